Context: an optimization exercise on an open-source flow, tuned for small area, a short achievable clock period and few clock cycles per item. The choices shown serve that exercise and are no tape-out recipe. Function was checked by simulation only, so behaviour that the tests miss may differ from the original. Order is by start time. A run may have started before the one above it ended, and the first run may already hold edits. Not every run is shown, and edits may drop behaviour that the tests do not exercise. No activity file was given, so power comes from the tool's default toggle rates.

$ cat config.mk
export PLATFORM = sky130hd
export DESIGN_NAME = Main_DP
export DESIGN_NICKNAME = Main_DP
export VERILOG_FILES = /design/flow/design.v
export SDC_FILE = /design/flow/constraint.sdc
export NUM_CORES = 8
export LEC_CHECK = 0
export CAP_MARGIN = 20
export CORE_MARGIN = 2
export CORE_UTILIZATION = 40
export SLEW_MARGIN = 20
$ cat constraint.sdc
create_clock -name core_clock -period 10.0 [get_ports {clk}]
set_input_delay 2.0000 -clock core_clock [delete_from_list [all_inputs] [get_ports {clk}]]
set_output_delay 2.0000 -clock core_clock [all_outputs]
set_load 0.01 [all_outputs]
$ cat design.v
module Main_DP (
	input clk, rst,
	input en,
	output [31:0] Data_o,
	output [27:0] Addr_GBF_in,
	output [27:0] Addr_GBF_w,
	output [23:0] Addr_GBF_o,
	input [31:0] Data_in,
	input [31:0] Data_w,
	output [3:0] we_o,
	output done
	);
	reg [3:0] k;
	reg [2:0] T;
	reg done_r;
	wire last = (T == 3'd4) && (k == 4'd5);
	wire adv = en && !last;
	wire [3:0] kn = !adv ? k : (k == 4'd11) ? 4'd0 : k + 4'd1;
	wire [2:0] Tn = !adv ? T : (k == 4'd11) ? T + 3'd1 : T;
	reg [6:0] addr_a [0:3];
	reg [4:0] addr_bh [0:3];
	reg [3:0] first;      
	reg we_r;
	reg [1:0] wcol;
	reg [1:0] wtile;
	integer p;
	always @(posedge clk or posedge rst) begin
		if (rst) begin
			k <= 4'd0;
			T <= 3'd0;
			done_r <= 1'b0;
			for (p = 0; p < 4; p = p + 1) begin
				addr_a[p] <= 7'd12 * p;
				addr_bh[p] <= 5'd0;
			end
			first <= 4'd0;
			we_r <= 1'b0;
			wcol <= 2'd0;
			wtile <= 2'd0;
		end else begin
			k <= kn;
			T <= Tn;
			done_r <= (Tn == 3'd4) && (kn == 4'd5);
			for (p = 0; p < 4; p = p + 1)
				addr_a[p] <= {Tn[1], 2'b00} * 7'd12 + 7'd12 * p + kn;
			addr_bh[0] <= {kn, Tn[0]};
			for (p = 1; p < 4; p = p + 1)
				addr_bh[p] <= addr_bh[p-1];
			for (p = 0; p < 4; p = p + 1)
				first[p] <= (kn == p + 1);
			we_r <= (Tn != 3'd0) && (kn >= 4'd1) && (kn <= 4'd4);
			wcol <= kn[1:0] - 2'd1;
			wtile <= Tn[1:0] - 2'd1;
		end
	end
	reg [7:0] a_d [0:3][0:3];    
	reg [7:0] b_r [0:3];
	reg [7:0] acc [0:3][0:3];    
	integer i, j;
	always @(posedge clk) begin
		for (i = 0; i < 4; i = i + 1) begin
			a_d[0][i] <= Data_in[8*i +: 8];
			b_r[i] <= Data_w[8*i +: 8];
		end
		for (j = 1; j < 4; j = j + 1)
			for (i = 0; i < 4; i = i + 1)
				a_d[j][i] <= a_d[j-1][i];
		for (i = 0; i < 4; i = i + 1)
			for (j = 0; j < 4; j = j + 1)
				acc[i][j] <= (first[j] ? 8'd0 : acc[i][j]) + a_d[j][i] * b_r[j];
	end
	genvar g;
	generate
		for (g = 0; g < 4; g = g + 1) begin : ports
			assign Addr_GBF_in[7*g +: 7] = addr_a[g];
			assign Addr_GBF_w[7*g +: 7] = {addr_bh[g], g[1:0]};
			assign Addr_GBF_o[6*g +: 6] = {wtile[1], g[1:0], wtile[0], wcol};
			assign Data_o[8*g +: 8] = acc[g][wcol];
			assign we_o[g] = we_r;
		end
	endgenerate
	assign done = done_r;
endmodule
$ cat run.sh
#!/bin/bash
# synth_recipe.tcl (not shown) runs the flow's synth.tcl, then flattens the netlist and writes it again
# the make line also repeats each setting of config.mk as NAME=value (left out here)
make -C /OpenROAD-flow-scripts/flow DESIGN_CONFIG=/design/flow/config.mk WORK_HOME=/design/flow/orfs CLKGATE_MAP_FILE= SYNTH_SCRIPT=/design/flow/synth_recipe.tcl finish
==> impl_metrics.ini, run 1 <==
[clocking]
postCtsResizedCells = 0
clock-root-buffer = sky130_fd_sc_hd__clkbuf_16
h-tree-depth = 2
number_of_clock_sinks = 331
clock_latency_ps = 590
clock_tree.buffer_depth = 3
cts_buffers = 44
cts_tree = yes
post-cts-setup-buffers = 0
cts_hold_buf = 0
path_clk_slew_ps = 60

[route]
drt_first_pass_iters = 5
met3_wirelength_from_detailed_routing_um = 2910
routed_via_count = 17200
remaining_drc_errors = 0
wl_met2_um = 32900
routedWlPerCell_um = 17.7
top_layer_used = met5
route.final.wire_length_um = 65200
routedLengthMet1_um = 26100
drt_iter0_markers = 623
post_drt_via_cell_ratio = 4.68
drtAntennaViolNets = 0

[die]
num_io_pins = 184
floorplan.die.height_um = 260
placement_rows = 94
die_area_sq_mm = 0.0678
coreArea_sq_mm = 0.0654
initial_utilization_pct = 40.2
die_x_um = 260

[sta]
tightest_slew_ps = 1020
setup_violations_final = 0
final.period_utilization_pct = 49.0
slew-limit-headroom_pct = 31.9
clock_skew_ps = 15.5
setup_tns_ps = 0
max_slew_violation_count = 0
maxClockFrequency_ghz = 0.204
grt_setup_unrepaired = false
timing.final.crit_period_ps = 4900
timing_hold_violations_final = 0

[grt]
grt-ovfl-total = 0
grt_antenna_before_repair = 2
grt_first_pass_wirelength_um = 105000
grt.total_usage_pct = 20.1
first_global_vias = 19300
grt_start_max_net_pins = 44

[worst_hold_path]
hold_path.class = reg -> reg

[logic_synthesis]
post_synth_mux_area_share_pct = 2.79
synth.yosys.seq_area_share_pct = 26.0
netlist.top_cell.by_area = sky130_fd_sc_hd__dfxtp_1
synth_area_leaders = sky130_fd_sc_hd__dfxtp_1 22%, sky130_fd_sc_hd__fa_1 22%, sky130_fd_sc_hd__ha_1 14%
post_synth_most_frequent_cells = 520 x sky130_fd_sc_hd__inv_1, 392 x sky130_fd_sc_hd__nand2_1, 289 x sky130_fd_sc_hd__ha_1
yosysWarningCount = 6
synth_area_per_cell_sq_um = 9.88
synth_xor_area_share_pct = 10.2
simple_gate_share_of_the_synthesized_area_pct = 13.5
synthCells = 2663
synth_top_family_by_area = adder cells
post_synth_fa_ha_maj_area_fraction_pct = 35.7
postSynth.asyncResetShare_pct = 13.0
synthDistinctLibCells = 32
synthMostInstantiatedCell = sky130_fd_sc_hd__inv_1
yosys_register_bits = 331
synth_compound_area_share_pct = 1.86
synthesis.area_sq_mm = 0.0263
synth_enable_flop_cells = 0
synth_top_area_share_pct = 21.9
ys.flop_type = sky130_fd_sc_hd__dfxtp_1

[setup_path]
crit_path_cell_trace = buf_4 > mux4_2 > clkdlybuf4s50_1
critPathCaptureType = output port
worst_path_largest_cell_delay_ps = 640
critical_path_arrival_ps = 2900
crit_fanout = 27
path_class = reg -> out
timing.critical_path.required_ps = 8000
crit_slowest_cell = sky130_fd_sc_hd__mux4_2
element_type_at_the_critical_path_start = flip-flop

[placement]
post-dp-hpwl_um = 50700
gpl.final_weighted_congestion = 0.865
portBuffers = 166

[cells_and_area]
final_layout_size_suffix_gt1_share_pct = 4.89
final_net_count = 3433
fillerInstances = 6141
syn_to_final_growth_pct = 14.5

[job]
maxCapViolCount = 0

[run_status]
run_status = finished clean
## routing by layer
layer,GRT usage (%),vias to the layer above
met1,23.6,8599
met2,35.6,350
met3,3.44,151
met5,0,-
met4,9.46,4
li1,-,8143
## state kept, by name (all words and copies together), names as in the netlist
signal / count
addr_bh: 19
done_r: 1
first: 4
wtile: 2
we_r: 1
a_d: 128
b_r: 32
wcol: 2
addr_a: 13
acc: 128
T: 1
## path summary, 6_finish.rpt
check / end / cells after the start / startpoint / slack [ps]
max reg2reg: acc[6][7]$_DFF_P_ / 13 / b_r[2][3]$_DFF_P_ / 5760
max: Data_o[2] / 3 / wcol[1]$_DFF_PP0_ / 5100
min: a_d[9][7]$_DFF_P_ / 0 / a_d[5][7]$_DFF_P_ / 350
min reg2reg: a_d[9][7]$_DFF_P_ / 0 / a_d[5][7]$_DFF_P_ / 350
min in group asynchronous: addr_bh[3][1]$_DFF_PP0_ / 3 / rst / 1880
max in group asynchronous: first[0]$_DFF_PP0_ / 3 / rst / 7670
## through the flow
stage | cell area (sq um) | cells | hold WS (ps) | util, % | worst slack (ps)
after floorplan | 26400 | 2678 | 331 | - | 5870
after global placement | 28600 | 3607 | 344 | 43.7 | 5440
after detailed placement | 28600 | 3607 | 341 | 43.7 | 5540
after CTS | 30100 | 3686 | 352 | 46.0 | 5020
after global routing | 30100 | 3686 | 359 | 46.0 | 4980
final | 30100 | 3687 | 351 | 46.0 | 5100
## area by class of cell
type                    count  area [sq um]  area share (%)
inverters                 520          1950            6.48
flip-flops and latches    331          6850            22.8
diodes                      1          2.50         0.00831
well taps                 864          1080            3.59
multi-input cells        1709         16900            56.1
clock inverters            17           267           0.885
repair buffers            183          1790            5.94
clock buffers              62          1280            4.25
## placed cells by master, fill, tap and decap left out, types with 4 or more instances in the layout
cell,n
sky130_fd_sc_hd__a21o_1,33
sky130_fd_sc_hd__a21oi_1,33
sky130_fd_sc_hd__and2_1,191
sky130_fd_sc_hd__buf_4,17
sky130_fd_sc_hd__bufinv_16,6
sky130_fd_sc_hd__clkbuf_1,8
sky130_fd_sc_hd__clkbuf_16,45
sky130_fd_sc_hd__clkbuf_8,9
sky130_fd_sc_hd__clkdlybuf4s50_1,166
sky130_fd_sc_hd__clkinv_2,7
sky130_fd_sc_hd__conb_1,17
sky130_fd_sc_hd__dfrtp_1,35
sky130_fd_sc_hd__dfstp_2,5
sky130_fd_sc_hd__dfxtp_1,287
sky130_fd_sc_hd__fa_1,288
sky130_fd_sc_hd__ha_1,289
sky130_fd_sc_hd__inv_1,520
sky130_fd_sc_hd__mux4_2,32
sky130_fd_sc_hd__nand2_1,392
sky130_fd_sc_hd__nand2b_1,91
sky130_fd_sc_hd__nor2b_1,38
sky130_fd_sc_hd__o21ai_0,4
sky130_fd_sc_hd__xnor2_1,215
sky130_fd_sc_hd__xnor2_2,6
sky130_fd_sc_hd__xnor3_1,12
sky130_fd_sc_hd__xor2_1,48
## worst max-delay path, delay by kind of cell, from the launching register on
kind / cells / cell delay, ps
multiplexers: 1 / 640
flip-flops: 1 / 560
buffers and inverters: 2 / 1060
## cell families after synthesis
logic type	after synthesis
mux	33
fa+ha+maj	577
simple gates	724
other cells	2
xor+xnor	281
flops	331
buf+inv	638
compound gates	77
Testbench counts, summed over its fixed seeds: cycles 6,784, jobs 128.
Power of run 1 is not shown: the default activity estimate is doubtful for this run.
==> inputs of run 2 (changes only) <==
--- a/design.v
+++ b/design.v
@@ -1,2 +1,134 @@
+module mac8(input [7:0] a, input [7:0] b, input [7:0] s, input [2:0] cx, output [7:0] ns, output [2:0] ncx);
+wire w1;
+wire w2;
+wire w3;
+wire w4;
+wire w5;
+wire w6;
+wire w7;
+wire w8;
+wire w9;
+wire w10;
+wire w11;
+wire w12;
+wire w13;
+wire w14;
+wire w15;
+wire w16;
+wire w17;
+wire w18;
+wire w19;
+wire w20;
+wire w21;
+wire w22;
+wire w23;
+wire w24;
+wire w25;
+wire w26;
+wire w27;
+wire w28;
+wire w29;
+wire w30;
+wire w31;
+wire w32;
+wire w33;
+wire w34;
+wire w35;
+wire w36;
+wire w37;
+wire w38;
+wire w39;
+wire w40;
+wire w41;
+wire w42;
+wire w43;
+wire w44;
+wire w45;
+wire w46;
+wire w47;
+wire w48;
+wire w49;
+wire w50;
+wire w51;
+wire w52;
+wire w53;
+wire w54;
+wire w55;
+wire w56;
+wire w57;
+wire w58;
+wire w59;
+wire w60;
+wire w61;
+wire w62;
+wire w63;
+wire w64;
+assign w1 = s[0] ^ (a[0] & b[0]);
+assign w2 = s[0] & (a[0] & b[0]);
+assign w3 = s[1] ^ (a[0] & b[1]) ^ (a[1] & b[0]);
+assign w4 = (s[1] & (a[0] & b[1])) | (s[1] & (a[1] & b[0])) | ((a[0] & b[1]) & (a[1] & b[0]));
+assign w5 = w2 ^ w3;
+assign w6 = w2 & w3;
+assign w7 = s[2] ^ (a[0] & b[2]) ^ (a[1] & b[1]);
+assign w8 = (s[2] & (a[0] & b[2])) | (s[2] & (a[1] & b[1])) | ((a[0] & b[2]) & (a[1] & b[1]));
+assign w9 = (a[2] & b[0]) ^ w4 ^ w7;
+assign w10 = ((a[2] & b[0]) & w4) | ((a[2] & b[0]) & w7) | (w4 & w7);
+assign w11 = w6 ^ w9;
+assign w12 = w6 & w9;
+assign w13 = s[3] ^ (a[0] & b[3]) ^ (a[1] & b[2]);
+assign w14 = (s[3] & (a[0] & b[3])) | (s[3] & (a[1] & b[2])) | ((a[0] & b[3]) & (a[1] & b[2]));
+assign w15 = (a[2] & b[1]) ^ (a[3] & b[0]) ^ w8;
+assign w16 = ((a[2] & b[1]) & (a[3] & b[0])) | ((a[2] & b[1]) & w8) | ((a[3] & b[0]) & w8);
+assign w17 = w13 ^ w10 ^ w15;
+assign w18 = (w13 & w10) | (w13 & w15) | (w10 & w15);
+assign w19 = w12 ^ w17;
+assign w20 = w12 & w17;
+assign w21 = s[4] ^ (a[0] & b[4]) ^ (a[1] & b[3]);
+assign w22 = (s[4] & (a[0] & b[4])) | (s[4] & (a[1] & b[3])) | ((a[0] & b[4]) & (a[1] & b[3]));
+assign w23 = (a[2] & b[2]) ^ (a[3] & b[1]) ^ (a[4] & b[0]);
+assign w24 = ((a[2] & b[2]) & (a[3] & b[1])) | ((a[2] & b[2]) & (a[4] & b[0])) | ((a[3] & b[1]) & (a[4] & b[0]));
+assign w25 = w14 ^ w21 ^ w23;
+assign w26 = (w14 & w21) | (w14 & w23) | (w21 & w23);
+assign w27 = w16 ^ w25 ^ w18;
+assign w28 = (w16 & w25) | (w16 & w18) | (w25 & w18);
+assign w29 = w20 ^ w27;
+assign w30 = w20 & w27;
+assign w31 = s[5] ^ cx[0] ^ (a[0] & b[5]);
+assign w32 = (s[5] & cx[0]) | (s[5] & (a[0] & b[5])) | (cx[0] & (a[0] & b[5]));
+assign w33 = (a[1] & b[4]) ^ (a[2] & b[3]) ^ (a[3] & b[2]);
+assign w34 = ((a[1] & b[4]) & (a[2] & b[3])) | ((a[1] & b[4]) & (a[3] & b[2])) | ((a[2] & b[3]) & (a[3] & b[2]));
+assign w35 = (a[4] & b[1]) ^ (a[5] & b[0]) ^ w22;
+assign w36 = ((a[4] & b[1]) & (a[5] & b[0])) | ((a[4] & b[1]) & w22) | ((a[5] & b[0]) & w22);
+assign w37 = w24 ^ w31 ^ w33;
+assign w38 = (w24 & w31) | (w24 & w33) | (w31 & w33);
+assign w39 = w26 ^ w35 ^ w37;
+assign w40 = (w26 & w35) | (w26 & w37) | (w35 & w37);
+assign w41 = w39 ^ w28;
+assign w42 = w39 & w28;
+assign w43 = s[6] ^ cx[1] ^ (a[0] & b[6]);
+assign w44 = (s[6] & cx[1]) | (s[6] & (a[0] & b[6])) | (cx[1] & (a[0] & b[6]));
+assign w45 = (a[1] & b[5]) ^ (a[2] & b[4]) ^ (a[3] & b[3]);
+assign w46 = ((a[1] & b[5]) & (a[2] & b[4])) | ((a[1] & b[5]) & (a[3] & b[3])) | ((a[2] & b[4]) & (a[3] & b[3]));
+assign w47 = (a[4] & b[2]) ^ (a[5] & b[1]) ^ (a[6] & b[0]);
+assign w48 = ((a[4] & b[2]) & (a[5] & b[1])) | ((a[4] & b[2]) & (a[6] & b[0])) | ((a[5] & b[1]) & (a[6] & b[0]));
+assign w49 = w32 ^ w34 ^ w43;
+assign w50 = (w32 & w34) | (w32 & w43) | (w34 & w43);
+assign w51 = w45 ^ w47 ^ w36;
+assign w52 = (w45 & w47) | (w45 & w36) | (w47 & w36);
+assign w53 = w38 ^ w49 ^ w51;
+assign w54 = (w38 & w49) | (w38 & w51) | (w49 & w51);
+assign w55 = w40 ^ w53;
+assign w56 = w40 & w53;
+assign w57 = s[7] ^ cx[2] ^ (a[0] & b[7]);
+assign w58 = (a[1] & b[6]) ^ (a[2] & b[5]) ^ (a[3] & b[4]);
+assign w59 = (a[4] & b[3]) ^ (a[5] & b[2]) ^ (a[6] & b[1]);
+assign w60 = (a[7] & b[0]) ^ w57 ^ w58;
+assign w61 = w59 ^ w44 ^ w46;
+assign w62 = w48 ^ w60 ^ w61;
+assign w63 = w50 ^ w62 ^ w52;
+assign w64 = w63 ^ w54;
+assign ns = {w56, w42, w30, w29, w19, w11, w5, w1};
+assign ncx = {w64, w55, w41};
+endmodule
 module Main_DP (
 	input clk, rst,
@@ -14,5 +146,5 @@
 	reg [2:0] T;
 	reg done_r;
-	wire last = (T == 3'd4) && (k == 4'd5);
+	wire last = (T == 3'd4) && (k == 4'd6);
 	wire adv = en && !last;
 	wire [3:0] kn = !adv ? k : (k == 4'd11) ? 4'd0 : k + 4'd1;
@@ -20,5 +152,6 @@
 	reg [6:0] addr_a [0:3];
 	reg [4:0] addr_bh [0:3];
-	reg [3:0] first;      
+	reg [3:0] first;
+	reg [3:0] sel;
 	reg we_r;
 	reg [1:0] wcol;
@@ -35,4 +168,5 @@
 			end
 			first <= 4'd0;
+			sel <= 4'd0;
 			we_r <= 1'b0;
 			wcol <= 2'd0;
@@ -41,5 +175,5 @@
 			k <= kn;
 			T <= Tn;
-			done_r <= (Tn == 3'd4) && (kn == 4'd5);
+			done_r <= (Tn == 3'd4) && (kn == 4'd6);
 			for (p = 0; p < 4; p = p + 1)
 				addr_a[p] <= {Tn[1], 2'b00} * 7'd12 + 7'd12 * p + kn;
@@ -47,15 +181,38 @@
 			for (p = 1; p < 4; p = p + 1)
 				addr_bh[p] <= addr_bh[p-1];
-			for (p = 0; p < 4; p = p + 1)
+			for (p = 0; p < 4; p = p + 1) begin
 				first[p] <= (kn == p + 1);
-			we_r <= (Tn != 3'd0) && (kn >= 4'd1) && (kn <= 4'd4);
-			wcol <= kn[1:0] - 2'd1;
-			wtile <= Tn[1:0] - 2'd1;
+				sel[p] <= (kn == p + 1);
+			end
+			we_r <= (T != 3'd0) && (k >= 4'd1) && (k <= 4'd4);
+			wcol <= k[1:0] - 2'd1;
+			wtile <= T[1:0] - 2'd1;
 		end
 	end
 	reg [7:0] a_d [0:3][0:3];    
 	reg [7:0] b_r [0:3];
-	reg [7:0] acc [0:3][0:3];    
+	reg [7:0] acc_s [0:3][0:3];  
+	reg [2:0] acc_c [0:3][0:3];  
+	wire [7:0] nxt_s [0:3][0:3];
+	wire [2:0] nxt_c [0:3][0:3];
+	reg [7:0] dout [0:3];
+	genvar gi, gj;
+	generate
+		for (gi = 0; gi < 4; gi = gi + 1) begin : row
+			for (gj = 0; gj < 4; gj = gj + 1) begin : col
+				mac8 u (
+					.a(a_d[gj][gi]),
+					.b(b_r[gj]),
+					.s(first[gj] ? 8'd0 : acc_s[gi][gj]),
+					.cx(first[gj] ? 3'd0 : acc_c[gi][gj]),
+					.ns(nxt_s[gi][gj]),
+					.ncx(nxt_c[gi][gj])
+				);
+			end
+		end
+	endgenerate
 	integer i, j;
+	reg [7:0] ms;
+	reg [2:0] mc;
 	always @(posedge clk) begin
 		for (i = 0; i < 4; i = i + 1) begin
@@ -67,6 +224,17 @@
 				a_d[j][i] <= a_d[j-1][i];
 		for (i = 0; i < 4; i = i + 1)
-			for (j = 0; j < 4; j = j + 1)
-				acc[i][j] <= (first[j] ? 8'd0 : acc[i][j]) + a_d[j][i] * b_r[j];
+			for (j = 0; j < 4; j = j + 1) begin
+				acc_s[i][j] <= nxt_s[i][j];
+				acc_c[i][j] <= nxt_c[i][j];
+			end
+		for (i = 0; i < 4; i = i + 1) begin
+			ms = 8'd0;
+			mc = 3'd0;
+			for (j = 0; j < 4; j = j + 1) begin
+				ms = ms | ({8{sel[j]}} & acc_s[i][j]);
+				mc = mc | ({3{sel[j]}} & acc_c[i][j]);
+			end
+			dout[i] <= {ms[7:5] + mc, ms[4:0]};
+		end
 	end
 	genvar g;
@@ -76,5 +244,5 @@
 			assign Addr_GBF_w[7*g +: 7] = {addr_bh[g], g[1:0]};
 			assign Addr_GBF_o[6*g +: 6] = {wtile[1], g[1:0], wtile[0], wcol};
-			assign Data_o[8*g +: 8] = acc[g][wcol];
+			assign Data_o[8*g +: 8] = dout[g];
 			assign we_o[g] = we_r;
 		end
==> run 2 against run 1 <==
  * Sequential share of layout area grew 5.9 points
  * Routed wire length decreased by 7.9%
  * Maximum frequency up 28%
  * Register-to-register slack better by 460 ps
  * Non-clock buffer count is 1 higher
  * Critical path depth is 2 lower
  * Hold slack got worse by 13 ps
  * Final area shrank 2.0%
==> impl_metrics.ini, run 2 <==
[run_status]
run_status = finished clean

[die]
initial_utilization_pct = 40.5
die_area_sq_mm = 0.0659
coreArea_sq_mm = 0.0631
num_io_pins = 184
placement_rows = 92
die_x_um = 257
floorplan.die.height_um = 257

[sta]
final.period_utilization_pct = 38.3
clock_skew_ps = 23.5
grt_setup_unrepaired = false
setup_tns_ps = 0
setup_violations_final = 0
timing.final.crit_period_ps = 3830
maxClockFrequency_ghz = 0.261
tightest_slew_ps = 1060
timing_hold_violations_final = 0
setup_slack_ps = 6170
slew-limit-headroom_pct = 29.2
max_slew_violation_count = 0
hold-worst-slack_ps = 338

[setup_path]
crit_path_cell_trace = clkdlybuf4s50_1
element_type_at_the_critical_path_start = flip-flop
worst-r2r-setup-slack_ps = 6220
worst_path_largest_cell_delay_ps = 630
timing.critical_path.buf_inv = 1
timing.critical_path.required_ps = 8000
crit_fanout = 13
timing.reg2reg.worst_path_depth = 12
path_class = reg -> out
worst_r2r_startpoint = first[3]$_DFF_PP0_
crit_slowest_cell = sky130_fd_sc_hd__clkdlybuf4s50_1
reg2reg_to = acc_c[7][2]$_DFF_P_
critPathCaptureType = output port
critical_path.top_delay_family = buffers and inverters
critical_path_arrival_ps = 1830
worst_setup_startpoint = addr_bh[0][1]$_DFF_PP0_

[power]
power.switching_fraction_pct = 38.1
cellLeakagePower_nw = 12.8
total_power_mw = 9.08
internal_power_mw = 5.62
sequential_group_share_of_total_power_pct = 28.9
clk_network_pwr_share_pct = 21.3
comb_power_share_pct = 49.8
power.ir.vdd_worst_mv = 0.145
power.net_switching_mw = 3.46
power_density_mw_per_mm2 = 308

[clocking]
clock-root-buffer = sky130_fd_sc_hd__clkbuf_16
cts_buffers = 49
clock_latency_ps = 600
post-cts-setup-buffers = 0
path_clk_slew_ps = 60
cts_tree = yes
postCtsResizedCells = 0
clock_tree.buffer_depth = 3
number_of_clock_sinks = 411
cts_hold_buf = 0
h-tree-depth = 2

[route]
remaining_drc_errors = 0
drt_iter0_markers = 851
route.final.wire_length_um = 60000
drt_first_pass_iters = 5
routed_via_count = 16200
drtAntennaViolNets = 0
routedWlPerCell_um = 17.5
post_drt_via_cell_ratio = 4.74

[cells_and_area]
final_net_count = 3071
most-common-layout-cells = 382 x sky130_fd_sc_hd__nand2_1, 368 x sky130_fd_sc_hd__dfxtp_1, 340 x sky130_fd_sc_hd__fa_1
reg_top3 = a_d: 128 flops, acc_s: 128 flops, acc_c: 48 flops
final_design_area_no_fill_sq_mm = 0.0295
final_layout_size_suffix_gt1_share_pct = 4.47
area.sequential_sq_mm = 0.00845
utilization_pct = 46.8
syn_to_final_growth_pct = 15.5
multi_input_area_sq_mm = 0.0155
mostFrequentLayoutCell = sky130_fd_sc_hd__nand2_1
fin_cells = 3422
fillerInstances = 5910

[logic_synthesis]
synthCells = 2423
synth_top_area_share_pct = 28.8
ys.flop_type = sky130_fd_sc_hd__dfxtp_1
yosys_register_bits = 411
post_synth_most_frequent_cells = 382 x sky130_fd_sc_hd__nand2_1, 368 x sky130_fd_sc_hd__dfxtp_1, 340 x sky130_fd_sc_hd__fa_1
netlist.top_cell.by_area = sky130_fd_sc_hd__dfxtp_1
yosysWarningCount = 15
synthesis.area_sq_mm = 0.0255
postSynth.asyncResetShare_pct = 10.5
synth_area_leaders = sky130_fd_sc_hd__dfxtp_1 29%, sky130_fd_sc_hd__fa_1 27%, sky130_fd_sc_hd__xnor2_1 7.4%
synthDistinctLibCells = 39
synth_area_per_cell_sq_um = 10.5
synth_enable_flop_cells = 0
synthMostInstantiatedCell = sky130_fd_sc_hd__nand2_1
synth.yosys.seq_area_share_pct = 33.1

[grt]
met3_track_demand_over_resource_pct = 2.81
gr-usage-met2_pct = 29.3
grt_use_met1_pct = 27.5
grt-ovfl-total = 0
grt_start_max_net_pins = 85
first_global_vias = 17700
grt_antenna_before_repair = 1
grt_first_pass_wirelength_um = 97900
grt.total_usage_pct = 18.8
globalRoute.busiestLayer = met2

[placement]
portBuffers = 166
gpl.final_weighted_congestion = 0.826
place_ws_ps = 5850
post-dp-hpwl_um = 45700
placedInstanceArea_sq_mm = 0.0277
placedCellCount = 3329

[worst_hold_path]
holdPathStages = 0
worst_hold_path.endpoint = a_d[15][7]$_DFF_P_
hold_path.class = reg -> reg
min_from = a_d[11][7]$_DFF_P_

[job]
maxCapViolCount = 0
-- run 2: cell types whose count changed after synthesis, moves of 16 or more --
cell	previous run	this run
sky130_fd_sc_hd__nor2b_1	38	66
sky130_fd_sc_hd__a22oi_1	0	56
sky130_fd_sc_hd__a221oi_1	0	16
sky130_fd_sc_hd__inv_1	520	262
sky130_fd_sc_hd__and2_1	191	224
sky130_fd_sc_hd__a21o_1	33	3
sky130_fd_sc_hd__mux4_2	32	0
sky130_fd_sc_hd__ha_1	289	130
sky130_fd_sc_hd__clkbuf_1	50	80
sky130_fd_sc_hd__a21oi_1	33	2
sky130_fd_sc_hd__fa_1	288	340
sky130_fd_sc_hd__dfxtp_1	288	368
-- run 2: logic make-up after synthesis --
logic type / after synthesis / share of synthesized area [%]
other: 2 / 0.0294
DFF: 411 / 33.1
muxes: 2 / 0.127
adders and majority gates: 470 / 33.0
AOI/OAI and AO/OA: 99 / 3.08
and+or+nand+nor: 785 / 15.4
xor gates and xnor gates: 253 / 8.67
buffers and inverters: 401 / 6.64
-- run 2: how the worst max path moves through the flow --
stage                                 to  slack (ps)  depth (start not counted)
detailed placement      done_r$_DFF_PP0_        5850                          8
global placement        done_r$_DFF_PP0_        5860                          8
floorplan           acc_c[15][2]$_DFF_P_        6460                         14
global route        acc_c[15][2]$_DFF_P_        5960                         13
finish                    Addr_GBF_in[7]        6170                          1
CTS                       Addr_GBF_in[7]        6130                          1
-- run 2: area by class of cell --
class | instances | share of cell area (%)
Antenna cell | 1 | 0.00848
Clock buffer | 63 | 4.54
Clock inverter | 29 | 1.42
Inverter | 262 | 3.33
Multi-Input combinational cell | 1626 | 52.4
Sequential cell | 411 | 28.7
Tap cell | 846 | 3.59
Timing Repair Buffer | 184 | 6.09
-- run 2: power groups by stage --
| stage | Sequential [mW] | Clock (mW) | Combinational (mW) |
|---|---|---|---|
| 5_1_grt | 2.68 | 2.04 | 5.26 |
| 4_1_cts | 2.62 | 1.98 | 4.62 |
| 2_1_floorplan | 2.51 | 0 | 3.34 |
| 6_report | 2.62 | 1.93 | 4.53 |
| 3_5_place_dp | 2.65 | 0 | 4.56 |
| 3_3_place_gp | 2.65 | 0 | 4.37 |
-- run 2: layer usage --
metal,up-vias,routed length (um)
met1,8285,28800
li1,7503,-
met2,354,27100
met5,-,0
met3,80,2880
met4,0,1220
Testbench counts for the RTL of run 2, summed over its fixed seeds: cycles 6,912, jobs 128.
==> inputs of run 3 (changes only) <==
==> flow/run.sh (new file) <==
#!/bin/bash
# Standard layout (standard.sh: ORFS synthesis, floorplan, placement, CTS, routing),
# with the timing repair asked to leave a larger setup margin than the 10 ns clock needs, so
# that it sizes the design for a shorter achieved period. Clock, constraints and every other
# setting are the standard ones.
set -euo pipefail
bash standard.sh SETUP_SLACK_MARGIN=7.0 finish > run_standard.log 2>&1
==> standard.sh (new file) <==
#!/bin/bash
# synth_recipe.tcl (not shown) runs the flow's synth.tcl, then flattens the netlist and writes it again
# the make line also repeats each setting of config.mk as NAME=value (left out here)
make -C /OpenROAD-flow-scripts/flow DESIGN_CONFIG=/design/flow/config.mk WORK_HOME=/design/flow/orfs CLKGATE_MAP_FILE= SYNTH_SCRIPT=/design/flow/synth_recipe.tcl "${@:-finish}"
removed: run.sh
==> run 3 against run 2 <==
  * Still clean
  * Register-to-register slack improved by 680 ps
  * Clock-buffer cell count rose by 3
  * Die area did not move
  * Routed wire length rose by 10%
  * Global-route usage rose by 1.8 points
  * Flip-flop and latch count did not move
==> impl_metrics.ini, run 3 <==
[cells_and_area]
syn_to_final_growth_pct = 22.1
utilization_pct = 49.4
final_layout_size_suffix_gt1_share_pct = 19.7
reg_top3 = a_d: 128 flops, acc_s: 128 flops, acc_c: 48 flops
most-common-layout-cells = 382 x sky130_fd_sc_hd__nand2_1, 330 x sky130_fd_sc_hd__dfxtp_1, 254 x sky130_fd_sc_hd__inv_1
fillerInstances = 5729
multi_input_area_sq_mm = 0.0163
final_net_count = 3135
antennaDiodeCount = 0
mostFrequentLayoutCell = sky130_fd_sc_hd__nand2_1
area.sequential_sq_mm = 0.00854

[logic_synthesis]
synthMostInstantiatedCell = sky130_fd_sc_hd__nand2_1
synth_area_leaders = sky130_fd_sc_hd__dfxtp_1 29%, sky130_fd_sc_hd__fa_1 27%, sky130_fd_sc_hd__xnor2_1 7.4%
yosysWarningCount = 15
synth_enable_flop_cells = 0
synthDistinctLibCells = 39
synth.yosys.seq_area_share_pct = 33.1
post_synth_most_frequent_cells = 382 x sky130_fd_sc_hd__nand2_1, 368 x sky130_fd_sc_hd__dfxtp_1, 340 x sky130_fd_sc_hd__fa_1
postSynth.asyncResetShare_pct = 10.5
netlist.top_cell.by_area = sky130_fd_sc_hd__dfxtp_1
synth_area_per_cell_sq_um = 10.5
synth_top_area_share_pct = 28.8
synthesis.area_sq_mm = 0.0255
ys.flop_type = sky130_fd_sc_hd__dfxtp_1
synthCells = 2423
yosys_register_bits = 411

[route]
routedWlPerCell_um = 19.0
drtAntennaViolNets = 0
post_drt_via_cell_ratio = 4.80
route.final.wire_length_um = 66000
drt_iter0_markers = 986
routed_via_count = 16700
remaining_drc_errors = 0
drt_first_pass_iters = 5

[power]
power.ir.vdd_worst_mv = 0.148
cellLeakagePower_nw = 13.6
power_density_mw_per_mm2 = 313

[clocking]
clock-root-buffer = sky130_fd_sc_hd__clkbuf_16
cts_buffers = 48
clock_latency_ps = 590
number_of_clock_sinks = 411
path_clk_slew_ps = 60
h-tree-depth = 2
clock_tree.buffer_depth = 3
cts_tree = yes

[sta]
setup_tns_ps = 0
setup_violations_final = 0
clock_skew_ps = 19.9
final.period_utilization_pct = 32.4
timing.final.crit_period_ps = 3240
tightest_slew_ps = 546
grt_setup_unrepaired = true
timing_hold_violations_final = 0
max_slew_violation_count = 0
maxClockFrequency_ghz = 0.308
slew-limit-headroom_pct = 63.6

[placement]
gpl.final_weighted_congestion = 0.831
post-dp-hpwl_um = 45400
portBuffers = 166

[setup_path]
crit_path_cell_trace = buf_6
timing.critical_path.required_ps = 8000
timing.critical_path.buf_inv = 1
critPathCaptureType = output port
worst_path_largest_cell_delay_ps = 560
critical_path.top_delay_family = flip-flops
path_class = reg -> out
element_type_at_the_critical_path_start = flip-flop
crit_fanout = 2
crit_slowest_cell = sky130_fd_sc_hd__dfstp_2
critical_path_arrival_ps = 1240

[die]
placement_rows = 92
num_io_pins = 184
die_area_sq_mm = 0.0659
die_x_um = 257
floorplan.die.height_um = 257
initial_utilization_pct = 40.5
coreArea_sq_mm = 0.0631

[job]
maxCapViolCount = 0

[run_status]
run_status = finished clean

[grt]
grt_antenna_before_repair = 1
grt.total_usage_pct = 20.6
grt_start_max_net_pins = 44
grt-ovfl-total = 0
grt_first_pass_wirelength_um = 105000
first_global_vias = 18300

[worst_hold_path]
hold_path.class = reg -> reg
[run 3: worst paths after layout]
check | slack, ps | from | end | cells after the start
worst max register to register | 6900 | first[3]$_DFF_PP0_ | acc_s[7][4]$_DFF_P_ | 9
worst min register to register | 350 | a_d[2][7]$_DFF_P_ | a_d[6][7]$_DFF_P_ | 0
worst min-delay path | 350 | a_d[2][7]$_DFF_P_ | a_d[6][7]$_DFF_P_ | 0
max in group asynchronous | 7700 | rst | first[3]$_DFF_PP0_ | 3
worst max-delay path | 6760 | addr_a[3][2]$_DFF_PP1_ | Addr_GBF_in[23] | 1
min in group asynchronous | 1880 | rst | addr_bh[3][4]$_DFF_PP0_ | 3
[run 3: cell type report]
| cell class | count | area share (%) |
|---|---|---|
| clock inverter | 21 | 0.702 |
| clock buffer | 66 | 4.43 |
| timing repair buffer | 249 | 8.52 |
| inverter | 262 | 3.15 |
| tap | 846 | 3.40 |
| sequential | 411 | 27.4 |
| multi-input combinational | 1626 | 52.4 |
[run 3: cell families (layout without fill, tap and decap cells)]
logic type / Yosys count / count (layout) / share of synthesized area (%)
DFF: 411 / 411 / 33.1
adders and majority gates: 470 / 470 / 33.0
buffers and inverters: 401 / 598 / 6.64
xor gates and xnor gates: 253 / 253 / 8.67
and+or+nand+nor: 785 / 785 / 15.4
muxes: 2 / 2 / 0.127
other: 2 / 17 / 0.0294
AOI/OAI and AO/OA: 99 / 99 / 3.08
[run 3: metal layers]
| layer | up-vias | part of all wire, % | global-route usage (%) |
|---|---|---|---|
| met5 | - | 0 | 0 |
| met3 | 108 | 5.7 | 3.48 |
| li1 | 7633 | - | - |
| met4 | 0 | 3.0 | 6.82 |
| met2 | 470 | 47 | 33.0 |
| met1 | 8489 | 44 | 28.3 |
[run 3: repair_timing]
action	in CTS	in global routing
gates cloned	13	0
gates resized for setup	617	107
endpoints found under the setup margin	238	170
buffers inserted	47	8
pin swaps	116	105
hold buffers	0	0
[run 3: report_power, final]
group	switching (mW)	total, mW	internal, mW
Sequential	0.425	2.66	2.24
Combinational	2.58	5.29	2.71
Clock	0.725	1.79	1.07
[run 3: metrics by stage]
stage	area [sq um]	worst slack, ps	hold slack, ps	power (mW)	instances
after floorplan	26000	6760	331	6.01	2438
after detailed placement	28000	5890	346	7.30	3326
after global routing	31200	6730	358	10.6	3481
final	31200	6760	351	9.74	3481
after global placement	28000	5950	340	7.12	3326
after CTS	30700	6720	350	9.62	3473
==> inputs of run 4 (changes only) <==
==> design.v (replaced) <==
module mac8(input [3:0] one, input [3:0] two, input [3:0] neg, input [7:0] b, input [7:0] s, input [2:0] cx, output [7:0] ns, output [2:0] ncx);
wire w1;
wire w2;
wire w3;
wire w4;
wire w5;
wire w6;
wire w7;
wire w8;
wire w9;
wire w10;
wire w11;
wire w12;
wire w13;
wire w14;
wire w15;
wire w16;
wire w17;
wire w18;
wire w19;
wire w20;
wire w21;
wire w22;
wire w23;
wire w24;
wire w25;
wire w26;
wire w27;
wire w28;
wire w29;
wire w30;
wire w31;
wire w32;
wire w33;
wire w34;
wire w35;
wire w36;
wire w37;
wire w38;
wire w39;
wire w40;
assign w1 = neg[0] ^ s[0] ^ ((one[0] & b[0]) ^ neg[0]);
assign w2 = (neg[0] & s[0]) | (neg[0] & ((one[0] & b[0]) ^ neg[0])) | (s[0] & ((one[0] & b[0]) ^ neg[0]));
assign w3 = s[1] ^ (((one[0] & b[1]) | (two[0] & b[0])) ^ neg[0]) ^ w2;
assign w4 = (s[1] & (((one[0] & b[1]) | (two[0] & b[0])) ^ neg[0])) | (s[1] & w2) | ((((one[0] & b[1]) | (two[0] & b[0])) ^ neg[0]) & w2);
assign w5 = neg[1] ^ s[2] ^ (((one[0] & b[2]) | (two[0] & b[1])) ^ neg[0]);
assign w6 = (neg[1] & s[2]) | (neg[1] & (((one[0] & b[2]) | (two[0] & b[1])) ^ neg[0])) | (s[2] & (((one[0] & b[2]) | (two[0] & b[1])) ^ neg[0]));
assign w7 = ((one[1] & b[0]) ^ neg[1]) ^ w5 ^ w4;
assign w8 = (((one[1] & b[0]) ^ neg[1]) & w5) | (((one[1] & b[0]) ^ neg[1]) & w4) | (w5 & w4);
assign w9 = s[3] ^ (((one[0] & b[3]) | (two[0] & b[2])) ^ neg[0]) ^ (((one[1] & b[1]) | (two[1] & b[0])) ^ neg[1]);
assign w10 = (s[3] & (((one[0] & b[3]) | (two[0] & b[2])) ^ neg[0])) | (s[3] & (((one[1] & b[1]) | (two[1] & b[0])) ^ neg[1])) | ((((one[0] & b[3]) | (two[0] & b[2])) ^ neg[0]) & (((one[1] & b[1]) | (two[1] & b[0])) ^ neg[1]));
assign w11 = w6 ^ w9 ^ w8;
assign w12 = (w6 & w9) | (w6 & w8) | (w9 & w8);
assign w13 = neg[2] ^ s[4] ^ (((one[0] & b[4]) | (two[0] & b[3])) ^ neg[0]);
assign w14 = (neg[2] & s[4]) | (neg[2] & (((one[0] & b[4]) | (two[0] & b[3])) ^ neg[0])) | (s[4] & (((one[0] & b[4]) | (two[0] & b[3])) ^ neg[0]));
assign w15 = (((one[1] & b[2]) | (two[1] & b[1])) ^ neg[1]) ^ ((one[2] & b[0]) ^ neg[2]) ^ w10;
assign w16 = ((((one[1] & b[2]) | (two[1] & b[1])) ^ neg[1]) & ((one[2] & b[0]) ^ neg[2])) | ((((one[1] & b[2]) | (two[1] & b[1])) ^ neg[1]) & w10) | (((one[2] & b[0]) ^ neg[2]) & w10);
assign w17 = w13 ^ w15 ^ w12;
assign w18 = (w13 & w15) | (w13 & w12) | (w15 & w12);
assign w19 = s[5] ^ cx[0] ^ (((one[0] & b[5]) | (two[0] & b[4])) ^ neg[0]);
assign w20 = (s[5] & cx[0]) | (s[5] & (((one[0] & b[5]) | (two[0] & b[4])) ^ neg[0])) | (cx[0] & (((one[0] & b[5]) | (two[0] & b[4])) ^ neg[0]));
assign w21 = (((one[1] & b[3]) | (two[1] & b[2])) ^ neg[1]) ^ (((one[2] & b[1]) | (two[2] & b[0])) ^ neg[2]) ^ w14;
assign w22 = ((((one[1] & b[3]) | (two[1] & b[2])) ^ neg[1]) & (((one[2] & b[1]) | (two[2] & b[0])) ^ neg[2])) | ((((one[1] & b[3]) | (two[1] & b[2])) ^ neg[1]) & w14) | ((((one[2] & b[1]) | (two[2] & b[0])) ^ neg[2]) & w14);
assign w23 = w19 ^ w16 ^ w21;
assign w24 = (w19 & w16) | (w19 & w21) | (w16 & w21);
assign w25 = neg[3] ^ s[6] ^ cx[1];
assign w26 = (neg[3] & s[6]) | (neg[3] & cx[1]) | (s[6] & cx[1]);
assign w27 = (((one[0] & b[6]) | (two[0] & b[5])) ^ neg[0]) ^ (((one[1] & b[4]) | (two[1] & b[3])) ^ neg[1]) ^ (((one[2] & b[2]) | (two[2] & b[1])) ^ neg[2]);
assign w28 = ((((one[0] & b[6]) | (two[0] & b[5])) ^ neg[0]) & (((one[1] & b[4]) | (two[1] & b[3])) ^ neg[1])) | ((((one[0] & b[6]) | (two[0] & b[5])) ^ neg[0]) & (((one[2] & b[2]) | (two[2] & b[1])) ^ neg[2])) | ((((one[1] & b[4]) | (two[1] & b[3])) ^ neg[1]) & (((one[2] & b[2]) | (two[2] & b[1])) ^ neg[2]));
assign w29 = ((one[3] & b[0]) ^ neg[3]) ^ w25 ^ w20;
assign w30 = (((one[3] & b[0]) ^ neg[3]) & w25) | (((one[3] & b[0]) ^ neg[3]) & w20) | (w25 & w20);
assign w31 = w27 ^ w22 ^ w29;
assign w32 = (w27 & w22) | (w27 & w29) | (w22 & w29);
assign w33 = s[7] ^ cx[2];
assign w34 = w33 ^ (((one[0] & b[7]) | (two[0] & b[6])) ^ neg[0]);
assign w35 = (((one[1] & b[5]) | (two[1] & b[4])) ^ neg[1]) ^ (((one[2] & b[3]) | (two[2] & b[2])) ^ neg[2]);
assign w36 = (((one[3] & b[1]) | (two[3] & b[0])) ^ neg[3]) ^ w26;
assign w37 = w34 ^ w35;
assign w38 = w36 ^ w37;
assign w39 = w28 ^ w38;
assign w40 = w39 ^ w30;
assign ns = {w32, w24, w18, w17, w11, w7, w3, w1};
assign ncx = {w40, w31, w23};
endmodule
module Main_DP (
	input clk, rst,
	input en,
	output [31:0] Data_o,
	output [27:0] Addr_GBF_in,
	output [27:0] Addr_GBF_w,
	output [23:0] Addr_GBF_o,
	input [31:0] Data_in,
	input [31:0] Data_w,
	output [3:0] we_o,
	output done
	);
	localparam NC = 3;           
	localparam LAST = 54;        
	reg [3:0] ka;
	reg [2:0] ta;
	wire stop = (ta == 3'd4) && (ka == 4'd7);     
	reg [3:0] first;     
	reg wstart;          
	reg done_r;
	reg [3:0] we_r;
	reg [1:0] wrow [0:3];
	reg [1:0] wtile [0:3];
	reg [6:0] addr_a [0:3];
	reg [4:0] addr_bh [0:3];    
	integer p;
	always @(posedge clk or posedge rst) begin
		if (rst) begin
			ka <= 4'd1;
			ta <= 3'd0;
			wstart <= 1'b0;
			done_r <= 1'b0;
			addr_a[0] <= 7'd0;
			for (p = 0; p < 4; p = p + 1) begin
				addr_bh[p] <= 5'd0;
				we_r[p] <= 1'b0;
				wrow[p] <= 2'd0;
				wtile[p] <= 2'd0;
			end
		end else if (en) begin
			if (!stop) begin
				ka <= (ka == 4'd11) ? 4'd0 : ka + 4'd1;
				ta <= (ka == 4'd11) ? ta + 3'd1 : ta;
			end
			wstart <= (ta != 3'd0) && (ka == 4'd1);
			done_r <= (ta == 3'd4) && (ka >= 4'd6);
			addr_a[0] <= {ta[1], 2'b00} * 7'd12 + ka;
			for (p = 0; p < 4; p = p + 1) begin
				addr_bh[p] <= (addr_bh[p][4:1] == 4'd11) ? {4'd0, ~addr_bh[p][0]} : addr_bh[p] + 5'd2;
				we_r[p] <= wstart || (we_r[p] && wrow[p] != 2'd3);
				wrow[p] <= we_r[p] ? wrow[p] + 2'd1 : 2'd0;
				if (we_r[p] && wrow[p] == 2'd3)
					wtile[p] <= wtile[p] + 2'd1;
			end
		end
	end
	always @(posedge clk)
		for (p = 0; p < 4; p = p + 1)
			first[p] <= en && (ka == p + 1);
	always @(posedge clk)
		for (p = 1; p < 4; p = p + 1)
			addr_a[p] <= addr_a[p-1] + 7'd12;
	reg [3:0] one [0:3];
	reg [3:0] two [0:3];
	reg [3:0] neg [0:3];
	reg [7:0] b_d [0:3][0:3];       
	reg [7:0] acc_s [0:3][0:3];     
	reg [NC-1:0] acc_c [0:3][0:3];  
	wire [7:0] nxt_s [0:3][0:3];
	wire [NC-1:0] nxt_c [0:3][0:3];
	reg [7:0] dout [0:3];
	genvar gi, gj;
	generate
		for (gi = 0; gi < 4; gi = gi + 1) begin : row
			for (gj = 0; gj < 4; gj = gj + 1) begin : col
				mac8 u (
					.one(one[gi]),
					.two(two[gi]),
					.neg(neg[gi]),
					.b(b_d[gi][gj]),
					.s(first[gi] ? 8'd0 : acc_s[gi][gj]),
					.cx(first[gi] ? {NC{1'b0}} : acc_c[gi][gj]),
					.ns(nxt_s[gi][gj]),
					.ncx(nxt_c[gi][gj])
				);
			end
		end
	endgenerate
	integer i, j, d;
	reg [7:0] ms;
	reg [NC-1:0] mc;
	reg [8:0] ax;
	always @(posedge clk) begin
		for (i = 0; i < 4; i = i + 1) begin
			ax = {Data_in[8*i +: 8], 1'b0};
			for (d = 0; d < 4; d = d + 1) begin
				one[i][d] <= ax[2*d+1] ^ ax[2*d];
				two[i][d] <= (ax[2*d+2] & ~ax[2*d+1] & ~ax[2*d]) | (~ax[2*d+2] & ax[2*d+1] & ax[2*d]);
				neg[i][d] <= ax[2*d+2];
			end
			b_d[0][i] <= Data_w[8*i +: 8];
		end
		for (i = 1; i < 4; i = i + 1)
			for (j = 0; j < 4; j = j + 1)
				b_d[i][j] <= b_d[i-1][j];
		for (i = 0; i < 4; i = i + 1)
			for (j = 0; j < 4; j = j + 1) begin
				acc_s[i][j] <= nxt_s[i][j];
				acc_c[i][j] <= nxt_c[i][j];
			end
		for (j = 0; j < 4; j = j + 1) begin
			ms = 8'd0;
			mc = {NC{1'b0}};
			for (i = 0; i < 4; i = i + 1) begin
				ms = ms | ({8{first[i]}} & acc_s[i][j]);
				mc = mc | ({NC{first[i]}} & acc_c[i][j]);
			end
			dout[j] <= {ms[7:8-NC] + mc, ms[7-NC:0]};
		end
	end
	genvar g;
	generate
		for (g = 0; g < 4; g = g + 1) begin : ports
			assign Addr_GBF_in[7*g +: 7] = addr_a[g];
			assign Addr_GBF_w[7*g +: 7] = {addr_bh[g], g[1:0]};
			assign Addr_GBF_o[6*g +: 6] = {wtile[g][1], wrow[g], wtile[g][0], g[1:0]};
			assign Data_o[8*g +: 8] = dout[g];
			assign we_o[g] = we_r[g];
		end
	endgenerate
	assign done = done_r;
endmodule
==> flow/run.sh (replaced) <==
#!/bin/bash
# The standard layout (standard.sh: ORFS synthesis, floorplan, placement, CTS, routing)
# at the design's clock and constraints, with these settings changed:
# - timing repair keeps a setup margin of 7 ns on the 10 ns clock, so it sizes the design
#   for a shorter achieved period;
# - port buffers are buf_2 cells;
# - CTS clusters up to 30 sinks within 100 um.
set -euo pipefail
bash standard.sh SETUP_SLACK_MARGIN=7.0 CTS_CLUSTER_SIZE=30 CTS_CLUSTER_DIAMETER=100 \
  "BUFFER_PORTS_ARGS=-buffer_cell sky130_fd_sc_hd__buf_2" finish > run_standard.log 2>&1
==> run 4 against run 3 <==
  * Critical path type unchanged
  * Largest power group unchanged
  * Sequential share of layout area increased by 6.0 points
  * Via count increased by 4.1%
  * Synthesized area increased by 0.19%
  * Power decreased by 8.0%
  * Highest routed layer unchanged
==> impl_metrics.ini, run 4 <==
[cells_and_area]
mostFrequentLayoutCell = sky130_fd_sc_hd__dfxtp_1
antennaDiodeCount = 0
utilization_pct = 45.6
final_net_count = 2810
reg_top3 = acc_s: 128 flops, b_d: 128 flops, acc_c: 48 flops
syn_to_final_growth_pct = 12.7
final_layout_size_suffix_gt1_share_pct = 15.9
most-common-layout-cells = 357 x sky130_fd_sc_hd__dfxtp_1, 311 x sky130_fd_sc_hd__a22oi_1, 300 x sky130_fd_sc_hd__xnor2_1

[logic_synthesis]
yosysWarningCount = 23
ys.flop_type = sky130_fd_sc_hd__dfxtp_1
synth.yosys.seq_area_share_pct = 37.3
synth_area_leaders = sky130_fd_sc_hd__dfxtp_1 32%, sky130_fd_sc_hd__fa_1 19%, sky130_fd_sc_hd__xnor2_1 10%
synth_enable_flop_cells = 0
synthesis.area_sq_mm = 0.0256
synthCells = 2342
netlist.top_cell.by_area = sky130_fd_sc_hd__dfxtp_1
postSynth.asyncResetShare_pct = 11.7
synthMostInstantiatedCell = sky130_fd_sc_hd__dfxtp_1
synthDistinctLibCells = 39
synth_area_per_cell_sq_um = 10.9
synth_top_area_share_pct = 32.0
post_synth_most_frequent_cells = 409 x sky130_fd_sc_hd__dfxtp_1, 312 x sky130_fd_sc_hd__a22oi_1, 301 x sky130_fd_sc_hd__xnor2_1
yosys_register_bits = 463

[power]
total_power_mw = 8.96
power_density_mw_per_mm2 = 311
power.ir.vdd_worst_mv = 0.197
cellLeakagePower_nw = 12.3

[setup_path]
timing.reg2reg.worst_path_depth = 9
worst_r2r_startpoint = first[1]$_DFF_P_
worst_path_largest_cell_delay_ps = 430
crit_fanout = 3
critical_path.endpoint = Addr_GBF_in[1]
worst_setup_startpoint = addr_a[0][1]$_DFFE_PP0P_
crit_slowest_cell = sky130_fd_sc_hd__dfrtp_1
timing.critical_path.buf_inv = 1
reg2reg_to = acc_s[4][4]$_DFF_P_
worst-r2r-setup-slack_ps = 7090
critical_path.top_delay_family = flip-flops
critical_path_arrival_ps = 1180
path_class = reg -> out
element_type_at_the_critical_path_start = flip-flop
timing.critical_path.required_ps = 8000
crit_path_cell_trace = buf_2
cp_num_cells = 1
critPathCaptureType = output port

[sta]
tightest_slew_ps = 936
max_slew_violation_count = 0
setup_violations_final = 0
grt_setup_unrepaired = true
timing.final.crit_period_ps = 3180
timing_hold_violations_final = 0
slew-limit-headroom_pct = 37.5
maxClockFrequency_ghz = 0.315
final.period_utilization_pct = 31.8
setup_tns_ps = 0
clock_skew_ps = 31.4

[grt]
grt_start_max_net_pins = 69
first_global_vias = 18200
grt.total_usage_pct = 21.7
grt-ovfl-total = 0
grt_antenna_before_repair = 0
grt_first_pass_wirelength_um = 111000

[clocking]
cts_tree = yes
number_of_clock_sinks = 463
clock_latency_ps = 590
h-tree-depth = 1
cts_buffers = 23
clock-root-buffer = sky130_fd_sc_hd__clkbuf_16
path_clk_slew_ps = 120
cts_hold_buf = 0
clock_tree.buffer_depth = 3

[die]
num_io_pins = 184
placement_rows = 92
floorplan.die.height_um = 257
initial_utilization_pct = 40.5
die_x_um = 257
die_area_sq_mm = 0.0660
coreArea_sq_mm = 0.0632

[route]
post_drt_via_cell_ratio = 5.21
routedWlPerCell_um = 21.8
route.final.wire_length_um = 72600
routed_via_count = 17400
drtAntennaViolNets = 0
drt_iter0_markers = 1469
remaining_drc_errors = 0
drt_first_pass_iters = 5

[placement]
post-dp-hpwl_um = 52200
portBuffers = 166
gpl.final_weighted_congestion = 0.874

[worst_hold_path]
min_from = b_d[11][7]$_DFF_P_
hold_path.class = reg -> reg

[run_status]
run_status = finished clean

[job]
maxCapViolCount = 0
==> run 4: changes by cell type after synthesis, moves of 84 or more <==
cell                      before  now
sky130_fd_sc_hd__fa_1        340  244
sky130_fd_sc_hd__and2_1      224    3
sky130_fd_sc_hd__nand2_1     382  119
sky130_fd_sc_hd__a22oi_1      56  312
sky130_fd_sc_hd__xnor2_1     217  301
sky130_fd_sc_hd__ha_1        130   22
==> run 4: area by class of cell <==
type                            instances  area, sq um
Sequential cell                       463         9620
Clock buffer                           27          612
Multi-Input combinational cell       1497        14400
Clock inverter                         11          160
Fill cell                            5851        34400
Timing Repair Buffer                  261         2060
Tap cell                              846         1060
Inverter                              231          888
==> run 4: where the power goes <==
group | switching, mW | internal (mW)
clock network | 0.681 | 0.474
logic | 2.37 | 2.27
registers | 0.567 | 2.60
total | 3.61 | 5.35
==> run 4: repair_timing <==
| item | CTS | global route |
|---|---|---|
| cloned | 0 | 3 |
| setup buffers | 51 | 15 |
| pin swaps | 0 | 0 |
| endpoints found under the setup margin | 232 | 124 |
| resized for setup | 95 | 50 |
==> run 4: cells by family after synthesis <==
| family | synth area share, % |
|---|---|
| DFF | 37.3 |
| xor gates and xnor gates | 16.0 |
| AOI/OAI and AO/OA | 11.5 |
| buffers and inverters | 6.57 |
| and+or+nand+nor | 7.07 |
| adders and majority gates | 20.2 |
| muxes | 1.35 |
| other | 0.0293 |
==> run 4: worst min-delay path by stage <==
stage / depth (start not counted) / slack (ps) / end
after detailed placement: 0 / 340 / addr_a[2][1]$_DFF_P_
after global placement: 0 / 340 / addr_a[2][1]$_DFF_P_
after CTS: 0 / 360 / b_d[15][7]$_DFF_P_
final: 0 / 360 / b_d[15][7]$_DFF_P_
after floorplan: 0 / 330 / b_d[12][0]$_DFF_P_
after global routing: 0 / 370 / b_d[15][7]$_DFF_P_
==> run 4: metal layers <==
metal	GRT usage (%)	vias to the layer above	share of wire [%]
li1	-	7825	-
met2	36.2	620	48
met4	6.02	0	2.8
met3	2.73	89	6.0
met5	0	-	0
met1	29.6	8844	43
==> run 4: stage by stage <==
| stage | hold WS [ps] | setup slack [ps] | instances | area (sq um) |
|---|---|---|---|---|
| after floorplan | 326 | 7010 | 2357 | 25700 |
| after global placement | 337 | 6230 | 3229 | 26900 |
| after detailed placement | 339 | 6150 | 3229 | 26900 |
| after CTS | 364 | 6800 | 3318 | 28400 |
| after global routing | 368 | 6780 | 3336 | 28800 |
| final | 364 | 6820 | 3336 | 28800 |
Testbench counts for the RTL of run 4, summed over its fixed seeds: cycles 6,912, jobs 128.
==> inputs of run 5 (changes only) <==
--- a/design.v
+++ b/design.v
@@ -1,3 +1,3 @@
-module mac8(input [3:0] one, input [3:0] two, input [3:0] neg, input [7:0] b, input [7:0] s, input [2:0] cx, output [7:0] ns, output [2:0] ncx);
+module mac8(input [3:0] one, input [3:0] two, input [3:0] neg, input [7:0] b, input [7:0] s, input [1:0] cx, output [7:0] ns, output [1:0] ncx);
 wire w1;
 wire w2;
@@ -64,22 +64,22 @@
 assign w23 = w19 ^ w16 ^ w21;
 assign w24 = (w19 & w16) | (w19 & w21) | (w16 & w21);
-assign w25 = neg[3] ^ s[6] ^ cx[1];
-assign w26 = (neg[3] & s[6]) | (neg[3] & cx[1]) | (s[6] & cx[1]);
-assign w27 = (((one[0] & b[6]) | (two[0] & b[5])) ^ neg[0]) ^ (((one[1] & b[4]) | (two[1] & b[3])) ^ neg[1]) ^ (((one[2] & b[2]) | (two[2] & b[1])) ^ neg[2]);
-assign w28 = ((((one[0] & b[6]) | (two[0] & b[5])) ^ neg[0]) & (((one[1] & b[4]) | (two[1] & b[3])) ^ neg[1])) | ((((one[0] & b[6]) | (two[0] & b[5])) ^ neg[0]) & (((one[2] & b[2]) | (two[2] & b[1])) ^ neg[2])) | ((((one[1] & b[4]) | (two[1] & b[3])) ^ neg[1]) & (((one[2] & b[2]) | (two[2] & b[1])) ^ neg[2]));
-assign w29 = ((one[3] & b[0]) ^ neg[3]) ^ w25 ^ w20;
-assign w30 = (((one[3] & b[0]) ^ neg[3]) & w25) | (((one[3] & b[0]) ^ neg[3]) & w20) | (w25 & w20);
-assign w31 = w27 ^ w22 ^ w29;
-assign w32 = (w27 & w22) | (w27 & w29) | (w22 & w29);
-assign w33 = s[7] ^ cx[2];
+assign w25 = neg[3] ^ s[6] ^ (((one[0] & b[6]) | (two[0] & b[5])) ^ neg[0]);
+assign w26 = (neg[3] & s[6]) | (neg[3] & (((one[0] & b[6]) | (two[0] & b[5])) ^ neg[0])) | (s[6] & (((one[0] & b[6]) | (two[0] & b[5])) ^ neg[0]));
+assign w27 = (((one[1] & b[4]) | (two[1] & b[3])) ^ neg[1]) ^ (((one[2] & b[2]) | (two[2] & b[1])) ^ neg[2]) ^ ((one[3] & b[0]) ^ neg[3]);
+assign w28 = ((((one[1] & b[4]) | (two[1] & b[3])) ^ neg[1]) & (((one[2] & b[2]) | (two[2] & b[1])) ^ neg[2])) | ((((one[1] & b[4]) | (two[1] & b[3])) ^ neg[1]) & ((one[3] & b[0]) ^ neg[3])) | ((((one[2] & b[2]) | (two[2] & b[1])) ^ neg[2]) & ((one[3] & b[0]) ^ neg[3]));
+assign w29 = w20 ^ w25 ^ w27;
+assign w30 = (w20 & w25) | (w20 & w27) | (w25 & w27);
+assign w31 = w22 ^ w29 ^ w24;
+assign w32 = (w22 & w29) | (w22 & w24) | (w29 & w24);
+assign w33 = s[7] ^ cx[1];
 assign w34 = w33 ^ (((one[0] & b[7]) | (two[0] & b[6])) ^ neg[0]);
 assign w35 = (((one[1] & b[5]) | (two[1] & b[4])) ^ neg[1]) ^ (((one[2] & b[3]) | (two[2] & b[2])) ^ neg[2]);
-assign w36 = (((one[3] & b[1]) | (two[3] & b[0])) ^ neg[3]) ^ w26;
-assign w37 = w34 ^ w35;
-assign w38 = w36 ^ w37;
-assign w39 = w28 ^ w38;
+assign w36 = (((one[3] & b[1]) | (two[3] & b[0])) ^ neg[3]) ^ w34;
+assign w37 = w35 ^ w36;
+assign w38 = w26 ^ w28;
+assign w39 = w37 ^ w38;
 assign w40 = w39 ^ w30;
-assign ns = {w32, w24, w18, w17, w11, w7, w3, w1};
-assign ncx = {w40, w31, w23};
+assign ns = {w32, w31, w18, w17, w11, w7, w3, w1};
+assign ncx = {w40, w23};
 endmodule
 module Main_DP (
@@ -95,17 +95,15 @@
 	output done
 	);
-	localparam NC = 3;           
-	localparam LAST = 54;        
+	localparam NC = 2;           
 	reg [3:0] ka;
 	reg [2:0] ta;
 	wire stop = (ta == 3'd4) && (ka == 4'd7);     
 	reg [3:0] first;     
-	reg wstart;          
 	reg done_r;
-	reg [3:0] we_r;
-	reg [1:0] wrow [0:3];
-	reg [1:0] wtile [0:3];
+	reg we_r;
+	reg [1:0] wrow;      
+	reg [1:0] wtile;
 	reg [6:0] addr_a [0:3];
-	reg [4:0] addr_bh [0:3];    
+	reg [4:0] addr_bh;   
 	integer p;
 	always @(posedge clk or posedge rst) begin
@@ -113,29 +111,16 @@
 			ka <= 4'd1;
 			ta <= 3'd0;
-			wstart <= 1'b0;
-			done_r <= 1'b0;
-			addr_a[0] <= 7'd0;
-			for (p = 0; p < 4; p = p + 1) begin
-				addr_bh[p] <= 5'd0;
-				we_r[p] <= 1'b0;
-				wrow[p] <= 2'd0;
-				wtile[p] <= 2'd0;
-			end
-		end else if (en) begin
-			if (!stop) begin
-				ka <= (ka == 4'd11) ? 4'd0 : ka + 4'd1;
-				ta <= (ka == 4'd11) ? ta + 3'd1 : ta;
-			end
-			wstart <= (ta != 3'd0) && (ka == 4'd1);
-			done_r <= (ta == 3'd4) && (ka >= 4'd6);
-			addr_a[0] <= {ta[1], 2'b00} * 7'd12 + ka;
-			for (p = 0; p < 4; p = p + 1) begin
-				addr_bh[p] <= (addr_bh[p][4:1] == 4'd11) ? {4'd0, ~addr_bh[p][0]} : addr_bh[p] + 5'd2;
-				we_r[p] <= wstart || (we_r[p] && wrow[p] != 2'd3);
-				wrow[p] <= we_r[p] ? wrow[p] + 2'd1 : 2'd0;
-				if (we_r[p] && wrow[p] == 2'd3)
-					wtile[p] <= wtile[p] + 2'd1;
-			end
-		end
+		end else if (en && !stop) begin
+			ka <= (ka == 4'd11) ? 4'd0 : ka + 4'd1;
+			ta <= (ka == 4'd11) ? ta + 3'd1 : ta;
+		end
+	end
+	always @(posedge clk) begin
+		done_r <= !rst && en && (ta == 3'd4) && (ka >= 4'd6);
+		we_r <= !rst && en && (ta != 3'd0) && (ka >= 4'd2) && (ka <= 4'd5);
+		wrow <= ka[1:0] - 2'd2;
+		wtile <= ta[1:0] - 2'd1;
+		addr_a[0] <= (!rst && en) ? {ta[1], 2'b00} * 7'd12 + ka : 7'd0;
+		addr_bh <= (!rst && en) ? {ka, ta[0]} : 5'd0;
 	end
 	always @(posedge clk)
@@ -200,5 +185,5 @@
 				mc = mc | ({NC{first[i]}} & acc_c[i][j]);
 			end
-			dout[j] <= {ms[7:8-NC] + mc, ms[7-NC:0]};
+			dout[j] <= ms + {mc[1], 1'b0, mc[0], 5'd0};
 		end
 	end
@@ -207,8 +192,8 @@
 		for (g = 0; g < 4; g = g + 1) begin : ports
 			assign Addr_GBF_in[7*g +: 7] = addr_a[g];
-			assign Addr_GBF_w[7*g +: 7] = {addr_bh[g], g[1:0]};
-			assign Addr_GBF_o[6*g +: 6] = {wtile[g][1], wrow[g], wtile[g][0], g[1:0]};
+			assign Addr_GBF_w[7*g +: 7] = {addr_bh, g[1:0]};
+			assign Addr_GBF_o[6*g +: 6] = {wtile[1], wrow, wtile[0], g[1:0]};
 			assign Data_o[8*g +: 8] = dout[g];
-			assign we_o[g] = we_r[g];
+			assign we_o[g] = we_r;
 		end
 	endgenerate
==> flow/run.sh (replaced) <==
#!/bin/bash
# The standard layout (standard.sh: ORFS synthesis, floorplan, placement, CTS, routing)
# at the design's clock and constraints, with these settings changed:
# - timing repair keeps a setup margin of 6.9 ns on the 10 ns clock, so it sizes the
#   design for a shorter achieved period;
# - the core is 70% full (a smaller die, shorter wires);
# - port buffers are buf_2 cells;
# - CTS clusters up to 25 sinks within 90 um.
set -euo pipefail
bash standard.sh SETUP_SLACK_MARGIN=6.9 CORE_UTILIZATION=70 CTS_CLUSTER_SIZE=25 CTS_CLUSTER_DIAMETER=90 \
  "BUFFER_PORTS_ARGS=-buffer_cell sky130_fd_sc_hd__buf_2" finish > run_standard.log 2>&1
==> run 5 against run 4 <==
  * Synthesized cell count fell by 7.7%
  * Global-route usage rose by 13 points
  * Setup slack improved by 93 ps
  * Routed wire length fell by 16%
==> impl_metrics.ini, run 5 <==
[route]
drtAntennaViolNets = 0
route.final.wire_length_um = 60600
drt_first_pass_iters = 6
remaining_drc_errors = 0
post_drt_via_cell_ratio = 5.97
routedWlPerCell_um = 22.9
drt_iter0_markers = 1605
routed_via_count = 15800

[cells_and_area]
syn_to_final_growth_pct = 5.48
reg_top3 = acc_s: 128 flops, b_d: 128 flops
final_design_area_no_fill_sq_mm = 0.0248
most-common-layout-cells = 372 x sky130_fd_sc_hd__dfxtp_1, 319 x sky130_fd_sc_hd__a22oi_1, 280 x sky130_fd_sc_hd__xnor2_1
final_layout_size_suffix_gt1_share_pct = 12.8
final_net_count = 2522
fin_cells = 2649
mostFrequentLayoutCell = sky130_fd_sc_hd__dfxtp_1
fillerInstances = 2494
antennaDiodeCount = 0

[worst_hold_path]
hold_path.class = reg -> reg
holdPathStages = 0

[setup_path]
worst_setup_startpoint = dout[3][4]$_DFF_P_
critPathCaptureType = output port
path_class = reg -> out
worst_r2r_startpoint = first[2]$_DFF_P_
reg2reg_to = acc_s[11][4]$_DFF_P_
timing.critical_path.buf_inv = 1
critical_path_arrival_ps = 1080
crit_slowest_cell = sky130_fd_sc_hd__dfxtp_1
critical_path.top_delay_family = flip-flops
critical_path.endpoint = Data_o[28]
element_type_at_the_critical_path_start = flip-flop
worst_path_largest_cell_delay_ps = 380
crit_path_cell_trace = buf_2
timing.critical_path.required_ps = 8000
crit_fanout = 1
cp_num_cells = 1
timing.reg2reg.worst_path_depth = 9
worst-r2r-setup-slack_ps = 6940

[logic_synthesis]
postSynth.asyncResetShare_pct = 1.70
synth_enable_flop_cells = 0
synth_area_leaders = sky130_fd_sc_hd__dfxtp_1 34%, sky130_fd_sc_hd__fa_1 20%, sky130_fd_sc_hd__xnor2_1 10%
ys.flop_type = sky130_fd_sc_hd__dfxtp_1
post_synth_most_frequent_cells = 405 x sky130_fd_sc_hd__dfxtp_1, 320 x sky130_fd_sc_hd__a22oi_1, 280 x sky130_fd_sc_hd__xnor2_1
synthDistinctLibCells = 39
yosysWarningCount = 17
synthMostInstantiatedCell = sky130_fd_sc_hd__dfxtp_1
netlist.top_cell.by_area = sky130_fd_sc_hd__dfxtp_1
synthCells = 2162
yosys_register_bits = 412
synth_area_per_cell_sq_um = 10.9
synth_top_area_share_pct = 34.4
synth.yosys.seq_area_share_pct = 35.2
synthesis.area_sq_mm = 0.0236

[sta]
tightest_slew_ps = 850
maxClockFrequency_ghz = 0.324
timing_hold_violations_final = 0
max_slew_violation_count = 0
setup_violations_final = 0
timing.final.crit_period_ps = 3080
grt_setup_unrepaired = true
final.period_utilization_pct = 30.8
clock_skew_ps = 22.4
slew-limit-headroom_pct = 43.3
hold-worst-slack_ps = 348
setup_tns_ps = 0

[die]
initial_utilization_pct = 70.6
floorplan.die.height_um = 187
num_io_pins = 184
coreArea_sq_mm = 0.0334
die_x_um = 187
die_area_sq_mm = 0.0351
placement_rows = 67

[clocking]
cts_buffers = 20
clock_latency_ps = 560
cts_tree = yes
number_of_clock_sinks = 412
cts_hold_buf = 0
clock_tree.buffer_depth = 3
h-tree-depth = 1
clock-root-buffer = sky130_fd_sc_hd__clkbuf_16
path_clk_slew_ps = 100

[power]
power.ir.vdd_worst_mv = 0.198
cellLeakagePower_nw = 10.7
power_density_mw_per_mm2 = 298

[placement]
portBuffers = 166
post-dp-hpwl_um = 44300
placedInstanceArea_sq_mm = 0.0241
gpl.final_weighted_congestion = 0.913
placedCellCount = 2620

[grt]
grt.total_usage_pct = 35.2
grt-ovfl-total = 0
first_global_vias = 15900
grt_antenna_before_repair = 1
grt_first_pass_wirelength_um = 94300
grt_start_max_net_pins = 77

[job]
maxCapViolCount = 0

[run_status]
run_status = finished clean
run 5: report_power, final:
part / switching [mW] / internal [mW]
Clock: 0.531 / 0.391
Sequential: 0.497 / 2.25
Combinational: 1.98 / 1.74
run 5: how the worst min path moves through the flow:
stage | from | endpoint
6_report | b_d[8][7]$_DFF_P_ | b_d[12][7]$_DFF_P_
3_5_place_dp | addr_a[1][1]$_DFF_P_ | addr_a[2][1]$_DFF_P_
5_1_grt | b_d[8][7]$_DFF_P_ | b_d[12][7]$_DFF_P_
3_3_place_gp | addr_a[1][1]$_DFF_P_ | addr_a[2][1]$_DFF_P_
2_1_floorplan | b_d[1][0]$_DFF_P_ | b_d[5][0]$_DFF_P_
4_1_cts | b_d[8][7]$_DFF_P_ | b_d[12][7]$_DFF_P_
run 5: repair_timing:
item	in CTS	in global routing
setup endpoints to repair	141	60
gates cloned	0	0
hold endpoints to repair	0	0
buffers inserted	2	1
gates resized for setup	26	26
run 5: area by class of cell:
class | instances | area, sq um | area share (%)
repair buffers | 185 | 1030 | 4.15
multi-input cells | 1377 | 13600 | 54.7
clock inverters | 2 | 16.3 | 0.0655
inverters | 201 | 774 | 3.12
flip-flops and latches | 412 | 8340 | 33.6
well taps | 448 | 561 | 2.26
clock buffers | 24 | 547 | 2.20
run 5: per-layer routing:
layer | vias to the layer above | track usage [%] | share of wire (%) | wire, um
met5 | - | 0 | 0 | 0
met2 | 915 | 53.4 | 45 | 27500
li1 | 6973 | - | - | -
met4 | 0 | 11.4 | 3.5 | 2150
met3 | 128 | 6.45 | 11 | 6380
met1 | 7807 | 51.5 | 41 | 24700
run 5: logic make-up (layout without fill, tap and decap cells):
kind of cell               Yosys count  count (layout)  share of synthesized area (%)
xor gates and xnor gates           425             425                           17.1
and+or+nand+nor                    298             298                           6.64
muxes                               17              17                          0.813
other                                2              17                         0.0319
buffers and inverters              388             412                           7.44
DFF                                412             412                           35.2
adders and majority gates          258             258                           21.4
AOI/OAI and AO/OA                  362             362                           11.4
run 5: stage by stage:
step / worst slack (ps) / util, % / power (mW)
6_report: 6920 / 74.5 / 7.39
3_5_place_dp: 6040 / 72.3 / 6.43
5_1_grt: 6870 / 74.5 / 8.06
2_1_floorplan: 6960 / - / 5.43
3_3_place_gp: 6130 / 72.3 / 6.22
4_1_cts: 6900 / 74.3 / 7.38
Testbench counts for the RTL of run 5, summed over its fixed seeds: cycles 6,912, jobs 128.
==> inputs of run 6 (changes only) <==
--- a/design.v
+++ b/design.v
@@ -117,5 +117,5 @@
 	end
 	always @(posedge clk) begin
-		done_r <= !rst && en && (ta == 3'd4) && (ka >= 4'd6);
+		done_r <= !rst && (done_r || (en && (ta == 3'd4) && (ka >= 4'd6)));
 		we_r <= !rst && en && (ta != 3'd0) && (ka >= 4'd2) && (ka <= 4'd5);
 		wrow <= ka[1:0] - 2'd2;
--- a/flow/run.sh
+++ b/flow/run.sh
@@ -5,7 +5,7 @@
 #   design for a shorter achieved period;
 # - the core is 70% full (a smaller die, shorter wires);
-# - port buffers are buf_2 cells;
+# - port buffers are buf_1 cells;
 # - CTS clusters up to 25 sinks within 90 um.
 set -euo pipefail
 bash standard.sh SETUP_SLACK_MARGIN=6.9 CORE_UTILIZATION=70 CTS_CLUSTER_SIZE=25 CTS_CLUSTER_DIAMETER=90 \
-  "BUFFER_PORTS_ARGS=-buffer_cell sky130_fd_sc_hd__buf_2" finish > run_standard.log 2>&1
+  "BUFFER_PORTS_ARGS=-buffer_cell sky130_fd_sc_hd__buf_1" finish > run_standard.log 2>&1
==> run 6 against run 5 <==
  * Final area is 0.94% lower
  * Sequential power is essentially flat
  * Via count fell by 1.2%
  * Non-clock buffer count decreased by 5
  * Synthesized area about the same
  * Clock power decreased by 0.7%
  * Clock-buffer cell count stayed put
  * Critical path depth did not move
  * Combinational power is essentially flat
  * Final cell count is 0.15% lower
  * Largest power group unchanged
==> impl_metrics.ini, run 6 <==
[run_status]
run_status = finished clean

[route]
post_drt_via_cell_ratio = 5.91
top_layer_used = met5
remaining_drc_errors = 0
met3_wirelength_from_detailed_routing_um = 5560
drtAntennaViolNets = 0
routedWlPerCell_um = 22.6
routed_via_count = 15600
route.final.wire_length_um = 59800
wl_met2_um = 27000
drt_iter0_markers = 1630
routedLengthMet1_um = 24700
drt_first_pass_iters = 6

[sta]
setup_violations_final = 0
clock_skew_ps = 18.8
final.period_utilization_pct = 30.8
slew-limit-headroom_pct = 47.9
timing_hold_violations_final = 0
hold-worst-slack_ps = 351
max_slew_violation_count = 0
tightest_slew_ps = 780
grt_setup_unrepaired = true
setup_tns_ps = 0
timing.final.crit_period_ps = 3080
maxClockFrequency_ghz = 0.325

[power]
power.net_switching_mw = 3.01
power.ir.vdd_worst_mv = 0.261
internal_power_mw = 4.35
power_density_mw_per_mm2 = 299
sequential_group_share_of_total_power_pct = 37.3
power.switching_fraction_pct = 40.9
cellLeakagePower_nw = 10.3
comb_power_share_pct = 50.3
clk_network_pwr_share_pct = 12.4

[logic_synthesis]
synth.yosys.seq_area_share_pct = 35.2
synthCells = 2165
postSynth.asyncResetShare_pct = 1.70
ys.flop_type = sky130_fd_sc_hd__dfxtp_1
synthDistinctLibCells = 39
synth_enable_flop_cells = 0
synthMostInstantiatedCell = sky130_fd_sc_hd__dfxtp_1
netlist.top_cell.by_area = sky130_fd_sc_hd__dfxtp_1
synthesis.area_sq_mm = 0.0236
synth_area_per_cell_sq_um = 10.9
synth_top_area_share_pct = 34.4
post_synth_most_frequent_cells = 405 x sky130_fd_sc_hd__dfxtp_1, 320 x sky130_fd_sc_hd__a22oi_1, 280 x sky130_fd_sc_hd__xnor2_1
yosysWarningCount = 17
yosys_register_bits = 412
synth_area_leaders = sky130_fd_sc_hd__dfxtp_1 34%, sky130_fd_sc_hd__fa_1 20%, sky130_fd_sc_hd__xnor2_1 10%

[clocking]
path_clk_slew_ps = 100
h-tree-depth = 1
clock_tree.buffer_depth = 3
clock_latency_ps = 560
number_of_clock_sinks = 412
cts_buffers = 20
cts_hold_buf = 0
clock-root-buffer = sky130_fd_sc_hd__clkbuf_16
cts_tree = yes

[setup_path]
timing.critical_path.buf_inv = 1
critical_path.top_delay_family = flip-flops
element_type_at_the_critical_path_start = flip-flop
reg2reg_to = acc_s[7][4]$_DFF_P_
worst_setup_startpoint = wtile[1]$_DFF_P_
crit_fanout = 4
cp_num_cells = 1
timing.critical_path.required_ps = 8000
crit_path_cell_trace = buf_1
critical_path_arrival_ps = 1080
timing.reg2reg.worst_path_depth = 9
crit_slowest_cell = sky130_fd_sc_hd__dfxtp_1
path_class = reg -> out
worst_r2r_startpoint = first[1]$_DFF_P_
worst-r2r-setup-slack_ps = 6990
critPathCaptureType = output port
critical_path.endpoint = Addr_GBF_o[17]
worst_path_largest_cell_delay_ps = 380

[grt]
grt-ovfl-total = 0
grt.total_usage_pct = 35.0
grt_first_pass_wirelength_um = 94300
first_global_vias = 15800
grt_start_max_net_pins = 77
grt_antenna_before_repair = 1

[cells_and_area]
final_layout_size_suffix_gt1_share_pct = 6.83
reg_top3 = acc_s: 128 flops, b_d: 128 flops
antennaDiodeCount = 0
fillerInstances = 2487
area.sequential_sq_mm = 0.00833
mostFrequentLayoutCell = sky130_fd_sc_hd__dfxtp_1
multi_input_area_sq_mm = 0.0136
most-common-layout-cells = 371 x sky130_fd_sc_hd__dfxtp_1, 320 x sky130_fd_sc_hd__a22oi_1, 280 x sky130_fd_sc_hd__xnor2_1
fin_cells = 2645
final_net_count = 2519
syn_to_final_growth_pct = 4.46

[placement]
post-dp-hpwl_um = 44200
portBuffers = 166
placedCellCount = 2620
gpl.final_weighted_congestion = 0.940

[die]
initial_utilization_pct = 70.6
floorplan.die.height_um = 187
num_io_pins = 184
placement_rows = 67
coreArea_sq_mm = 0.0334
die_area_sq_mm = 0.0351
die_x_um = 187

[job]
maxCapViolCount = 0

[worst_hold_path]
hold_path.class = reg -> reg
==> run 6: cell types whose count changed in the layout (fill, tap and decap cells not counted), sizes merged <==
cell,previous run,this run
clkbuf,24,55
nand2b,93,94
o21a,1,0
o2111a,1,0
nor2,21,22
a41oi,0,1
o21ai,21,22
buf,185,149
clkinvlp,1,0
==> run 6: worst min path at each step <==
stage / to / cells after the start / slack (ps) / from
2_1_floorplan: b_d[8][0]$_DFF_P_ / 0 / 330 / b_d[4][0]$_DFF_P_
6_report: b_d[12][7]$_DFF_P_ / 0 / 350 / b_d[8][7]$_DFF_P_
3_3_place_gp: addr_a[3][0]$_DFF_P_ / 0 / 330 / addr_a[2][0]$_DFF_P_
4_1_cts: b_d[12][7]$_DFF_P_ / 0 / 350 / b_d[8][7]$_DFF_P_
3_5_place_dp: addr_a[2][1]$_DFF_P_ / 0 / 340 / addr_a[1][1]$_DFF_P_
5_1_grt: addr_a[3][0]$_DFF_P_ / 0 / 360 / addr_a[2][0]$_DFF_P_
==> run 6: cells by family after synthesis <==
logic type	share of synthesized area (%)
compound gates	11.4
simple gates	6.68
flops	35.2
fa+ha+maj	21.4
mux	0.813
xor+xnor	17.1
other cells	0.0319
buf+inv	7.45
==> run 6: timing repair <==
item | in CTS | in global routing
pin swaps | 0 | 0
setup endpoints to repair | 152 | 84
gates cloned | 0 | 0
endpoints found under the hold margin | 0 | 0
setup buffers | 0 | 0
gates resized for setup | 38 | 53
==> run 6: cell type report <==
type	instances	area share (%)
clock buffer	24	2.18
inverter	201	3.15
sequential	412	33.9
clock inverter	1	0.0661
multi-input combinational	1379	55.2
tap	448	2.28
timing repair buffer	180	3.29
==> run 6: power groups by stage <==
stage | logic [mW] | registers, mW | clock network, mW
CTS | 3.71 | 2.72 | 0.930
global placement | 3.47 | 2.74 | 0
detailed placement | 3.68 | 2.75 | 0
floorplan | 2.89 | 2.54 | 0
global route | 4.27 | 2.79 | 0.984
finish | 3.70 | 2.74 | 0.916
==> run 6: per-layer routing <==
layer	GRT usage [%]	vias up
met3	7.05	125
met5	0	-
met1	50.2	7777
met4	13.2	2
met2	53.0	767
li1	-	6957
==> run 6: stage by stage <==
stage | total power [mW] | utilization (%) | setup WS (ps) | instance area (sq um)
floorplan | 5.43 | - | 6960 | 23600
global placement | 6.21 | 71.7 | 6130 | 23900
detailed placement | 6.43 | 71.7 | 6010 | 23900
CTS | 7.37 | 73.5 | 6900 | 24500
global route | 8.04 | 73.8 | 6840 | 24600
finish | 7.36 | 73.8 | 6920 | 24600
Testbench counts for the RTL of run 6, summed over its fixed seeds: cycles 6,912, jobs 128.
==> inputs of run 7 (changes only) <==
--- a/design.v
+++ b/design.v
@@ -40,40 +40,40 @@
 wire w39;
 wire w40;
-assign w1 = neg[0] ^ s[0] ^ ((one[0] & b[0]) ^ neg[0]);
-assign w2 = (neg[0] & s[0]) | (neg[0] & ((one[0] & b[0]) ^ neg[0])) | (s[0] & ((one[0] & b[0]) ^ neg[0]));
-assign w3 = s[1] ^ (((one[0] & b[1]) | (two[0] & b[0])) ^ neg[0]) ^ w2;
-assign w4 = (s[1] & (((one[0] & b[1]) | (two[0] & b[0])) ^ neg[0])) | (s[1] & w2) | ((((one[0] & b[1]) | (two[0] & b[0])) ^ neg[0]) & w2);
-assign w5 = neg[1] ^ s[2] ^ (((one[0] & b[2]) | (two[0] & b[1])) ^ neg[0]);
-assign w6 = (neg[1] & s[2]) | (neg[1] & (((one[0] & b[2]) | (two[0] & b[1])) ^ neg[0])) | (s[2] & (((one[0] & b[2]) | (two[0] & b[1])) ^ neg[0]));
-assign w7 = ((one[1] & b[0]) ^ neg[1]) ^ w5 ^ w4;
-assign w8 = (((one[1] & b[0]) ^ neg[1]) & w5) | (((one[1] & b[0]) ^ neg[1]) & w4) | (w5 & w4);
-assign w9 = s[3] ^ (((one[0] & b[3]) | (two[0] & b[2])) ^ neg[0]) ^ (((one[1] & b[1]) | (two[1] & b[0])) ^ neg[1]);
-assign w10 = (s[3] & (((one[0] & b[3]) | (two[0] & b[2])) ^ neg[0])) | (s[3] & (((one[1] & b[1]) | (two[1] & b[0])) ^ neg[1])) | ((((one[0] & b[3]) | (two[0] & b[2])) ^ neg[0]) & (((one[1] & b[1]) | (two[1] & b[0])) ^ neg[1]));
+assign w1 = neg[0] ^ ((one[0] & b[0]) ^ neg[0]) ^ s[0];
+assign w2 = (neg[0] & ((one[0] & b[0]) ^ neg[0])) | (neg[0] & s[0]) | (((one[0] & b[0]) ^ neg[0]) & s[0]);
+assign w3 = (((one[0] & b[1]) | (two[0] & b[0])) ^ neg[0]) ^ s[1] ^ w2;
+assign w4 = ((((one[0] & b[1]) | (two[0] & b[0])) ^ neg[0]) & s[1]) | ((((one[0] & b[1]) | (two[0] & b[0])) ^ neg[0]) & w2) | (s[1] & w2);
+assign w5 = neg[1] ^ (((one[0] & b[2]) | (two[0] & b[1])) ^ neg[0]) ^ ((one[1] & b[0]) ^ neg[1]);
+assign w6 = (neg[1] & (((one[0] & b[2]) | (two[0] & b[1])) ^ neg[0])) | (neg[1] & ((one[1] & b[0]) ^ neg[1])) | ((((one[0] & b[2]) | (two[0] & b[1])) ^ neg[0]) & ((one[1] & b[0]) ^ neg[1]));
+assign w7 = s[2] ^ w5 ^ w4;
+assign w8 = (s[2] & w5) | (s[2] & w4) | (w5 & w4);
+assign w9 = (((one[0] & b[3]) | (two[0] & b[2])) ^ neg[0]) ^ (((one[1] & b[1]) | (two[1] & b[0])) ^ neg[1]) ^ s[3];
+assign w10 = ((((one[0] & b[3]) | (two[0] & b[2])) ^ neg[0]) & (((one[1] & b[1]) | (two[1] & b[0])) ^ neg[1])) | ((((one[0] & b[3]) | (two[0] & b[2])) ^ neg[0]) & s[3]) | ((((one[1] & b[1]) | (two[1] & b[0])) ^ neg[1]) & s[3]);
 assign w11 = w6 ^ w9 ^ w8;
 assign w12 = (w6 & w9) | (w6 & w8) | (w9 & w8);
-assign w13 = neg[2] ^ s[4] ^ (((one[0] & b[4]) | (two[0] & b[3])) ^ neg[0]);
-assign w14 = (neg[2] & s[4]) | (neg[2] & (((one[0] & b[4]) | (two[0] & b[3])) ^ neg[0])) | (s[4] & (((one[0] & b[4]) | (two[0] & b[3])) ^ neg[0]));
-assign w15 = (((one[1] & b[2]) | (two[1] & b[1])) ^ neg[1]) ^ ((one[2] & b[0]) ^ neg[2]) ^ w10;
-assign w16 = ((((one[1] & b[2]) | (two[1] & b[1])) ^ neg[1]) & ((one[2] & b[0]) ^ neg[2])) | ((((one[1] & b[2]) | (two[1] & b[1])) ^ neg[1]) & w10) | (((one[2] & b[0]) ^ neg[2]) & w10);
+assign w13 = neg[2] ^ (((one[0] & b[4]) | (two[0] & b[3])) ^ neg[0]) ^ (((one[1] & b[2]) | (two[1] & b[1])) ^ neg[1]);
+assign w14 = (neg[2] & (((one[0] & b[4]) | (two[0] & b[3])) ^ neg[0])) | (neg[2] & (((one[1] & b[2]) | (two[1] & b[1])) ^ neg[1])) | ((((one[0] & b[4]) | (two[0] & b[3])) ^ neg[0]) & (((one[1] & b[2]) | (two[1] & b[1])) ^ neg[1]));
+assign w15 = ((one[2] & b[0]) ^ neg[2]) ^ s[4] ^ w10;
+assign w16 = (((one[2] & b[0]) ^ neg[2]) & s[4]) | (((one[2] & b[0]) ^ neg[2]) & w10) | (s[4] & w10);
 assign w17 = w13 ^ w15 ^ w12;
 assign w18 = (w13 & w15) | (w13 & w12) | (w15 & w12);
-assign w19 = s[5] ^ cx[0] ^ (((one[0] & b[5]) | (two[0] & b[4])) ^ neg[0]);
-assign w20 = (s[5] & cx[0]) | (s[5] & (((one[0] & b[5]) | (two[0] & b[4])) ^ neg[0])) | (cx[0] & (((one[0] & b[5]) | (two[0] & b[4])) ^ neg[0]));
-assign w21 = (((one[1] & b[3]) | (two[1] & b[2])) ^ neg[1]) ^ (((one[2] & b[1]) | (two[2] & b[0])) ^ neg[2]) ^ w14;
-assign w22 = ((((one[1] & b[3]) | (two[1] & b[2])) ^ neg[1]) & (((one[2] & b[1]) | (two[2] & b[0])) ^ neg[2])) | ((((one[1] & b[3]) | (two[1] & b[2])) ^ neg[1]) & w14) | ((((one[2] & b[1]) | (two[2] & b[0])) ^ neg[2]) & w14);
+assign w19 = (((one[0] & b[5]) | (two[0] & b[4])) ^ neg[0]) ^ (((one[1] & b[3]) | (two[1] & b[2])) ^ neg[1]) ^ (((one[2] & b[1]) | (two[2] & b[0])) ^ neg[2]);
+assign w20 = ((((one[0] & b[5]) | (two[0] & b[4])) ^ neg[0]) & (((one[1] & b[3]) | (two[1] & b[2])) ^ neg[1])) | ((((one[0] & b[5]) | (two[0] & b[4])) ^ neg[0]) & (((one[2] & b[1]) | (two[2] & b[0])) ^ neg[2])) | ((((one[1] & b[3]) | (two[1] & b[2])) ^ neg[1]) & (((one[2] & b[1]) | (two[2] & b[0])) ^ neg[2]));
+assign w21 = s[5] ^ cx[0] ^ w14;
+assign w22 = (s[5] & cx[0]) | (s[5] & w14) | (cx[0] & w14);
 assign w23 = w19 ^ w16 ^ w21;
 assign w24 = (w19 & w16) | (w19 & w21) | (w16 & w21);
-assign w25 = neg[3] ^ s[6] ^ (((one[0] & b[6]) | (two[0] & b[5])) ^ neg[0]);
-assign w26 = (neg[3] & s[6]) | (neg[3] & (((one[0] & b[6]) | (two[0] & b[5])) ^ neg[0])) | (s[6] & (((one[0] & b[6]) | (two[0] & b[5])) ^ neg[0]));
-assign w27 = (((one[1] & b[4]) | (two[1] & b[3])) ^ neg[1]) ^ (((one[2] & b[2]) | (two[2] & b[1])) ^ neg[2]) ^ ((one[3] & b[0]) ^ neg[3]);
-assign w28 = ((((one[1] & b[4]) | (two[1] & b[3])) ^ neg[1]) & (((one[2] & b[2]) | (two[2] & b[1])) ^ neg[2])) | ((((one[1] & b[4]) | (two[1] & b[3])) ^ neg[1]) & ((one[3] & b[0]) ^ neg[3])) | ((((one[2] & b[2]) | (two[2] & b[1])) ^ neg[2]) & ((one[3] & b[0]) ^ neg[3]));
+assign w25 = neg[3] ^ (((one[0] & b[6]) | (two[0] & b[5])) ^ neg[0]) ^ (((one[1] & b[4]) | (two[1] & b[3])) ^ neg[1]);
+assign w26 = (neg[3] & (((one[0] & b[6]) | (two[0] & b[5])) ^ neg[0])) | (neg[3] & (((one[1] & b[4]) | (two[1] & b[3])) ^ neg[1])) | ((((one[0] & b[6]) | (two[0] & b[5])) ^ neg[0]) & (((one[1] & b[4]) | (two[1] & b[3])) ^ neg[1]));
+assign w27 = (((one[2] & b[2]) | (two[2] & b[1])) ^ neg[2]) ^ ((one[3] & b[0]) ^ neg[3]) ^ s[6];
+assign w28 = ((((one[2] & b[2]) | (two[2] & b[1])) ^ neg[2]) & ((one[3] & b[0]) ^ neg[3])) | ((((one[2] & b[2]) | (two[2] & b[1])) ^ neg[2]) & s[6]) | (((one[3] & b[0]) ^ neg[3]) & s[6]);
 assign w29 = w20 ^ w25 ^ w27;
 assign w30 = (w20 & w25) | (w20 & w27) | (w25 & w27);
 assign w31 = w22 ^ w29 ^ w24;
 assign w32 = (w22 & w29) | (w22 & w24) | (w29 & w24);
-assign w33 = s[7] ^ cx[1];
-assign w34 = w33 ^ (((one[0] & b[7]) | (two[0] & b[6])) ^ neg[0]);
-assign w35 = (((one[1] & b[5]) | (two[1] & b[4])) ^ neg[1]) ^ (((one[2] & b[3]) | (two[2] & b[2])) ^ neg[2]);
-assign w36 = (((one[3] & b[1]) | (two[3] & b[0])) ^ neg[3]) ^ w34;
+assign w33 = (((one[0] & b[7]) | (two[0] & b[6])) ^ neg[0]) ^ (((one[1] & b[5]) | (two[1] & b[4])) ^ neg[1]);
+assign w34 = (((one[2] & b[3]) | (two[2] & b[2])) ^ neg[2]) ^ (((one[3] & b[1]) | (two[3] & b[0])) ^ neg[3]);
+assign w35 = s[7] ^ cx[1];
+assign w36 = w33 ^ w34;
 assign w37 = w35 ^ w36;
 assign w38 = w26 ^ w28;
==> run 7 against run 6 <==
  * Final area down 0.85%
  * Via count is essentially flat
  * Combinational power fell by 8.9%
==> impl_metrics.ini, run 7 <==
[run_status]
run_status = finished clean

[cells_and_area]
reg_top3 = acc_s: 128 flops, b_d: 128 flops
fillerInstances = 2345
final_net_count = 2493
syn_to_final_growth_pct = 4.83
utilization_pct = 74.8
antennaDiodeCount = 0
mostFrequentLayoutCell = sky130_fd_sc_hd__dfxtp_1
most-common-layout-cells = 373 x sky130_fd_sc_hd__dfxtp_1, 320 x sky130_fd_sc_hd__a22oi_1, 224 x sky130_fd_sc_hd__fa_1
final_layout_size_suffix_gt1_share_pct = 6.63

[clocking]
clock_latency_ps = 550
cts_tree = yes
cts_hold_buf = 0
path_clk_slew_ps = 100
h-tree-depth = 1
clock_tree.buffer_depth = 3
cts_buffers = 20
clock-root-buffer = sky130_fd_sc_hd__clkbuf_16
number_of_clock_sinks = 412

[logic_synthesis]
synthesis.area_sq_mm = 0.0233
synth_area_per_cell_sq_um = 10.8
synth_enable_flop_cells = 0
yosys_register_bits = 412
ys.flop_type = sky130_fd_sc_hd__dfxtp_1
synthCells = 2149
synthMostInstantiatedCell = sky130_fd_sc_hd__dfxtp_1
post_synth_most_frequent_cells = 405 x sky130_fd_sc_hd__dfxtp_1, 320 x sky130_fd_sc_hd__a22oi_1, 224 x sky130_fd_sc_hd__fa_1
yosysWarningCount = 17
postSynth.asyncResetShare_pct = 1.70
synth.yosys.seq_area_share_pct = 35.6
synth_area_leaders = sky130_fd_sc_hd__dfxtp_1 35%, sky130_fd_sc_hd__fa_1 19%, sky130_fd_sc_hd__a22oi_1 10%
synthDistinctLibCells = 39
synth_top_area_share_pct = 34.8
netlist.top_cell.by_area = sky130_fd_sc_hd__dfxtp_1

[sta]
maxClockFrequency_ghz = 0.326
max_slew_violation_count = 0
slew-limit-headroom_pct = 48.1
timing_hold_violations_final = 0
setup_violations_final = 0
setup_tns_ps = 0
final.period_utilization_pct = 30.7
timing.final.crit_period_ps = 3070
setup_slack_ps = 6930
grt_setup_unrepaired = false
clock_skew_ps = 13.9
tightest_slew_ps = 778

[route]
drt_iter0_markers = 1627
drt_first_pass_iters = 7
drtAntennaViolNets = 0
route.final.wire_length_um = 57300
post_drt_via_cell_ratio = 5.94
routedWlPerCell_um = 21.8
routed_via_count = 15600
remaining_drc_errors = 0

[grt]
first_global_vias = 15900
grt.total_usage_pct = 33.5
grt_first_pass_wirelength_um = 91100
grt_antenna_before_repair = 1
grt-ovfl-total = 0
grt_start_max_net_pins = 72

[setup_path]
path_class = reg -> out
worst_setup_startpoint = addr_a[0][2]$_SDFF_PN0_
reg2reg_to = acc_s[11][6]$_DFF_P_
worst_path_largest_cell_delay_ps = 380
timing.reg2reg.worst_path_depth = 7
crit_path_cell_trace = buf_1
worst-r2r-setup-slack_ps = 7020
crit_fanout = 6
timing.critical_path.required_ps = 8000
crit_slowest_cell = sky130_fd_sc_hd__dfxtp_4
timing.critical_path.buf_inv = 1
worst_r2r_startpoint = two[2][1]$_DFF_P_
critical_path.top_delay_family = flip-flops
critPathCaptureType = output port
element_type_at_the_critical_path_start = flip-flop
critical_path_arrival_ps = 1070

[die]
die_x_um = 186
num_io_pins = 184
die_area_sq_mm = 0.0347
placement_rows = 66
initial_utilization_pct = 71.4
coreArea_sq_mm = 0.0326
floorplan.die.height_um = 186

[worst_hold_path]
min_from = b_d[10][7]$_DFF_P_
hold_path.class = reg -> reg
holdPathStages = 0
worst_hold_path.endpoint = b_d[14][7]$_DFF_P_

[placement]
place_ws_ps = 6590
portBuffers = 166
post-dp-hpwl_um = 42200
gpl.final_weighted_congestion = 0.886

[power]
cellLeakagePower_nw = 10.3
power_density_mw_per_mm2 = 287
power.ir.vdd_worst_mv = 0.214
total_power_mw = 7.00

[job]
maxCapViolCount = 0
[run 7: cell count changes after synthesis, moves of 12 or more]
cell	change
sky130_fd_sc_hd__fa_1	-16
sky130_fd_sc_hd__inv_1	-12
sky130_fd_sc_hd__mux2i_1	+16
sky130_fd_sc_hd__nand2b_1	-32
sky130_fd_sc_hd__nor2b_1	+32
sky130_fd_sc_hd__xnor2_1	-60
sky130_fd_sc_hd__xor2_1	+66
[run 7: timing repair]
| item | in CTS | in global routing |
|---|---|---|
| endpoints found under the setup margin | 102 | 76 |
| resized for setup | 40 | 46 |
| buffers inserted | 0 | 0 |
[run 7: logic make-up (layout without fill, tap and decap cells)]
logic type | after synthesis | in the layout | synth area share [%]
AND/OR/NAND/NOR | 300 | 300 | 6.76
multiplexers | 33 | 33 | 1.51
AO/OA/AOI/OAI | 362 | 362 | 11.5
buffers and inverters | 373 | 396 | 7.19
other | 2 | 17 | 0.0323
flip-flops | 412 | 412 | 35.6
adder cells (fa/ha/maj) | 242 | 242 | 20.2
XOR/XNOR | 425 | 425 | 17.1
[run 7: worst max path at each step]
stage               slack (ps)                    to  depth (start not counted)
finish                    6930        Addr_GBF_w[26]                          1
global route              6900        Addr_GBF_w[16]                          1
CTS                       6900         Addr_GBF_o[2]                          1
detailed placement        6590     ta[2]$_DFFE_PP0P_                          5
global placement          6640     ta[2]$_DFFE_PP0P_                          5
floorplan                 6930  acc_s[11][6]$_DFF_P_                          9
[run 7: power breakdown]
part,switching [mW],total (mW),internal [mW]
clock network,0.529,0.944,0.415
registers,0.442,2.69,2.24
logic,1.80,3.37,1.57
total,2.77,7.00,4.23
[run 7: area by class of cell]
| cell class | instances | area (sq um) | area share, % |
|---|---|---|---|
| flip-flops and latches | 412 | 8350 | 34.2 |
| clock buffers | 23 | 543 | 2.23 |
| multi-input cells | 1379 | 13400 | 54.8 |
| inverters | 185 | 694 | 2.85 |
| repair buffers | 186 | 851 | 3.49 |
| clock inverters | 2 | 38.8 | 0.159 |
| well taps | 442 | 553 | 2.27 |
[run 7: layer usage]
metal / share of wire, % / global-route usage [%]
met1: 41 / 47.5
met2: 46 / 52.4
met3: 8.5 / 5.23
met4: 4.3 / 12.3
met5: 0.023 / 0
[run 7: stage by stage]
step                hold WS (ps)  instance area, sq um  cells
floorplan                    326                 23300   2164
global placement             338                 23700   2604
detailed placement           343                 23700   2604
CTS                          357                 24300   2629
global route                 367                 24400   2629
finish                       358                 24400   2629
Testbench counts for the RTL of run 7, summed over its fixed seeds: cycles 6,912, jobs 128.
==> inputs of run 8 (changes only) <==
==> run.sh (new file) <==
#!/bin/bash
# synth_recipe.tcl (not shown) runs the flow's synth.tcl, then flattens the netlist and writes it again
# the make line also repeats each setting of config.mk as NAME=value (left out here)
make -C /OpenROAD-flow-scripts/flow DESIGN_CONFIG=/design/flow/config.mk WORK_HOME=/design/flow/orfs CLKGATE_MAP_FILE= SYNTH_SCRIPT=/design/flow/synth_recipe.tcl finish
--- a/config.mk
+++ b/config.mk
@@ -8,4 +8,7 @@
 export CAP_MARGIN = 20
 export CORE_MARGIN = 2
-export CORE_UTILIZATION = 40
+export CORE_UTILIZATION = 70
+export CTS_CLUSTER_DIAMETER = 90
+export CTS_CLUSTER_SIZE = 25
+export SETUP_SLACK_MARGIN = 5
 export SLEW_MARGIN = 20
removed: flow/run.sh
removed: standard.sh
==> run 8 against run 7 <==
  * Setup slack worse by 500 ps
  * Maximum frequency is 14% lower
  * Via count grew 0.76%
  * Global-route usage grew 0.35 points
  * Final area rose by 3.8%
  * Flip-flop and latch count is the same
  * Sequential power barely moved
  * Utilization increased by 2.8 points
  * Still clean on timing, DRC and antenna
  * First-iteration DRC count increased by 1.9%
  * Highest routed layer is now met4
  * Synthesized cell count did not move
  * Combinational power is 6.2% higher
==> impl_metrics.ini, run 8 <==
[run_status]
run_status = finished clean

[logic_synthesis]
post_synth_fa_ha_maj_area_fraction_pct = 20.2
ys.flop_type = sky130_fd_sc_hd__dfxtp_1
netlist.top_cell.by_area = sky130_fd_sc_hd__dfxtp_1
yosysWarningCount = 17
post_synth_mux_area_share_pct = 1.51
synth_compound_area_share_pct = 11.5
synthesis.area_sq_mm = 0.0233
synth_enable_flop_cells = 0
synthDistinctLibCells = 39
synth.yosys.seq_area_share_pct = 35.6
synthMostInstantiatedCell = sky130_fd_sc_hd__dfxtp_1
synthCells = 2149
synth_area_per_cell_sq_um = 10.8
simple_gate_share_of_the_synthesized_area_pct = 6.76
yosys_register_bits = 412
synth_area_leaders = sky130_fd_sc_hd__dfxtp_1 35%, sky130_fd_sc_hd__fa_1 19%, sky130_fd_sc_hd__a22oi_1 10%
postSynth.asyncResetShare_pct = 1.70
post_synth_most_frequent_cells = 405 x sky130_fd_sc_hd__dfxtp_1, 320 x sky130_fd_sc_hd__a22oi_1, 224 x sky130_fd_sc_hd__fa_1
synth_xor_area_share_pct = 17.1
synth_top_family_by_area = adder cells
synth_top_area_share_pct = 34.8

[sta]
grt_setup_unrepaired = false
tightest_slew_ps = 1020
setup_violations_final = 0
setup_tns_ps = 0
timing.final.crit_period_ps = 3570
clock_skew_ps = 19.6
slew-limit-headroom_pct = 32.0
max_slew_violation_count = 0
setup_slack_ps = 6430
timing_hold_violations_final = 0
maxClockFrequency_ghz = 0.280
final.period_utilization_pct = 35.7

[placement]
place_ws_ps = 6260
portBuffers = 166
gpl.final_weighted_congestion = 0.884
post-dp-hpwl_um = 42200

[clocking]
clock-root-buffer = sky130_fd_sc_hd__clkbuf_16
clock_latency_ps = 550
cts_buffers = 20
number_of_clock_sinks = 412
postCtsResizedCells = 0
path_clk_slew_ps = 100
cts_hold_buf = 0
post-cts-setup-buffers = 0
h-tree-depth = 1
clock_tree.buffer_depth = 3
cts_tree = yes

[die]
placement_rows = 66
coreArea_sq_mm = 0.0326
num_io_pins = 184
die_area_sq_mm = 0.0347
floorplan.die.height_um = 186
initial_utilization_pct = 71.4
die_x_um = 186

[grt]
grt_start_max_net_pins = 77
first_global_vias = 16400
grt_first_pass_wirelength_um = 91800
grt.total_usage_pct = 33.8
grt-ovfl-total = 0
grt_antenna_before_repair = 1

[setup_path]
critical_path_arrival_ps = 1570
crit_fanout = 6
critical_path.top_delay_family = buffers and inverters
path_class = reg -> out
timing.reg2reg.worst_path_depth = 8
timing.critical_path.required_ps = 8000
worst-r2r-setup-slack_ps = 6610
critPathCaptureType = output port
crit_path_cell_trace = clkdlybuf4s50_1
worst_path_largest_cell_delay_ps = 580
worst_r2r_startpoint = first[0]$_DFF_P_
reg2reg_to = acc_s[0][4]$_DFF_P_
element_type_at_the_critical_path_start = flip-flop
crit_slowest_cell = sky130_fd_sc_hd__clkdlybuf4s50_1
timing.critical_path.buf_inv = 1

[route]
routedLengthMet1_um = 23400
met3_wirelength_from_detailed_routing_um = 5440
drtAntennaViolNets = 0
drt_first_pass_iters = 5
post_drt_via_cell_ratio = 5.98
top_layer_used = met4
drt_iter0_markers = 1658
wl_met2_um = 26400
remaining_drc_errors = 0
routed_via_count = 15700
route.final.wire_length_um = 58100
routedWlPerCell_um = 22.1

[cells_and_area]
reg_top3 = acc_s: 128 flops, b_d: 128 flops
most-common-layout-cells = 399 x sky130_fd_sc_hd__dfxtp_1, 320 x sky130_fd_sc_hd__a22oi_1, 224 x sky130_fd_sc_hd__fa_1
utilization_pct = 77.6
syn_to_final_growth_pct = 8.79
final_net_count = 2495
mostFrequentLayoutCell = sky130_fd_sc_hd__dfxtp_1
final_layout_size_suffix_gt1_share_pct = 3.61
fillerInstances = 2245

[power]
sequential_group_share_of_total_power_pct = 37.2
clk_network_pwr_share_pct = 13.0
comb_power_share_pct = 49.8
power.net_switching_mw = 2.80
power_density_mw_per_mm2 = 284
cellLeakagePower_nw = 10.6
power.switching_fraction_pct = 38.9
power.ir.vdd_worst_mv = 0.176
internal_power_mw = 4.40

[worst_hold_path]
min_from = addr_a[1][0]$_DFF_P_
worst_hold_path.endpoint = addr_a[2][0]$_DFF_P_
hold_path.class = reg -> reg
holdPathStages = 0

[job]
maxCapViolCount = 0
[run 8: cell count changes in the layout (fill, tap and decap cells not counted), sizes merged]
| cell | before | now |
|---|---|---|
| diode | 0 | 1 |
| clkbuf | 43 | 25 |
| buf | 166 | 22 |
| clkdlybuf4s50 | 0 | 166 |
[run 8: stage by stage]
step                      cells  area (sq um)  total power, mW  hold slack [ps]
after detailed placement   2606         24700             6.24              336
after global routing       2633         25300             7.78              365
after global placement     2606         24700             5.99              337
after floorplan            2164         23300             5.15              326
after CTS                  2633         25300             7.21              356
final                      2634         25300             7.20              358
[run 8: cell type report]
type	instances	area (sq um)	area share [%]
Tap cell	442	553	2.18
Multi-Input combinational cell	1379	13400	52.8
Clock inverter	2	38.8	0.153
Timing Repair Buffer	188	1830	7.21
Clock buffer	25	541	2.13
Sequential cell	412	8290	32.7
Antenna cell	1	2.50	0.00988
Inverter	185	694	2.74
[run 8: worst max-delay path by stage]
| stage | start | endpoint | cells after the start |
|---|---|---|---|
| floorplan | one[2][0]$_DFF_P_ | acc_s[11][6]$_DFF_P_ | 9 |
| global placement | en | ta[2]$_DFFE_PP0P_ | 5 |
| detailed placement | en | ta[2]$_DFFE_PP0P_ | 5 |
| CTS | addr_a[0][1]$_SDFF_PN0_ | Addr_GBF_w[18] | 1 |
| global route | addr_a[0][1]$_SDFF_PN0_ | Addr_GBF_w[18] | 1 |
| finish | addr_a[0][1]$_SDFF_PN0_ | Addr_GBF_w[18] | 1 |
[run 8: cells by family after synthesis]
logic type      count (synthesis)
compound gates                362
xor+xnor                      425
fa+ha+maj                     242
buf+inv                       373
flops                         412
mux                            33
other cells                     2
simple gates                  300
[run 8: per-layer routing]
metal / up-vias / global-route usage, %
met5: - / 0
met4: 0 / 15.1
met3: 155 / 6.06
met2: 898 / 52.7
met1: 7723 / 46.6
li1: 6966 / -
[run 8: power by group through the flow]
stage | Sequential, mW | Clock (mW) | Combinational, mW
after CTS | 2.67 | 0.951 | 3.59
after global placement | 2.68 | 0 | 3.31
final | 2.68 | 0.938 | 3.58
after detailed placement | 2.69 | 0 | 3.55
after global routing | 2.72 | 1.00 | 4.06
after floorplan | 2.53 | 0 | 2.62

[what the ideal ports hide]
No port has a modelled driver above. Below, the same layouts with a new extraction and two added sets of constraints.
Step 1, drivers: a clkbuf_16 drives clk and a buf_2 each remaining input, both assumed.
Step 2 moves the port delays by t, midway between the first and last clock arrival at a register: inputs arrive t later, outputs are due t later. That takes back most of the time a late clock gives input paths.
a / b / c = ideal / step 1 / step 2; a / b = the first two.
| run | shift t [ns] | setup WS [ns] | hold slack, ns |
|---|---|---|---|
| run 1 | 0.645 | 5.102 / 5.038 / 5.683 | 0.351 / 0.351 / 0.351 |
| run 2 | 0.644 | 6.171 / 6.113 / 5.851 | 0.338 / 0.338 / 0.338 |
| run 3 | 0.643 | 6.758 / 6.698 / 6.466 | 0.351 / 0.351 / 0.351 |
| run 4 | 0.639 | 6.824 / 6.757 / 6.572 | 0.364 / 0.364 / 0.364 |
| run 5 | 0.599 | 6.916 / 6.862 / 6.723 | 0.348 / 0.348 / 0.348 |
| run 6 | 0.601 | 6.925 / 6.868 / 6.556 | 0.351 / 0.351 / 0.351 |
| run 7 | 0.598 | 6.933 / 6.877 / 6.577 | 0.358 / 0.358 / 0.358 |
| run 8 | 0.593 | 6.433 / 6.376 / 6.239 | 0.358 / 0.358 / 0.358 |
After both steps setup and hold are still met in every run listed. For run 6, which loses most, drivers alone change the setup slack by -0.057 ns; drivers and shift together by -0.369 ns.
